What follows belongs to an exercise in optimizing a design on an open flow for small area; a production flow would make more cautious choices. Where RTL was checked, it was by simulation tests only, not by an equivalence proof against the original. Order is by start time. A run may have started before the one above it ended, and the first run may already hold edits. Not every run is shown, and edits may drop behaviour that the tests do not exercise. For runs 2 to 7, only the layout was checked, not whether the RTL still works. The clock cells of runs 13 and 14 come from the design's own scripts or RTL, not from TritonCTS. The clock input has no modelled driver; a real chip could not lean on it and would need a root buffer or a full tree. Power is estimated from default activity; no workload was simulated.

==> flow/design.v <==
module counters
(
  input wire rst, clk, tick, en, split,
  output wire [3:0] o_hr_0, o_hr_1, o_min_0, o_min_1, o_sec_0, o_sec_1, o_cent_0, o_cent_1
);
reg split_en;
reg [3:0] hr_0, hr_1, min_0, min_1, sec_0, sec_1, cent_0, cent_1;
always @(posedge clk or posedge rst) begin
    if (rst) begin
        hr_0 <= 4'd0;
        hr_1 <= 4'd0;
        min_0 <= 4'd0;
        min_1 <= 4'd0;
        sec_0 <= 4'd0;
        sec_1 <= 4'd0;
        cent_0 <= 4'd0;
        cent_1 <= 4'd0;
    end
    else begin
        if (tick && en) begin
            if (cent_0 == 4'd9) begin
                cent_0 <= 4'd0;
                if (cent_1 == 4'd9) begin
                    cent_1 <= 4'd0;
                    if (sec_0 == 4'd9) begin
                        sec_0 <= 4'd0;
                        if (sec_1 == 4'd5) begin
                            sec_1 <= 4'd0;
                            if (min_0 == 4'd9) begin
                                min_0 <= 4'd0;
                                if (min_1 == 4'd5) begin
                                    min_1 <= 4'd0;
                                    if (hr_0 == 4'd9) begin
                                        hr_0 <= 4'd0;
                                        if (hr_1 == 4'd9) begin
                                            hr_1 <= 4'd0;
                                        end
                                        else begin
                                            hr_1 <= hr_1 + 4'd1;
                                        end
                                    end
                                    else begin
                                        hr_0 <= hr_0 + 4'd1;
                                    end
                                end
                                else begin
                                    min_1 <= min_1 + 4'd1;
                                end
                            end
                            else begin
                                min_0 <= min_0 + 4'd1;
                            end
                        end
                        else begin
                            sec_1 <= sec_1 + 4'd1;
                        end
                    end
                    else begin
                        sec_0 <= sec_0 + 4'd1;
                    end
                end
                else begin
                    cent_1 <= cent_1 + 4'd1;
                end
            end
            else begin
                cent_0 <= cent_0 + 4'd1;
            end
        end
    end
end
assign o_hr_0 = hr_0;
assign o_hr_1 = hr_1;
assign o_min_0 = min_0;
assign o_min_1 = min_1;
assign o_sec_0 = sec_0;
assign o_sec_1 = sec_1;
assign o_cent_0 = cent_0;
assign o_cent_1 = cent_1;
endmodule
module dcm
#(parameter [31:0] CLK_DIV = 32'd1, parameter [31:0] SLOW_DIV = 32'd49)
(
  input wire rst, clk,
  output wire tick_cent, tick_500ms
);
reg [31:0] counter_clk;
reg clock, clock_500ms;
reg [31:0] counter500;
wire wrap    = (counter_clk >= CLK_DIV);
wire wrap500 = wrap && (counter500 >= SLOW_DIV);
always @(posedge clk or posedge rst) begin
  if (rst) begin
    clock <= 0;
    clock_500ms <= 0;
    counter_clk <= 0;
    counter500 <= 32'd0;
  end
  else begin
    if (wrap) begin
      clock <= ~clock;
      counter_clk <= 32'd0;
      counter500 <= counter500 + 32'd1;
      if (counter500 >= SLOW_DIV) begin
        clock_500ms <= ~clock_500ms;
        counter500 <= 32'd0;
      end
    end
    else begin
      counter_clk <= counter_clk + 32'd1;
    end
  end
end
assign tick_cent  = wrap & ~clock;
assign tick_500ms = wrap500 & ~clock_500ms;
endmodule
module dspl_drv_NexysA7 
#(parameter HALF_MS_COUNT = 3)
(
  input clock, reset,
  input [5:0] d1, d2, d3, d4, d5, d6, d7, d8,
  output reg [7:0] an, dec_cat
);
  reg ck_1KHz;
  reg [2:0] dig_selection;
  reg [4:0] selected_dig;
  reg [31:0] count_50K;
  always @(posedge clock or posedge reset)
  begin
    if (reset == 1'b1) begin
      ck_1KHz   <= 1'b0;
      count_50K <= 32'd0;
    end
    else begin
      if (count_50K == HALF_MS_COUNT-1) begin
        ck_1KHz   <= ~ck_1KHz;
        count_50K <= 32'd0;
      end
      else begin
        count_50K <= count_50K + 1;
      end
    end
  end
  wire scan_tick = (count_50K == HALF_MS_COUNT-1) && !ck_1KHz;
  always @(posedge clock or posedge reset)
  begin
    if (reset == 1'b1) begin
      dig_selection <= 3'd0;
      selected_dig  <= 5'd0;
      an            <= 8'b11111111;  
    end
    else if (scan_tick) begin
      if (dig_selection == 3'b111) begin
        dig_selection <= 3'd0;
      end
      else begin
        dig_selection <= dig_selection + 1;
      end
      case (dig_selection)
        3'd0 : begin
          selected_dig <= d1[4:0];
          an <= {7'b1111111, ~d1[5]};
        end
        3'd1 : begin
          selected_dig <= d2[4:0];
          an <= {6'b111111, ~d2[5], 1'b1};
        end
        3'd2 : begin
          selected_dig <= d3[4:0];
          an <= {5'b11111, ~d3[5], 2'b11};
        end
        3'd3 : begin
          selected_dig <= d4[4:0];
          an <= {4'b1111, ~d4[5], 3'b111};
        end
        3'd4 : begin
          selected_dig <= d5[4:0];
          an <= {3'b111, ~d5[5], 4'b1111};
        end
        3'd5 : begin
          selected_dig <= d6[4:0];
          an <= {2'b11, ~d6[5], 5'b11111};
        end
        3'd6 : begin
          selected_dig <= d7[4:0];
          an <= {1'b1, ~d7[5], 6'b111111};
        end
        default : begin
          selected_dig <= d8[4:0];
          an <= {~d8[5], 7'b1111111};
        end
      endcase
    end
  end
  always @*
  begin
    case (selected_dig[4:1])
      4'h0 : dec_cat[7:1] = 7'b0000001;
      4'h1 : dec_cat[7:1] = 7'b1001111;
      4'h2 : dec_cat[7:1] = 7'b0010010;
      4'h3 : dec_cat[7:1] = 7'b0000110;
      4'h4 : dec_cat[7:1] = 7'b1001100;
      4'h5 : dec_cat[7:1] = 7'b0100100;
      4'h6 : dec_cat[7:1] = 7'b0100000;
      4'h7 : dec_cat[7:1] = 7'b0001111;
      4'h8 : dec_cat[7:1] = 7'b0000000;
      4'h9 : dec_cat[7:1] = 7'b0000100;
      default : dec_cat[7:1] = 7'b0111000;
    endcase
    dec_cat[0] = ~selected_dig[0];
  end
endmodule
module dm
(
    input wire rst, clk, tick_500ms, splitcheck,
    input wire [3:0] hr_0, hr_1, min_0, min_1, sec_0, sec_1, cent_0, cent_1,
    output wire [7:0] an, dec_ddp
);
wire [5:0] d1, d2, d3, d4, d5, d6, d7, d8;
reg [3:0] split1, split2, split3, split4, split5, split6, split7, split8;
wire [3:0] digit1, digit2, digit3, digit4, digit5, digit6, digit7, digit8;
reg splitswitch, lightswitch;
always @(posedge clk or posedge rst) begin
  if (rst) begin
    split1 <= 4'b0;
    split2 <= 4'b0;
    split3 <= 4'b0;
    split4 <= 4'b0;
    split5 <= 4'b0;
    split6 <= 4'b0;
    split7 <= 4'b0;
    split8 <= 4'b0;
    splitswitch <= 1'b0;
  end else begin
    if (splitcheck) begin
        split1 <= cent_0;
        split2 <= cent_1;
        split3 <= sec_0;
        split4 <= sec_1;
        split5 <= min_0;
        split6 <= min_1;
        split7 <= hr_0;
        split8 <= hr_1;
        splitswitch <= ~splitswitch;
    end
   end
end
always@(posedge clk or posedge rst) begin
  if (rst) begin
    lightswitch <= 1'b1;
  end else if (tick_500ms) begin
    if (splitswitch) begin
      lightswitch <= ~lightswitch;
    end else begin
      lightswitch <= 1'b1;
    end
  end
end
assign digit1 = splitswitch ? split1 : cent_0;
assign digit2 = splitswitch ? split2 : cent_1;
assign digit3 = splitswitch ? split3 : sec_0;
assign digit4 = splitswitch ? split4 : sec_1;
assign digit5 = splitswitch ? split5 : min_0;
assign digit6 = splitswitch ? split6 : min_1;
assign digit7 = splitswitch ? split7 : hr_0;
assign digit8 = splitswitch ? split8 : hr_1;
assign d1 = ({lightswitch, digit1, 1'b0});
assign d2 = ({lightswitch, digit2, 1'b0});
assign d3 = ({lightswitch, digit3, 1'b0});
assign d4 = ({lightswitch, digit4, 1'b0}); 
assign d5 = ({lightswitch, digit5, 1'b0});
assign d6 = ({lightswitch, digit6, 1'b0}); 
assign d7 = ({lightswitch, digit7, 1'b0});
assign d8 = ({lightswitch, digit8, 1'b0}); 
dspl_drv_NexysA7 driver (
  .reset(rst), 
  .clock(clk), 
  .d1(d1), 
  .d2(d2), 
  .d3(d3), 
  .d4(d4), 
  .d5(d5), 
  .d6(d6), 
  .d7(d7), 
  .d8(d8), 
  .an(an), 
  .dec_cat(dec_ddp)
);
endmodule
module edge_detector_sintese
#(parameter [16:0] DEB = 17'd20)
(
  input clk, rst, din,
  output reg rising
);
  reg [16:0] contador;
  reg [1:0] EA;
  always @(posedge clk or posedge rst)
  begin
    if (rst == 1'b1) begin
	  EA <= 2'd0;
      rising <= 1'b0;
	  contador <= 17'd0;
    end
    else begin
      case (EA)
        2'd0 : begin
          if (din == 1'b1) begin
            contador <= 17'd0;
			EA <= 2'd1;
			rising <= 1'b1;
          end
        end
        2'd1 : begin
	      EA <= 2'd2;
	      rising <= 1'b0;
        end	
        default : begin
          if (contador > DEB) begin  
            if (din == 1'b0) begin
              EA <= 2'd0;
            end
		  end
		  else begin
		    contador <= contador + 1;
          end
        end
      endcase
    end
  end
endmodule
module top
(
    input wire clk, rst, start, stop, split,
    output wire [7:0] an, dec_ddp
);
wire start_ed, stop_ed, split_ed;
wire tick_cent, tick_500ms;
wire [3:0] o_hr_0, o_hr_1, o_min_0, o_min_1, o_sec_0, o_sec_1, o_cent_0, o_cent_1;
reg en;
edge_detector_sintese ed_start (
    .clk(clk),
    .rst(rst),
    .din(start),
    .rising(start_ed)
);
edge_detector_sintese ed_stop (
    .clk(clk),
    .rst(rst),
    .din(stop),
    .rising(stop_ed)
);
edge_detector_sintese ed_split (
    .clk(clk),
    .rst(rst),
    .din(split),
    .rising(split_ed)
);
dcm dcm (
  .rst(rst),
  .clk(clk),
  .tick_cent(tick_cent),
  .tick_500ms(tick_500ms)
);
counters counters (
    .rst(rst),
    .clk(clk),
    .tick(tick_cent),
    .o_hr_0(o_hr_0),
    .o_hr_1(o_hr_1),
    .o_min_0(o_min_0),
    .o_min_1(o_min_1),
    .o_sec_0(o_sec_0),
    .o_sec_1(o_sec_1),
    .o_cent_0(o_cent_0),
    .o_cent_1(o_cent_1),
    .split(split_ed),
    .en(en)
);
dm dm (
    .rst(rst),
    .clk(clk),
    .tick_500ms(tick_500ms),
    .splitcheck(split_ed),
    .hr_0(o_hr_0),
    .hr_1(o_hr_1),
    .min_0(o_min_0),
    .min_1(o_min_1),
    .sec_0(o_sec_0),
    .sec_1(o_sec_1),
    .cent_0(o_cent_0),
    .cent_1(o_cent_1),
    .an(an),
    .dec_ddp(dec_ddp)
);
localparam S_IDLE = 2'b00;
localparam S_RUNNING = 2'b01;
localparam S_SPLIT = 2'b10;
localparam S_STOP = 2'b11;
reg [1:0] EA;
wire splitcontrol;
always @(posedge clk or posedge rst) begin
    if (rst) begin
        EA <= S_IDLE;
    end
    else begin
        case (EA)
            S_IDLE: begin
                if (start_ed == 1) begin
                    EA <= S_RUNNING;
                end
            end
            S_RUNNING: begin
                if (stop_ed == 1) begin
                    EA <= S_STOP;
                end else if (split_ed == 1) begin
                    EA <= S_SPLIT;
                end
            end
            S_SPLIT: begin
                if (splitcontrol == 1) begin
                EA <= S_RUNNING;
                end
            end
            S_STOP: begin
                if (start_ed == 1) begin
                    EA <= S_RUNNING;
                end
            end
            default: begin EA <= S_IDLE; end
        endcase
    end
end
always @(posedge clk or posedge rst) begin
    if (rst) begin
        en <= 1'b0;
    end
    else begin
        case (EA)
            S_IDLE: begin
                en <= 1'b0;
            end
            S_RUNNING: begin
                en <= 1'b1;
            end
            S_SPLIT: begin
                en <= 1'b1;
            end
            S_STOP: begin
                en <= 1'b0;
            end
            default: begin en <= 1'b0; end
        endcase
    end
end
assign splitcontrol = ~split_ed;
endmodule
==> flow/run.sh <==
#!/bin/bash
# synth_recipe.tcl (not shown) runs the flow's synth.tcl, then flattens the netlist and writes it again
# the make line also repeats each setting of config.mk as NAME=value (left out here)
make -C /OpenROAD-flow-scripts/flow DESIGN_CONFIG=/design/flow/config.mk WORK_HOME=/design/flow/orfs CLKGATE_MAP_FILE= SYNTH_SCRIPT=/design/flow/synth_recipe.tcl finish
==> flow/config.mk <==
export PLATFORM = sky130hd
export DESIGN_NAME = top
export DESIGN_NICKNAME = top
export VERILOG_FILES = /design/flow/design.v
export SDC_FILE = /design/flow/constraint.sdc
export NUM_CORES = 4
export LEC_CHECK = 0
export CAP_MARGIN = 20
export CORE_MARGIN = 2
export CORE_UTILIZATION = 40
export SLEW_MARGIN = 20
==> flow/constraint.sdc <==
create_clock -name core_clock -period 10.0 [get_ports {clk}]
set_input_delay 2.0000 -clock core_clock [delete_from_list [all_inputs] [get_ports {clk}]]
set_output_delay 2.0000 -clock core_clock [all_outputs]
set_load 0.01 [all_outputs]
==> key figures, run 1 <==
Power
  – Leak: 5.69 nW
  – Logic pwr share: 16.2%
  – Int Power: 1.88 mW
  – VDD IR max: 165 uV
  – Sw Pwr: 710 uW
  – Part of the power in the clock network: 38.9%
  – Pwr dens: 204 mW/mm^2
  – Sequential Power Share: 45.0%
  – Net Sw Frac: 27.4%

Timing
  – Final setup margin: 5.90 ns
  – Setup Viol. Count Final: 0
  – Fmax: 0.244 GHz
  – Crit share post-route: 41.0%
  – RSZ-0062 raised after global routing: no
  – Slew Viols, Final: 0
  – Worst-Margin Slew: 1.03 ns
  – Final hold viol count: 0
  – Setup Skew: 0.00901 ns
  – Slew headroom: 31.3%
  – Fin crit period: 4.10 ns
  – Setup TNS: 0 ns

Synth
  – Register bit total from synthesis: 243
  – Mux contribution to synthesized area: 7.26%
  – Area leader, netlist: dfrtp_1
  – Syn_area_per_cell: 11.2 sq um
  – Synth Warn #: 6
  – Xor-xnor portion of the synthesized cell area: 4.51%
  – Sequential fraction of the synthesis area: 55.0%
  – Mapped Area: 0.0111 sq mm
  – Post-synthesis adder-cell area fraction: 3.16%
  – Post-synth EDFFs: 0
  – Largest family of logic cells by synthesized area: simple AND/OR/NAND/NOR gates
  – Simple-gate share of the synthesized area: 18.7%
  – Post-synthesis cell type count: 66
  – Post-synth top flop: dfrtp_1
  – Asr flop ratio synth: 100%
  – Compound-Gate Fraction of Synth Area: 8.38%
  – Main area contributors after synthesis: dfrtp_1 (53%), mux2_2 (4.4%), ha_1 (3.2%), xnor2_1 (3.0%), nor2_1 (2.6%)
  – Top-area cell type share of the netlist area: 52.9%
  – Cells after synthesis: 991

Setup path
  – Worst-path fanout max: 6
  – Worst setup startpoint: dm.driver.selected_dig[2]
  – Crit. End Element: output pin
  – WP data arrival: 2.10 ns
  – Critical path class: flip-flop to output pin
  – Worst setup path end: dec_ddp[4]
  – Worst r2r path cells: 6
  – Crit path launch type: flip-flop
  – Worst EP required: 8.00 ns
  – R2R Path End: counters.hr_1[3]
  – Reg2reg start: dcm.counter_clk[0]
  – Worst reg2reg setup slack: 7.19 ns

CTS
  – Worst-case clock buffer depth: 3
  – Post-CTS setup buffer count: 0
  – Cts hold-fix bufs: 0
  – Clock Sinks: 243
  – Clock transition at path regs: 0.06 ns
  – CTS tree: done
  – H-tree depth: 1
  – Post-cts sizing count: 0
  – Worst skew pair latency: 0.54 ns
  – CTS buffer count: 27
  – Clk root buf: clkbuf_16

Flow run
  – Max-Cap Viols: 0

Route
  – Metal2 WL: 9320 microns
  – Met1 WL: 9760 microns
  – TritonRoute pass-1 iters: 4
  – Vias: 7224
  – Highest Signal Layer: met4
  – Initial DRC Count: 411
  – Routed Antenna Nets: 0
  – Drt wl/cell: 14.1 microns
  – WL met3: 778 microns
  – Via density: 5.03
  – DRC: 0
  – Post-Route WL: 20200 microns

Global routing
  – First-pass GRT wire length: 36200 microns
  – GR Overflow Total: 0
  – Overall routing resource usage: 14.9%
  – Largest net degree at the start of global routing: 124
  – Vias in the first global route: 7327
  – Initial antenna violation count: 0

Die
  – FP Rows: 60
  – Die Footprint: 0.0290 sq mm
  – Die span in y: 170 microns
  – Die width: 170 microns
  – Starting Density: 40.9%
  – Area of the core: 0.0271 sq mm
  – IO Pins: 21

Final layout
  – Layout cell share with drive strength beyond 1: 12.1%
  – Area Overhead vs Synth: 14.8%
  – FF/Latch Area: 0.00609 sq mm
  – Commonest non-fill, non-tap cell in the layout: dfrtp_1
  – Area of the multi-input gates: 0.00478 sq mm
  – Filler instances: 2501
  – Commonest cells after routing, fill and taps aside: dfrtp_1 (234), nor2_1 (78), nand2_1 (57)
  – # diodes: 0
  – Final Net Count: 1076

Outcome
  – Status: finished clean

Placed design
  – GPL Wtd Cong: 0.741
  – IO buf count: 19
  – Pre-CTS WS: 5.83 ns
  – Hpwl dp: 13300 microns

Min path
  – Worst min path class: flip-flop to flip-flop
  – HP Start: dcm.clock
Yosys cell counts, types with 7 or more instances:
cell / number
a31oi_1: 10
nand3_1: 32
clkbuf_1: 22
a21o_1: 8
a21oi_1: 29
a22o_1: 7
nor4b_1: 7
nand4_1: 24
dfrtp_1: 234
nand2b_1: 11
nand2_1: 57
mux2_2: 43
o211ai_1: 7
and3_1: 19
nor2b_1: 41
xor2_1: 19
mux2i_1: 23
dfstp_2: 9
o21a_1: 11
nor4_1: 31
and4_1: 12
nor3_1: 17
nor2_1: 78
o21ai_0: 34
inv_1: 48
xnor2_1: 38
ha_1: 28
buf_2: 7
metal layers:
metal | vias up | GRT usage (%)
li1 | 3588 | -
met1 | 3519 | 21.2
met2 | 92 | 24.0
met3 | 25 | 2.44
met4 | 0 | 3.79
met5 | - | 0
cell families (layout without fill, tap and decap cells):
group	count (synthesis)	after routing
buffers and inverters	83	128
adders and majority gates	28	28
and+or+nand+nor	367	367
AOI/OAI and AO/OA	141	141
muxes	70	70
other	2	30
xor gates and xnor gates	57	57
DFF	243	243
worst min path at each step:
stage | endpoint | slack (ns) | cells past startpoint
floorplan | dm.driver.count_50K[31] | 0.45 | 1
detailed placement | dcm.clock_500ms | 0.47 | 1
global route | dm.driver.count_50K[31] | 0.51 | 1
CTS | dcm.clock | 0.48 | 1
finish | dcm.clock | 0.48 | 1
global placement | dcm.clock_500ms | 0.46 | 1
power by group through the flow:
| stage | Clock (mW) | Sequential (mW) | Combinational (mW) |
|---|---|---|---|
| finish | 1.01 | 1.16 | 0.419 |
| global placement | 0 | 1.18 | 0.417 |
| global route | 1.08 | 1.18 | 0.482 |
| detailed placement | 0 | 1.18 | 0.427 |
| floorplan | 0 | 1.14 | 0.360 |
| CTS | 1.04 | 1.17 | 0.428 |
per-stage QoR:
| step | hold slack [ns] | power [mW] | area [sq um] | utilization [%] | cells |
|---|---|---|---|---|---|
| finish | 0.479 | 2.59 | 12700 | 46.9 | 1436 |
| global route | 0.505 | 2.75 | 12700 | 46.9 | 1436 |
| CTS | 0.478 | 2.63 | 12700 | 46.9 | 1436 |
| detailed placement | 0.469 | 1.61 | 11800 | 43.5 | 1386 |
| global placement | 0.462 | 1.60 | 11800 | 43.5 | 1386 |
| floorplan | 0.447 | 1.50 | 11200 | - | 1019 |
final cells by class:
class	count	share of cell area [%]
flip-flops and latches	243	47.9
multi-input cells	693	37.6
clock buffers	39	5.98
well taps	372	3.66
repair buffers	30	2.15
inverters	48	1.48
clock inverters	11	1.24
critical path, cell delays in order, from the launching register on:
cell	delay (ns)
dfrtp_1	0.41
inv_1	0.16
ha_1	0.21
a211oi_1	0.08
a31oi_1	0.15
clkdlybuf4s50_1	0.55
sequential cells by signal (all words and copies together) (netlist names), 8 cells and up:
register             count
dcm.counter_clk         32
ed_split.contador       17
ed_start.contador       17
dm.driver.an             8
dcm.counter500          32
ed_stop.contador        17
dm.driver.count_50K     32
==> run 2, diff against run 1 <==
==> flow/design.v (replaced) <==
module counters
(
  input wire rst, clk, inc, freeze,
  output wire [29:0] disp
);
reg [3:0] c0, c1, c2, c4, c6, c7;
reg [2:0] c3, c5;
reg [29:0] d;
wire w0 = (c0 == 4'd9);
wire w1 = (c1 == 4'd9);
wire w2 = (c2 == 4'd9);
wire w3 = (c3 == 3'd5);
wire w4 = (c4 == 4'd9);
wire w5 = (c5 == 3'd5);
wire w6 = (c6 == 4'd9);
wire w7 = (c7 == 4'd9);
wire i0 = inc;
wire i1 = i0 & w0;
wire i2 = i1 & w1;
wire i3 = i2 & w2;
wire i4 = i3 & w3;
wire i5 = i4 & w4;
wire i6 = i5 & w5;
wire i7 = i6 & w6;
wire [3:0] n0 = i0 ? (w0 ? 4'd0 : c0 + 4'd1) : c0;
wire [3:0] n1 = i1 ? (w1 ? 4'd0 : c1 + 4'd1) : c1;
wire [3:0] n2 = i2 ? (w2 ? 4'd0 : c2 + 4'd1) : c2;
wire [2:0] n3 = i3 ? (w3 ? 3'd0 : c3 + 3'd1) : c3;
wire [3:0] n4 = i4 ? (w4 ? 4'd0 : c4 + 4'd1) : c4;
wire [2:0] n5 = i5 ? (w5 ? 3'd0 : c5 + 3'd1) : c5;
wire [3:0] n6 = i6 ? (w6 ? 4'd0 : c6 + 4'd1) : c6;
wire [3:0] n7 = i7 ? (w7 ? 4'd0 : c7 + 4'd1) : c7;
always @(posedge clk or posedge rst) begin
  if (rst) begin
    c0 <= 4'd0; c1 <= 4'd0; c2 <= 4'd0; c3 <= 3'd0;
    c4 <= 4'd0; c5 <= 3'd0; c6 <= 4'd0; c7 <= 4'd0;
  end else begin
    c0 <= n0; c1 <= n1; c2 <= n2; c3 <= n3;
    c4 <= n4; c5 <= n5; c6 <= n6; c7 <= n7;
  end
end
always @(posedge clk) begin
  if (!freeze)
    d <= {n7, n6, n5, n4, n3, n2, n1, n0};
end
assign disp = d;
endmodule
module dcm
(
  input wire rst, clk,
  output wire tick_cent, tick_500ms, tick_scan
);
reg [1:0] j;     
reg [1:0] m;     
reg [5:0] c50;   
always @(posedge clk or posedge rst) begin
  if (rst) begin
    j <= 2'b00;
    m <= 2'b00;
    c50 <= 6'd0;
  end else begin
    j <= {j[0], ~j[1]};
    m <= {m[0], ~(m[0] | m[1])};
    if (tick_cent)
      c50 <= (c50 == 6'd49) ? 6'd0 : c50 + 6'd1;
  end
end
assign tick_cent  = ~j[1] & j[0];
assign tick_500ms = j[1] & ~j[0] & (c50 == 6'd25);
assign tick_scan  = m[1] & ~(j[1] ^ j[0]);
endmodule
module dspl_drv_NexysA7
(
  input clock, reset, tick, light,
  input [29:0] digits,
  output [7:0] an, dec_cat
);
  reg [2:0] s;
  reg [3:0] sel;
  reg lit;
  reg [3:0] dig;
  always @* begin
    case (s)
      3'd0: dig = digits[3:0];
      3'd1: dig = digits[7:4];
      3'd2: dig = digits[11:8];
      3'd3: dig = {1'b0, digits[14:12]};
      3'd4: dig = digits[18:15];
      3'd5: dig = {1'b0, digits[21:19]};
      3'd6: dig = digits[25:22];
      default: dig = digits[29:26];
    endcase
  end
  always @(posedge clock or posedge reset) begin
    if (reset) begin
      s <= 3'd0;
      sel <= 4'd0;
      lit <= 1'b0;
    end else if (tick) begin
      s <= s + 3'd1;
      sel <= dig;
      lit <= light;
    end
  end
  genvar i;
  generate
    for (i = 0; i < 8; i = i + 1) begin : g_an
      assign an[i] = ~(lit & (s == ((i + 1) % 8)));
    end
  endgenerate
  reg [6:0] seg;
  always @* begin
    case (sel)
      4'h0 : seg = 7'b0000001;
      4'h1 : seg = 7'b1001111;
      4'h2 : seg = 7'b0010010;
      4'h3 : seg = 7'b0000110;
      4'h4 : seg = 7'b1001100;
      4'h5 : seg = 7'b0100100;
      4'h6 : seg = 7'b0100000;
      4'h7 : seg = 7'b0001111;
      4'h8 : seg = 7'b0000000;
      4'h9 : seg = 7'b0000100;
      default : seg = 7'b0111000;
    endcase
  end
  assign dec_cat = {seg, 1'b1};
endmodule
module dm
(
    input wire rst, clk, tick_500ms, splitcheck,
    output wire freeze_next, light
);
reg splitswitch, lightswitch;
always @(posedge clk or posedge rst) begin
  if (rst)
    splitswitch <= 1'b0;
  else
    splitswitch <= splitswitch ^ splitcheck;
end
always @(posedge clk or posedge rst) begin
  if (rst)
    lightswitch <= 1'b1;
  else if (tick_500ms)
    lightswitch <= ~splitswitch | ~lightswitch;
end
assign freeze_next = splitswitch ^ splitcheck;
assign light = lightswitch;
endmodule
module edge_detector_sintese
(
  input clk, rst, din,
  output rising,  
  output held0    
);
  reg [4:0] st;
  always @(posedge clk or posedge rst) begin
    if (rst)
      st <= 5'd0;
    else if (st == 5'd0)
      st <= {4'd0, din};
    else if (st == 5'd23)
      st <= din ? 5'd23 : 5'd0;
    else
      st <= st + 5'd1;
  end
  assign rising = (st == 5'd1);
  assign held0  = (st == 5'd2);
endmodule
module top
(
    input wire clk, rst, start, stop, split,
    output wire [7:0] an, dec_ddp
);
wire start_ed, stop_ed, split_ed, split_h0;
wire start_h0, stop_h0;
wire tick_cent, tick_500ms, tick_scan;
wire freeze_next, light;
wire [29:0] disp;
edge_detector_sintese ed_start (.clk(clk), .rst(rst), .din(start), .rising(start_ed), .held0(start_h0));
edge_detector_sintese ed_stop  (.clk(clk), .rst(rst), .din(stop),  .rising(stop_ed),  .held0(stop_h0));
edge_detector_sintese ed_split (.clk(clk), .rst(rst), .din(split), .rising(split_ed), .held0(split_h0));
dcm dcm (.rst(rst), .clk(clk), .tick_cent(tick_cent), .tick_500ms(tick_500ms), .tick_scan(tick_scan));
reg on, en;
wire in_split = en & split_h0;
always @(posedge clk or posedge rst) begin
    if (rst) begin
        on <= 1'b0;
        en <= 1'b0;
    end else begin
        on <= on ? (in_split | ~stop_ed) : start_ed;
        en <= on;
    end
end
counters counters (.rst(rst), .clk(clk), .inc(tick_cent & en), .freeze(freeze_next), .disp(disp));
dm dm (.rst(rst), .clk(clk), .tick_500ms(tick_500ms), .splitcheck(split_ed),
       .freeze_next(freeze_next), .light(light));
dspl_drv_NexysA7 driver (.clock(clk), .reset(rst), .tick(tick_scan), .light(light),
                         .digits(disp), .an(an), .dec_cat(dec_ddp));
endmodule
==> run 2 against run 1 <==
  * Fmax is 1.5% higher
  * Register-to-register slack worse by 0.15 ns
  * Critical path depth grew 1
  * Routed wire length shrank 58%
  * Flip-flop and latch count decreased by 146
  * Cell area down 58%
  * Clock skew is 0.0015 ns higher
  * Utilization is 0.41 points lower
  * Die area decreased by 56%
  * Sequential share of layout area rose by 0.23 points
  * Non-clock buffer count down 9
  * Critical path type unchanged
  * Largest power group unchanged
==> key figures, run 2 <==
CTS
  – Worst-case clock buffer depth: 2
  – Post-cts sizing count: 0
  – CTS buffer count: 9
  – CTS tree: done
  – Worst skew pair latency: 0.34 ns
  – Clock transition at path regs: 0.07 ns
  – Cts hold-fix bufs: 0
  – Clock Sinks: 97
  – Clk root buf: clkbuf_16
  – Post-CTS setup buffer count: 0
  – H-tree depth: 3

Setup path
  – Buf+Inv Stages, Crit Path: 2
  – Crit path depth: 6
  – Reg2reg start: dcm.j[1]
  – Critical path's most frequent cell: a21oi_1
  – Worst EP required: 8.00 ns
  – Crit path launch type: flip-flop
  – Critical path class: flip-flop to output pin
  – Worst reg2reg setup slack: 7.04 ns
  – Worst-path fanout max: 4
  – Worst r2r path cells: 6
  – Family with the most delay on the worst path: buffers and inverters
  – Worst path slowest cell: clkdlybuf4s50_1
  – Worst-path cell chain: inv_1 > ha_1 > a21oi_1 > nor2_1 > a21oi_1 > clkdlybuf4s50_1
  – Crit. End Element: output pin
  – R2R Path End: counters.d[14]
  – CP peak stage delay: 0.55 ns
  – WP data arrival: 2.04 ns

Min path
  – Worst min path class: flip-flop to flip-flop
  – HP Start: dcm.m[0]
  – WHS Endpoint: dcm.m[1]
  – Depth of the worst hold-timing path: 0

Synth
  – Top cells by count, synth: dfrtp_1 (66), nand2_1 (50), inv_1 (33)
  – Top-area cell type share of the netlist area: 34.7%
  – Post-synth EDFFs: 30
  – Post-synth top flop: dfrtp_1
  – Synth Warn #: 6
  – Syn_area_per_cell: 10.7 sq um
  – Register bit total from synthesis: 97
  – Sequential fraction of the synthesis area: 54.3%
  – Cells after synthesis: 443
  – Main area contributors after synthesis: dfrtp_1 (35%), edfxtp_1 (19%), ha_1 (6.6%), nand2_1 (3.9%), inv_1 (2.6%)
  – Asr flop ratio synth: 69.1%
  – Mapped Area: 0.00475 sq mm
  – Count leader, synth: dfrtp_1
  – Post-synthesis cell type count: 57
  – Area leader, netlist: dfrtp_1

Die
  – IO Pins: 21
  – Area of the core: 0.0115 sq mm
  – Die width: 113 microns
  – Die span in y: 113 microns
  – FP Rows: 39
  – Die Footprint: 0.0128 sq mm
  – Starting Density: 41.3%

Placed design
  – Placed Cells: 590
  – GPL Wtd Cong: 0.794
  – Pre-CTS WS: 6.31 ns
  – Hpwl dp: 5890 microns
  – IO buf count: 19

Final layout
  – Biggest regs: counters.d (30), dcm.c50 (6)
  – Final Net Count: 488
  – # diodes: 0
  – Largest Register: counters.d
  – Filler instances: 1065
  – Area Overhead vs Synth: 12.7%
  – Max reg flops: 30
  – Layout cell share with drive strength beyond 1: 7.34%
  – Commonest cells after routing, fill and taps aside: dfrtp_1 (66), nand2_1 (50), inv_1 (32), nor2_1 (32), edfxtp_1 (30)
  – Fin cells: 606
  – Commonest non-fill, non-tap cell in the layout: dfrtp_1

Timing
  – RSZ-0062 raised after global routing: no
  – Final hold viol count: 0
  – Fin crit period: 4.04 ns
  – Worst-Margin Slew: 0.881 ns
  – Slew Viols, Final: 0
  – Final setup margin: 5.96 ns
  – Slew headroom: 41.3%
  – Crit share post-route: 40.4%
  – Setup TNS: 0 ns
  – Setup Viol. Count Final: 0
  – Setup Skew: 0.0105 ns
  – Fmax: 0.248 GHz

Power
  – Int Power: 894 uW
  – VDD IR max: 108 uV
  – Pwr dens: 248 mW/mm^2
  – Part of the power in the clock network: 24.3%
  – Leak: 2.31 nW
  – Logic pwr share: 26.4%
  – Sequential Power Share: 49.3%
  – Net Sw Frac: 32.6%
  – Sw Pwr: 432 uW

Route
  – Post-Route WL: 8440 microns
  – Via density: 5.15
  – Drt wl/cell: 13.9 microns
  – TritonRoute pass-1 iters: 15
  – Initial DRC Count: 230
  – Vias: 3118
  – DRC: 0
  – Routed Antenna Nets: 0

Global routing
  – Largest net degree at the start of global routing: 68
  – Initial antenna violation count: 0
  – Vias in the first global route: 3050
  – First-pass GRT wire length: 14800 microns
  – GR Overflow Total: 0
  – Overall routing resource usage: 14.6%

Flow run
  – Max-Cap Viols: 0

Outcome
  – Status: finished clean
[run 2: logic make-up after synthesis]
group,share of synthesized area [%]
simple gates,16.8
flops,54.3
compound gates,11.2
buf+inv,4.05
fa+ha+maj,6.58
xor+xnor,3.50
mux,3.55
other cells,0.0789
[run 2: layer usage]
layer	part of all wire [%]	GRT usage (%)	vias up
met5	0	0	-
met1	50	20.6	1466
met4	1.5	7.07	0
met2	45	21.7	49
met3	3.4	2.95	12
li1	-	-	1591
[run 2: cell type report]
type | instances | area (sq um) | share of cell area [%]
multi-input combinational | 296 | 1990 | 37.1
timing repair buffer | 21 | 205 | 3.83
clock buffer | 12 | 256 | 4.79
sequential | 97 | 2580 | 48.1
clock inverter | 4 | 23.8 | 0.444
tap | 143 | 179 | 3.34
inverter | 33 | 124 | 2.31
[run 2: through the flow]
step | util, % | power [mW] | hold WS [ns] | area, sq um
finish | 46.5 | 1.33 | 0.381 | 5360
detailed placement | 44.1 | 1.01 | 0.372 | 5080
CTS | 46.5 | 1.34 | 0.382 | 5360
floorplan | - | 0.878 | 0.355 | 4750
global placement | 44.1 | 1.00 | 0.363 | 5080
global route | 46.5 | 1.42 | 0.400 | 5360
[run 2: power by group through the flow]
| stage | clock network [mW] | registers (mW) | logic, mW |
|---|---|---|---|
| 4_1_cts | 0.332 | 0.655 | 0.356 |
| 3_5_place_dp | 0 | 0.661 | 0.354 |
| 6_report | 0.322 | 0.653 | 0.351 |
| 3_3_place_gp | 0 | 0.661 | 0.343 |
| 2_1_floorplan | 0 | 0.621 | 0.256 |
| 5_1_grt | 0.350 | 0.673 | 0.401 |
[run 2: worst max-delay path by stage]
stage,start,to
final,driver.sel[0],dec_ddp[4]
after CTS,driver.sel[1],dec_ddp[4]
after floorplan,rst,counters.c0[0]
after global placement,driver.s[2],an[2]
after global routing,driver.s[2],an[2]
after detailed placement,driver.s[2],an[2]
==> run 3, diff against run 2 <==
==> flow/design.v (replaced) <==
module counters
(
  input wire rst, clk, inc, hold,
  output wire [29:0] disp
);
reg [29:0] c;    
reg [29:0] d;
wire [29:0] n;
wire [8:0] i;
assign i[0] = inc;
localparam [8*5-1:0] LSB = {5'd26, 5'd22, 5'd19, 5'd15, 5'd12, 5'd8, 5'd4, 5'd0};
genvar k;
generate for (k = 0; k < 8; k = k + 1) begin : g
  localparam integer L = LSB[k*5 +: 5];
  if (k == 3 || k == 5) begin : six
    wire [2:0] b = c[L +: 3];
    wire a = i[k] & b[0];
    assign n[L]   = b[0] ^ i[k];
    assign n[L+1] = b[1] ^ (a & ~b[2]);
    assign n[L+2] = b[2] ^ (a & (b[2] | b[1]));
    assign i[k+1] = a & b[2];
  end else begin : ten
    wire [3:0] b = c[L +: 4];
    wire a = i[k] & b[0];
    assign n[L]   = b[0] ^ i[k];
    assign n[L+1] = b[1] ^ (a & ~b[3]);
    assign n[L+2] = b[2] ^ (a & b[1]);
    assign n[L+3] = b[3] ^ (a & (b[3] | (b[2] & b[1])));
    assign i[k+1] = a & b[3];
  end
end endgenerate
always @(posedge clk or posedge rst)
  if (rst) c <= 30'd0;
  else     c <= n;
always @(posedge clk)
  if (!hold) d <= c;
assign disp = d;
endmodule
module dcm
(
  input wire rst, clk,
  output wire tick_next, tick_500ms, tick_scan
);
reg [1:0] j;    
reg h;          
reg [4:0] q;    
reg [1:0] m;    
always @(posedge clk or posedge rst) begin
  if (rst) begin
    j <= 2'b00;
    h <= 1'b0;
    q <= 5'b11111;
    m <= 2'b00;
  end else begin
    j <= {j[0], ~j[1]};
    h <= h ^ (j[1] & ~j[0]);
    q <= {q[3:0], (q[4] ^ q[2]) | (q[3] & ~q[2] & q[0])};
    m <= {m[0], ~(m[0] | m[1])};
  end
end
assign tick_next  = ~j[1] & ~j[0];
assign tick_500ms = ~h & j[1] & ~j[0] & ~q[4] & q[3] & q[1] & q[0];
assign tick_scan  = m[1] & ~(j[1] ^ j[0]);
endmodule
module dspl_drv_NexysA7
(
  input clock, reset, tick, light,
  input [29:0] digits,
  output [7:0] an, dec_cat
);
  reg [2:0] s;
  reg [3:0] x;
  reg lit;
  reg [3:0] dig;
  always @* begin
    case (s)
      3'd0: dig = digits[3:0];
      3'd1: dig = digits[7:4];
      3'd2: dig = digits[11:8];
      3'd3: dig = {1'b0, digits[14:12]};
      3'd4: dig = digits[18:15];
      3'd5: dig = {1'b0, digits[21:19]};
      3'd6: dig = digits[25:22];
      default: dig = digits[29:26];
    endcase
  end
  always @(posedge clock or posedge reset) begin
    if (reset) begin
      s <= 3'd0;
      x <= 4'd0;
      lit <= 1'b0;
    end else if (tick) begin
      s <= s + 3'd1;
      x <= dig;
      lit <= light;
    end
  end
  genvar i;
  generate for (i = 0; i < 8; i = i + 1) begin : g_an
    assign an[i] = ~(lit & (s == ((i + 1) % 8)));
  end endgenerate
  wire sa = (~x[0] & ~x[1] & x[2]) | (x[0] & ~x[1] & ~x[2] & ~x[3]);
  wire sb = (x[0] & ~x[1] & x[2]) | (~x[0] & x[1] & x[2]);
  wire sc = ~x[0] & x[1] & ~x[2];
  wire sd = (~x[0] & ~x[1] & x[2]) | (x[0] & x[1] & x[2]) | (x[0] & ~x[1] & ~x[2] & ~x[3]);
  wire se = x[0] | (~x[1] & x[2]);
  wire sf = (x[1] & ~x[2]) | (x[0] & x[1]) | (x[0] & ~x[2] & ~x[3]);
  wire sg = (~x[1] & ~x[2] & ~x[3]) | (x[0] & x[1] & x[2]);
  assign dec_cat = {sa, sb, sc, sd, se, sf, sg, 1'b1};
endmodule
module dm
(
    input wire rst, clk, tick_500ms, splitcheck,
    output wire hold_next, light
);
reg splitswitch, lightswitch;
always @(posedge clk or posedge rst) begin
  if (rst)
    splitswitch <= 1'b0;
  else
    splitswitch <= splitswitch ^ splitcheck;
end
always @(posedge clk or posedge rst) begin
  if (rst)
    lightswitch <= 1'b1;
  else if (tick_500ms)
    lightswitch <= ~splitswitch | ~lightswitch;
end
assign hold_next = splitswitch ^ splitcheck;
assign light = lightswitch;
endmodule
module edge_detector_sintese
(
  input clk, rst, din,
  output rising,  
  output held0    
);
  reg [4:0] s;
  wire [4:0] n;
  always @(posedge clk or posedge rst)
    if (rst) s <= 5'd0;
    else     s <= n;
  assign n[0] = (~s[1] & s[4]) | (~s[0] & s[3] & ~s[4]) | (s[1] & s[2] & ~s[4]) |
                (~s[2] & ~s[3] & s[4]) | (s[0] & s[4] & din) | (~s[0] & ~s[1] & ~s[2] & din);
  assign n[1] = s[0] & ~(s[2] & s[3] & s[4] & ~din);
  assign n[2] = s[1] & ~(s[0] & s[2] & s[4] & ~din);
  assign n[3] = s[2] & ~(s[3] & s[4] & ~din);
  assign n[4] = s[3] & ~(s[2] & s[4] & ~din);
  assign rising = s[0] & ~s[1] & ~s[2] & ~s[3] & ~s[4];
  assign held0  = ~s[0] & s[1] & ~s[2] & ~s[3] & ~s[4];
endmodule
module top
(
    input wire clk, rst, start, stop, split,
    output wire [7:0] an, dec_ddp
);
wire start_ed, stop_ed, split_ed, split_h0;
wire tick_next, tick_500ms, tick_scan;
wire hold_next, light;
wire [29:0] disp;
edge_detector_sintese ed_start (.clk(clk), .rst(rst), .din(start), .rising(start_ed), .held0());
edge_detector_sintese ed_stop  (.clk(clk), .rst(rst), .din(stop),  .rising(stop_ed),  .held0());
edge_detector_sintese ed_split (.clk(clk), .rst(rst), .din(split), .rising(split_ed), .held0(split_h0));
dcm dcm (.rst(rst), .clk(clk), .tick_next(tick_next), .tick_500ms(tick_500ms), .tick_scan(tick_scan));
reg on, en;
wire in_split = en & split_h0;
always @(posedge clk or posedge rst) begin
    if (rst) begin
        on <= 1'b0;
        en <= 1'b0;
    end else begin
        on <= on ? (in_split | ~stop_ed) : start_ed;
        en <= on;
    end
end
counters counters (.rst(rst), .clk(clk), .inc(tick_next & on), .hold(hold_next), .disp(disp));
dm dm (.rst(rst), .clk(clk), .tick_500ms(tick_500ms), .splitcheck(split_ed),
       .hold_next(hold_next), .light(light));
dspl_drv_NexysA7 driver (.clock(clk), .reset(rst), .tick(tick_scan), .light(light),
                         .digits(disp), .an(an), .dec_cat(dec_ddp));
endmodule
==> run 3 against run 2 <==
  * Clock power decreased by 29%
  * Die area decreased by 14%
  * Sequential share of layout area increased by 9.2 points
  * Largest power group unchanged
  * Power decreased by 17%
  * Critical endpoint is now an[2]
  * Sequential power decreased by 2%
  * Critical path depth decreased by 2
  * Routed wire length decreased by 25%
  * First-iteration DRC count decreased by 59%
==> key figures, run 3 <==
Global routing
  – First-pass GRT wire length: 11300 microns
  – Largest net degree at the start of global routing: 68
  – Overall routing resource usage: 13.1%
  – GR Overflow Total: 0
  – Vias in the first global route: 2293
  – Initial antenna violation count: 0

Flow run
  – Max-Cap Viols: 0

Placed design
  – GPL Wtd Cong: 0.753
  – Placed Cells: 457
  – Hpwl dp: 4330 microns
  – Pre-CTS WS: 5.89 ns
  – IO buf count: 19

Timing
  – Setup Viol. Count Final: 0
  – Final setup margin: 5.89 ns
  – Fin crit period: 4.11 ns
  – Setup Skew: 0.00860 ns
  – Worst-Margin Slew: 0.825 ns
  – Crit share post-route: 41.1%
  – Slew Viols, Final: 0
  – Hold_ws: 0.372 ns
  – RSZ-0062 raised after global routing: no
  – Slew headroom: 45.0%
  – Fmax: 0.243 GHz
  – Final hold viol count: 0
  – Setup TNS: 0 ns

Die
  – Area of the core: 0.00982 sq mm
  – Die width: 105 microns
  – Starting Density: 41.5%
  – Die span in y: 105 microns
  – IO Pins: 21
  – Die Footprint: 0.0110 sq mm
  – FP Rows: 36

Route
  – Metal2 WL: 2820 microns
  – Post-Route WL: 6350 microns
  – DRC: 0
  – Initial DRC Count: 95
  – Drt wl/cell: 13.4 microns
  – TritonRoute pass-1 iters: 5
  – Routed Antenna Nets: 0
  – Via density: 4.89
  – WL met3: 208 microns
  – Vias: 2314
  – Met1 WL: 3200 microns
  – Highest Signal Layer: met4

Synth
  – Mapped Area: 0.00407 sq mm
  – Simple-gate share of the synthesized area: 10.8%
  – Register bit total from synthesis: 97
  – Top cells by count, synth: dfrtp_1 (61), edfxtp_1 (30), nand2_1 (30)
  – Compound-Gate Fraction of Synth Area: 8.97%
  – Xor-xnor portion of the synthesized cell area: 3.87%
  – Main area contributors after synthesis: dfrtp_1 (37%), edfxtp_1 (22%), ha_1 (4.9%), dfstp_2 (3.9%), xnor2_1 (3.2%)
  – Sequential fraction of the synthesis area: 63.5%
  – Syn_area_per_cell: 12.7 sq um
  – Synth Warn #: 6
  – Post-synth top flop: dfrtp_1
  – Area leader, netlist: dfrtp_1
  – Cells after synthesis: 321
  – Post-synth EDFFs: 30
  – Post-synthesis adder-cell area fraction: 4.91%
  – Largest family of logic cells by synthesized area: simple AND/OR/NAND/NOR gates
  – Count leader, synth: dfrtp_1
  – Post-synthesis cell type count: 44
  – Top-area cell type share of the netlist area: 37.5%
  – Asr flop ratio synth: 69.1%
  – Mux contribution to synthesized area: 3.10%

CTS
  – CTS buffer count: 9
  – Clock transition at path regs: 0.08 ns
  – Clock Sinks: 97
  – CTS tree: done
  – Clk root buf: clkbuf_8
  – Worst-case clock buffer depth: 2
  – Cts hold-fix bufs: 0
  – H-tree depth: 3
  – Post-cts sizing count: 0
  – Worst skew pair latency: 0.36 ns
  – Post-CTS setup buffer count: 0

Setup path
  – Worst r2r path cells: 20
  – CP peak stage delay: 0.78 ns
  – Buf+Inv Stages, Crit Path: 2
  – Crit path launch type: flip-flop
  – WP data arrival: 2.11 ns
  – Crit path depth: 4
  – Crit. End Element: output pin
  – Worst-path cell chain: inv_1 > ha_1 > nand2_1 > clkdlybuf4s50_1
  – Worst EP required: 8.00 ns
  – Worst path slowest cell: dfrtp_1
  – Family with the most delay on the worst path: flip-flops
  – Worst-path fanout max: 21
  – Critical path class: flip-flop to output pin

Final layout
  – Fin cells: 473
  – Biggest regs: counters.c (30), counters.d (30)
  – Commonest cells after routing, fill and taps aside: dfrtp_1 (61), nand2_1 (30), edfxtp_1 (30)
  – Layout cell share with drive strength beyond 1: 10.0%
  – # diodes: 0
  – Area Overhead vs Synth: 10.7%
  – Commonest non-fill, non-tap cell in the layout: dfrtp_1
  – Final Net Count: 356

Power
  – Leak: 1.92 nW
  – Pwr dens: 243 mW/mm^2
  – VDD IR max: 79.0 uV
  – Post-route total power: 1.10 mW

Min path
  – Depth of the worst hold-timing path: 0
  – Worst min path class: flip-flop to flip-flop

Outcome
  – Status: finished clean
[run 3: cell count changes in the layout (fill, tap and decap cells not counted), moves of 6 or more]
| cell | change |
|---|---|
| clkbuf_16 | -9 |
| inv_1 | -14 |
| o21ai_0 | -16 |
| nor2_1 | -26 |
| nand2_1 | -20 |
| ha_1 | -9 |
| clkbuf_8 | +9 |
| and2_1 | +6 |
| a21oi_1 | -7 |
[run 3: metal layers]
layer	track usage, %	up-vias
met4	6.48	0
met5	0	-
met2	18.6	34
met3	3.49	9
li1	-	1141
met1	18.5	1130
[run 3: per-stage QoR]
step / instance area [sq um] / util (%)
floorplan: 4070 / -
global placement: 4330 / 44.1
detailed placement: 4330 / 44.1
finish: 4510 / 45.9
global route: 4510 / 45.9
CTS: 4510 / 45.9
[run 3: cell families (layout without fill, tap and decap cells)]
kind of cell	count (synthesis)	in the layout
buffers and inverters	37	56
xor gates and xnor gates	18	18
other	1	1
and+or+nand+nor	86	86
adders and majority gates	16	16
DFF	97	97
muxes	12	12
AOI/OAI and AO/OA	54	54
[run 3: power breakdown]
group	total, mW	internal [mW]	switching (mW)	leakage [nW]
clock network	0.230	0.103	0.127	0.0927
registers	0.639	0.548	0.0907	1.17
logic	0.228	0.111	0.117	0.655
[run 3: area by class of cell]
cell class	count	area [sq um]
Clock buffer	11	151
Clock inverter	5	30.0
Fill cell	903	5310
Inverter	19	71.3
Multi-Input combinational cell	187	1300
Sequential cell	97	2580
Tap cell	133	166
Timing Repair Buffer	21	205
[run 3: final timing paths]
| check | startpoint | endpoint | slack, ns |
|---|---|---|---|
| min in group asynchronous | rst | ed_stop.s[4] | 2.20 |
| worst min register to register | dcm.q[1] | dcm.q[2] | 0.37 |
| worst max register to register | dcm.j[0] | counters.c[29] | 5.90 |
| worst min-delay path | dcm.q[1] | dcm.q[2] | 0.37 |
| max in group asynchronous | rst | driver.x[1] | 7.26 |
| worst max-delay path | driver.s[2] | an[2] | 5.89 |
==> run 4, diff against run 3 <==
--- a/flow/config.mk
+++ b/flow/config.mk
@@ -8,4 +8,5 @@
 export CAP_MARGIN = 20
 export CORE_MARGIN = 2
 export CORE_UTILIZATION = 40
+export CTS_BUF_LIST = sky130_fd_sc_hd__clkbuf_4 sky130_fd_sc_hd__clkbuf_8
 export SLEW_MARGIN = 20
==> run 4 against run 3 <==
  * Clock skew unchanged
  * Non-clock buffer count is the same
  * Critical endpoint unchanged
  * Clock-buffer cell count stayed put
==> key figures, run 4 <==
Outcome
  – Status: finished clean

CTS
  – Worst-case clock buffer depth: 2
  – Clock Sinks: 97
  – H-tree depth: 3
  – Worst skew pair latency: 0.36 ns
  – Cts hold-fix bufs: 0
  – CTS buffer count: 9
  – CTS tree: done
  – Post-CTS setup buffer count: 0
  – Clock transition at path regs: 0.08 ns
  – Post-cts sizing count: 0
  – Clk root buf: clkbuf_8

Min path
  – Depth of the worst hold-timing path: 0
  – Worst min path class: flip-flop to flip-flop

Synth
  – Mapped Area: 0.00407 sq mm
  – Xor-xnor portion of the synthesized cell area: 3.87%
  – Mux contribution to synthesized area: 3.10%
  – Post-synthesis cell type count: 44
  – Syn_area_per_cell: 12.7 sq um
  – Main area contributors after synthesis: dfrtp_1 (37%), edfxtp_1 (22%), ha_1 (4.9%), dfstp_2 (3.9%), xnor2_1 (3.2%)
  – Sequential fraction of the synthesis area: 63.5%
  – Asr flop ratio synth: 69.1%
  – Post-synth top flop: dfrtp_1
  – Top cells by count, synth: dfrtp_1 (61), edfxtp_1 (30), nand2_1 (30)
  – Area leader, netlist: dfrtp_1
  – Simple-gate share of the synthesized area: 10.8%
  – Post-synth EDFFs: 30
  – Register bit total from synthesis: 97
  – Compound-Gate Fraction of Synth Area: 8.97%
  – Synth Warn #: 6
  – Largest family of logic cells by synthesized area: simple AND/OR/NAND/NOR gates
  – Count leader, synth: dfrtp_1
  – Cells after synthesis: 321
  – Top-area cell type share of the netlist area: 37.5%
  – Post-synthesis adder-cell area fraction: 4.91%

Power
  – Sequential Power Share: 58.3%
  – VDD IR max: 79.0 uV
  – Logic pwr share: 20.8%
  – Leak: 1.92 nW
  – Sw Pwr: 335 uW
  – Part of the power in the clock network: 20.9%
  – Pwr dens: 243 mW/mm^2
  – Net Sw Frac: 30.5%
  – Int Power: 763 uW

Die
  – Die width: 105 microns
  – Area of the core: 0.00982 sq mm
  – Die span in y: 105 microns
  – Die Footprint: 0.0110 sq mm
  – IO Pins: 21
  – FP Rows: 36
  – Starting Density: 41.5%

Setup path
  – WP data arrival: 2.11 ns
  – Crit. End Element: output pin
  – Worst-path fanout max: 21
  – Crit path launch type: flip-flop
  – Critical path class: flip-flop to output pin
  – Worst EP required: 8.00 ns
  – Worst r2r path cells: 20

Global routing
  – Largest net degree at the start of global routing: 68
  – Vias in the first global route: 2293
  – Overall routing resource usage: 13.1%
  – Initial antenna violation count: 0
  – First-pass GRT wire length: 11300 microns
  – GR Overflow Total: 0

Timing
  – Slew Viols, Final: 0
  – Worst-Margin Slew: 0.825 ns
  – Setup Viol. Count Final: 0
  – Slew headroom: 45.0%
  – Fmax: 0.243 GHz
  – Fin crit period: 4.11 ns
  – Setup Skew: 0.00860 ns
  – Final hold viol count: 0
  – Setup TNS: 0 ns
  – RSZ-0062 raised after global routing: no
  – Crit share post-route: 41.1%

Final layout
  – Biggest regs: counters.c (30), counters.d (30)
  – Final Net Count: 356
  – # diodes: 0
  – Layout cell share with drive strength beyond 1: 10.0%
  – Area Overhead vs Synth: 10.7%
  – Commonest non-fill, non-tap cell in the layout: dfrtp_1
  – Final Core Density: 45.9%
  – Commonest cells after routing, fill and taps aside: dfrtp_1 (61), nand2_1 (30), edfxtp_1 (30)

Flow run
  – Max-Cap Viols: 0

Route
  – Drt wl/cell: 13.4 microns
  – Vias: 2314
  – Initial DRC Count: 95
  – DRC: 0
  – TritonRoute pass-1 iters: 5
  – Via density: 4.89
  – Routed Antenna Nets: 0
  – Post-Route WL: 6350 microns

Placed design
  – IO buf count: 19
  – Hpwl dp: 4330 microns
  – GPL Wtd Cong: 0.753
run 4: cell counts after synthesis:
Identical to the previous run, type by type.
run 4: worst max-delay path, cell delays in order (launching register included):
cell and delay, ns:
dfrtp_1 0.78, inv_1 0.10, ha_1 0.26, nand2_1 0.08, clkdlybuf4s50_1 0.54
run 4: cells by family (layout without fill, tap and decap cells):
| logic type | count (synthesis) | after routing |
|---|---|---|
| flip-flops | 97 | 97 |
| AND/OR/NAND/NOR | 86 | 86 |
| AO/OA/AOI/OAI | 54 | 54 |
| buffers and inverters | 37 | 56 |
| XOR/XNOR | 18 | 18 |
| adder cells (fa/ha/maj) | 16 | 16 |
| multiplexers | 12 | 12 |
| other | 1 | 1 |
run 4: cell type report:
class / count / area, sq um
clock buffer: 11 / 151
clock inverter: 5 / 30.0
fill: 903 / 5310
inverter: 19 / 71.3
multi-input combinational: 187 / 1300
sequential: 97 / 2580
tap: 133 / 166
timing repair buffer: 21 / 205
run 4: stage by stage:
stage               total power [mW]  instance area [sq um]  hold WS [ns]  setup WS [ns]  instances
detailed placement             0.880                   4330         0.362           5.89        457
CTS                             1.11                   4510         0.374           5.84        473
global placement               0.867                   4330         0.356           5.95        457
floorplan                      0.804                   4070         0.354           6.16        321
global route                    1.17                   4510         0.381           5.54        473
finish                          1.10                   4510         0.372           5.89        473
run 4: worst paths after layout:
path,start,endpoint,slack (ns)
worst max-delay path,driver.s[2],an[2],5.89
worst min-delay path,dcm.q[1],dcm.q[2],0.37
worst max register to register,dcm.j[0],counters.c[29],5.90
worst min register to register,dcm.q[1],dcm.q[2],0.37
max in group asynchronous,rst,driver.x[1],7.26
min in group asynchronous,rst,ed_stop.s[4],2.20
run 4: routing by layer:
metal | GRT usage, % | share of wire, % | vias up
met4 | 6.48 | 1.8 | 0
li1 | - | - | 1141
met5 | 0 | 0 | -
met2 | 18.6 | 44 | 34
met1 | 18.5 | 50 | 1130
met3 | 3.49 | 3.3 | 9
run 4: power groups by stage:
stage / registers, mW / logic (mW) / clock network (mW)
2_1_floorplan: 0.609 / 0.195 / 0
3_3_place_gp: 0.641 / 0.225 / 0
3_5_place_dp: 0.646 / 0.234 / 0
4_1_cts: 0.639 / 0.234 / 0.239
5_1_grt: 0.657 / 0.260 / 0.257
6_report: 0.639 / 0.228 / 0.230
==> run 5, diff against run 4 <==
==> flow/flow/run.sh (new file) <==
#!/bin/bash
# Standard layout; the full output of the flow goes to flow.log here.
set -e
bash standard.sh > flow.log 2>&1
==> flow/standard.sh (new file) <==
#!/bin/bash
# synth_recipe.tcl (not shown) runs the flow's synth.tcl, then flattens the netlist and writes it again
# the make line also repeats each setting of config.mk as NAME=value (left out here)
make -C /OpenROAD-flow-scripts/flow DESIGN_CONFIG=/design/flow/config.mk WORK_HOME=/design/flow/orfs CLKGATE_MAP_FILE= SYNTH_SCRIPT=/design/flow/synth_recipe.tcl "${@:-finish}"
--- a/flow/config.mk
+++ b/flow/config.mk
@@ -8,5 +8,4 @@
 export CAP_MARGIN = 20
 export CORE_MARGIN = 2
 export CORE_UTILIZATION = 40
-export CTS_BUF_LIST = sky130_fd_sc_hd__clkbuf_4 sky130_fd_sc_hd__clkbuf_8
 export SLEW_MARGIN = 20
removed: flow/run.sh
==> run 5 against run 4 <==
  * Cell count is the same
  * Die area unchanged
  * Clock-buffer cell count did not move
  * Cell area is the same
  * Non-clock buffer count unchanged
  * Critical path depth is the same
  * Critical endpoint unchanged
==> key figures, run 5 <==
Synth
  – Post-synthesis cell type count: 44
  – Asr flop ratio synth: 69.1%
  – Post-synthesis adder-cell area fraction: 4.91%
  – Mux contribution to synthesized area: 3.10%
  – Sequential fraction of the synthesis area: 63.5%
  – Largest family of logic cells by synthesized area: simple AND/OR/NAND/NOR gates
  – Synth Warn #: 6
  – Simple-gate share of the synthesized area: 10.8%
  – Area leader, netlist: dfrtp_1
  – Mapped Area: 0.00407 sq mm
  – Top cells by count, synth: dfrtp_1 (61), edfxtp_1 (30), nand2_1 (30)
  – Compound-Gate Fraction of Synth Area: 8.97%
  – Cells after synthesis: 321
  – Xor-xnor portion of the synthesized cell area: 3.87%
  – Syn_area_per_cell: 12.7 sq um
  – Post-synth EDFFs: 30
  – Register bit total from synthesis: 97
  – Post-synth top flop: dfrtp_1
  – Top-area cell type share of the netlist area: 37.5%
  – Main area contributors after synthesis: dfrtp_1 (37%), edfxtp_1 (22%), ha_1 (4.9%), dfstp_2 (3.9%), xnor2_1 (3.2%)
  – Count leader, synth: dfrtp_1

CTS
  – Post-cts sizing count: 0
  – CTS tree: done
  – Worst-case clock buffer depth: 2
  – Post-CTS setup buffer count: 0
  – Clk root buf: clkbuf_8
  – Worst skew pair latency: 0.36 ns
  – CTS buffer count: 9
  – Clock Sinks: 97
  – H-tree depth: 3
  – Cts hold-fix bufs: 0
  – Clock transition at path regs: 0.08 ns

Placed design
  – IO buf count: 19
  – GPL Wtd Cong: 0.753
  – Hpwl dp: 4330 microns
  – Placed Cells: 457

Global routing
  – First-pass GRT wire length: 11300 microns
  – GR Overflow Total: 0
  – Largest net degree at the start of global routing: 68
  – Overall routing resource usage: 13.1%
  – Vias in the first global route: 2293
  – Initial antenna violation count: 0

Final layout
  – Fin cells: 473
  – Final Net Count: 356
  – Layout cell share with drive strength beyond 1: 10.0%
  – Commonest non-fill, non-tap cell in the layout: dfrtp_1
  – # diodes: 0
  – Commonest cells after routing, fill and taps aside: dfrtp_1 (61), nand2_1 (30), edfxtp_1 (30)
  – Biggest regs: counters.c (30), counters.d (30)
  – Area Overhead vs Synth: 10.7%

Setup path
  – Worst EP required: 8.00 ns
  – CP peak stage delay: 0.78 ns
  – Crit. End Element: output pin
  – Critical path class: flip-flop to output pin
  – Worst-path fanout max: 21
  – Worst path slowest cell: dfrtp_1
  – Family with the most delay on the worst path: flip-flops
  – WP data arrival: 2.11 ns
  – Crit path launch type: flip-flop
  – Buf+Inv Stages, Crit Path: 2
  – Worst-path cell chain: inv_1 > ha_1 > nand2_1 > clkdlybuf4s50_1
  – Worst reg2reg setup slack: 5.90 ns

Timing
  – Setup TNS: 0 ns
  – Fmax: 0.243 GHz
  – Slew headroom: 45.0%
  – Crit share post-route: 41.1%
  – Slew Viols, Final: 0
  – Setup Skew: 0.00860 ns
  – Final hold viol count: 0
  – Worst-Margin Slew: 0.825 ns
  – Setup Viol. Count Final: 0
  – RSZ-0062 raised after global routing: no
  – Fin crit period: 4.11 ns

Die
  – Die width: 105 microns
  – IO Pins: 21
  – Die span in y: 105 microns
  – FP Rows: 36
  – Area of the core: 0.00982 sq mm
  – Starting Density: 41.5%
  – Die Footprint: 0.0110 sq mm

Route
  – Vias: 2314
  – Drt wl/cell: 13.4 microns
  – Via density: 4.89
  – Post-Route WL: 6350 microns
  – TritonRoute pass-1 iters: 5
  – DRC: 0
  – Initial DRC Count: 95
  – Routed Antenna Nets: 0

Power
  – VDD IR max: 79.0 uV
  – Pwr dens: 243 mW/mm^2
  – Leak: 1.92 nW

Min path
  – Worst min path class: flip-flop to flip-flop

Flow run
  – Max-Cap Viols: 0

Outcome
  – Status: finished clean
run 5: cell counts after synthesis:
No cell type changed its count.
run 5: cells by family after synthesis:
logic type	after synthesis
fa+ha+maj	16
xor+xnor	18
buf+inv	37
other cells	1
compound gates	54
mux	12
simple gates	86
flops	97
run 5: area by class of cell:
cell class	instances	area (sq um)
inverters	19	71.3
repair buffers	21	205
clock inverters	5	30.0
fillers	903	5310
multi-input cells	187	1300
well taps	133	166
flip-flops and latches	97	2580
clock buffers	11	151
run 5: report_power, final:
group | total (mW) | internal, mW | switching (mW) | leakage [nW]
Sequential | 0.639 | 0.548 | 0.0907 | 1.17
Clock | 0.230 | 0.103 | 0.127 | 0.0927
Combinational | 0.228 | 0.111 | 0.117 | 0.655
run 5: worst paths after layout:
path                                  start              to  cells after the start
worst max-delay path            driver.s[2]           an[2]                      4
worst min-delay path               dcm.q[1]        dcm.q[2]                      0
worst max register to register     dcm.j[0]  counters.c[29]                     20
worst min register to register     dcm.q[1]        dcm.q[2]                      0
max in group asynchronous               rst     driver.x[1]                      3
min in group asynchronous               rst    ed_stop.s[4]                      3
run 5: routing by layer:
metal  vias to the layer above  global-route usage (%)  part of all wire, %
met3                         9                    3.49                  3.3
met4                         0                    6.48                  1.8
met2                        34                    18.6                   44
met1                      1130                    18.5                   50
li1                       1141                       -                    -
met5                         -                       0                    0
run 5: through the flow:
stage | setup slack [ns] | power [mW] | hold slack [ns] | utilization, % | cell area (sq um)
2_1_floorplan | 6.16 | 0.804 | 0.354 | - | 4070
3_3_place_gp | 5.95 | 0.867 | 0.356 | 44.1 | 4330
3_5_place_dp | 5.89 | 0.880 | 0.362 | 44.1 | 4330
4_1_cts | 5.84 | 1.11 | 0.374 | 45.9 | 4510
5_1_grt | 5.54 | 1.17 | 0.381 | 45.9 | 4510
6_report | 5.89 | 1.10 | 0.372 | 45.9 | 4510
==> run 6, diff against run 5 <==
==> flow/flow/run.sh (replaced) <==
#!/bin/bash
# Standard layout, with the port buffers made of the smallest buffer cell.
# The full output of the flow goes to flow.log here.
set -e
bash standard.sh "BUFFER_PORTS_ARGS=-buffer_cell sky130_fd_sc_hd__buf_1" finish > flow.log 2>&1
==> run 6 against run 5 <==
  * Routed wire length barely moved
  * Critical path type is now flip-flop to flip-flop
  * Clock-buffer cell count fell by 2
  * Utilization fell by 1.1 points
  * Fmax barely moved
  * Global-route usage fell by 0.19 points
  * Hold slack got worse by 0.0031 ns
  * Synthesized cell count did not move
  * Combinational power fell by 12%
  * Via count fell by 1.2%
  * Cell count did not move
  * Critical endpoint is now counters.c[27]
  * First-iteration DRC count rose by 83%
  * Still clean on timing, DRC and antenna
==> key figures, run 6 <==
Outcome
  – Status: finished clean

Synth
  – Mapped Area: 0.00407 sq mm
  – Area leader, netlist: dfrtp_1
  – Syn_area_per_cell: 12.7 sq um
  – Main area contributors after synthesis: dfrtp_1 (37%), edfxtp_1 (22%), ha_1 (4.9%), dfstp_2 (3.9%), xnor2_1 (3.2%)
  – Post-synth top flop: dfrtp_1
  – Top cells by count, synth: dfrtp_1 (61), edfxtp_1 (30), nand2_1 (30)
  – Count leader, synth: dfrtp_1
  – Synth Warn #: 6
  – Asr flop ratio synth: 69.1%
  – Top-area cell type share of the netlist area: 37.5%
  – Sequential fraction of the synthesis area: 63.5%
  – Post-synthesis cell type count: 44
  – Cells after synthesis: 321
  – Post-synth EDFFs: 30
  – Register bit total from synthesis: 97

CTS
  – Cts hold-fix bufs: 0
  – Worst-case clock buffer depth: 2
  – Clk root buf: clkbuf_8
  – Worst skew pair latency: 0.36 ns
  – Clock Sinks: 97
  – Clock transition at path regs: 0.09 ns
  – CTS tree: done
  – Post-CTS setup buffer count: 0
  – CTS buffer count: 9
  – H-tree depth: 3
  – Post-cts sizing count: 0

Timing
  – Slew Viols, Final: 0
  – Setup Viol. Count Final: 0
  – Fin crit period: 4.11 ns
  – Worst-Margin Slew: 0.831 ns
  – Final setup margin: 5.89 ns
  – Setup Skew: 0.00945 ns
  – RSZ-0062 raised after global routing: no
  – Setup TNS: 0 ns
  – Crit share post-route: 41.1%
  – Slew headroom: 44.6%
  – Fmax: 0.243 GHz
  – Final hold viol count: 0

Die
  – Die width: 105 microns
  – IO Pins: 21
  – Die span in y: 105 microns
  – Die Footprint: 0.0110 sq mm
  – Starting Density: 41.5%
  – FP Rows: 36
  – Area of the core: 0.00982 sq mm

Setup path
  – Crit path launch type: flip-flop
  – Crit. End Element: flip-flop
  – Critical path class: flip-flop to flip-flop
  – WP data arrival: 4.39 ns
  – Worst-path fanout max: 5
  – Worst EP required: 10.28 ns

Final layout
  – Commonest non-fill, non-tap cell in the layout: dfrtp_1
  – Commonest cells after routing, fill and taps aside: dfrtp_1 (61), nand2_1 (30), edfxtp_1 (30)
  – Layout cell share with drive strength beyond 1: 9.71%
  – Biggest regs: counters.c (30), counters.d (30)
  – Final Net Count: 356
  – Filler instances: 918
  – # diodes: 0
  – Final Core Density: 44.8%
  – Area Overhead vs Synth: 8.05%

Placed design
  – IO buf count: 19
  – GPL Wtd Cong: 0.756
  – Pre-CTS WS: 5.88 ns
  – Hpwl dp: 4360 microns

Global routing
  – First-pass GRT wire length: 11100 microns
  – Largest net degree at the start of global routing: 68
  – GR Overflow Total: 0
  – Vias in the first global route: 2274
  – Initial antenna violation count: 0
  – Overall routing resource usage: 12.9%

Route
  – Initial DRC Count: 174
  – Routed Antenna Nets: 0
  – TritonRoute pass-1 iters: 5
  – DRC: 0
  – Drt wl/cell: 13.4 microns
  – Via density: 4.84
  – Post-Route WL: 6350 microns
  – Vias: 2287

Min path
  – Worst min path class: flip-flop to flip-flop

Power
  – Pwr dens: 247 mW/mm^2
  – Leak: 1.87 nW
  – VDD IR max: 89.0 uV

Flow run
  – Max-Cap Viols: 0
## run 6: kinds of logic (layout without fill, tap and decap cells)
logic type	count (synthesis)	in the layout	synth area share (%)
adders and majority gates	16	16	4.91
AOI/OAI and AO/OA	54	54	8.97
xor gates and xnor gates	18	18	3.87
muxes	12	12	3.10
buffers and inverters	37	56	4.82
DFF	97	97	63.5
and+or+nand+nor	86	86	10.8
other	1	1	0.0920
## run 6: final timing paths
kind	from	end	slack [ns]	cells past startpoint
min	dcm.q[1]	dcm.q[2]	0.37	0
min in group asynchronous	rst	ed_start.s[1]	1.85	3
max reg2reg	dcm.j[0]	counters.c[27]	5.89	20
min reg2reg	dcm.q[1]	dcm.q[2]	0.37	0
max in group asynchronous	rst	counters.c[26]	7.60	3
max	dcm.j[0]	counters.c[27]	5.89	20
## run 6: per-stage QoR
stage | cell area, sq um | hold slack (ns) | total power, mW | cells
finish | 4400 | 0.369 | 1.09 | 473
global route | 4400 | 0.376 | 1.16 | 473
CTS | 4400 | 0.370 | 1.10 | 473
detailed placement | 4210 | 0.357 | 0.847 | 457
global placement | 4210 | 0.357 | 0.838 | 457
floorplan | 4070 | 0.354 | 0.804 | 321
## run 6: report_power, final
part           internal, mW  total [mW]  switching, mW  leakage (nW)
registers             0.548       0.637         0.0885          1.17
logic                0.0850       0.200          0.115         0.600
clock network         0.116       0.249          0.134        0.0991
## run 6: cell type report
class,count,area [sq um],share of cell area (%)
sequential,97,2580,58.7
clock buffer,9,124,2.81
inverter,19,71.3,1.62
timing repair buffer,21,86.3,1.96
multi-input combinational,187,1300,29.5
clock inverter,7,68.8,1.56
tap,133,166,3.78
## run 6: layer usage
layer  wire length, microns  GRT usage [%]
met1                   3230           17.5
met2                   2760           19.2
met3                    248           4.30
met4                    111           5.14
met5                      0              0
## run 6: critical path, stage by stage (launching register included)
cell	delay, ns
dfrtp_1	0.37
inv_1	0.07
ha_1	0.19
and2_1	0.15
ha_1	0.24
and2_1	0.18
ha_1	0.24
and2_1	0.16
ha_1	0.24
and2_1	0.17
ha_1	0.23
and2_1	0.17
ha_1	0.24
and2_1	0.17
ha_1	0.21
and2_1	0.14
ha_1	0.24
and2_1	0.17
ha_1	0.21
nand2b_1	0.11
xnor2_1	0.12
==> run 7, diff against run 6 <==
==> flow/flow/run.sh (replaced) <==
#!/bin/bash
set -e
bash standard.sh "BUFFER_PORTS_ARGS=-buffer_cell sky130_fd_sc_hd__buf_1" "CTS_ARGS=-sink_clustering_enable -repair_clock_nets -buf_list sky130_fd_sc_hd__clkbuf_8 -dont_use_dummy_load" finish > flow.log 2>&1
==> run 7 against run 6 <==
  * Sequential share of layout area up 0.93 points
  * Sequential power about the same
  * Power down 5.0%
  * Clock power down 22%
  * Critical path depth unchanged
  * Flip-flop and latch count unchanged
  * Register-to-register slack about the same
  * Largest cell class unchanged
  * Largest power group unchanged
==> key figures, run 7 <==
Synth
  – Mapped Area: 0.00407 sq mm
  – Synth Warn #: 6
  – Top-area cell type share of the netlist area: 37.5%
  – Sequential fraction of the synthesis area: 63.5%
  – Register bit total from synthesis: 97
  – Main area contributors after synthesis: dfrtp_1 (37%), edfxtp_1 (22%), ha_1 (4.9%), dfstp_2 (3.9%), xnor2_1 (3.2%)
  – Asr flop ratio synth: 69.1%
  – Post-synth EDFFs: 30
  – Count leader, synth: dfrtp_1
  – Top cells by count, synth: dfrtp_1 (61), edfxtp_1 (30), nand2_1 (30)
  – Syn_area_per_cell: 12.7 sq um
  – Post-synthesis cell type count: 44
  – Area leader, netlist: dfrtp_1
  – Cells after synthesis: 321
  – Post-synth top flop: dfrtp_1

CTS
  – Post-cts sizing count: 0
  – Clk root buf: clkbuf_8
  – Clock transition at path regs: 0.08 ns
  – Clock Sinks: 97
  – Cts hold-fix bufs: 0
  – Worst-case clock buffer depth: 2
  – Worst skew pair latency: 0.36 ns
  – CTS tree: done
  – Post-CTS setup buffer count: 0
  – CTS buffer count: 9
  – H-tree depth: 3

Setup path
  – WP data arrival: 4.37 ns
  – Worst r2r path cells: 20
  – R2R Path End: counters.c[27]
  – Worst setup path end: counters.c[27]
  – Worst reg2reg setup slack: 5.91 ns
  – Reg2reg start: dcm.j[1]
  – Worst-path fanout max: 5
  – Crit. End Element: flip-flop
  – Worst setup startpoint: dcm.j[1]
  – Crit path launch type: flip-flop
  – Critical path class: flip-flop to flip-flop
  – Worst EP required: 10.27 ns

Power
  – Pwr dens: 238 mW/mm^2
  – Post-route total power: 1.03 mW
  – Int Power: 715 uW
  – Sequential Power Share: 61.9%
  – Logic pwr share: 19.3%
  – VDD IR max: 78.1 uV
  – Sw Pwr: 317 uW
  – Leak: 1.84 nW
  – Net Sw Frac: 30.8%
  – Part of the power in the clock network: 18.8%

Final layout
  – Area Overhead vs Synth: 6.36%
  – Final Net Count: 356
  – Biggest regs: counters.c (30), counters.d (30)
  – Layout cell share with drive strength beyond 1: 8.41%
  – Commonest non-fill, non-tap cell in the layout: dfrtp_1
  – # diodes: 0
  – Commonest cells after routing, fill and taps aside: dfrtp_1 (61), nand2_1 (30), edfxtp_1 (30)

Route
  – Vias: 2312
  – TritonRoute pass-1 iters: 6
  – Post-Route WL: 6340 microns
  – Drt wl/cell: 13.6 microns
  – Via density: 4.96
  – DRC: 0
  – Initial DRC Count: 156
  – Routed Antenna Nets: 0

Global routing
  – GR Overflow Total: 0
  – First-pass GRT wire length: 11100 microns
  – Largest net degree at the start of global routing: 68
  – GR Util met3: 4.80%
  – Vias in the first global route: 2276
  – Initial antenna violation count: 0
  – Most Used Layer, Global Route: met2
  – M2 GR Usage: 19.0%
  – Overall routing resource usage: 12.9%
  – Met1 Resource Use GR: 17.2%

Timing
  – Slew headroom: 44.9%
  – RSZ-0062 raised after global routing: no
  – Fmax: 0.244 GHz
  – Final hold viol count: 0
  – Setup Viol. Count Final: 0
  – Fin crit period: 4.09 ns
  – Worst-Margin Slew: 0.827 ns
  – Setup TNS: 0 ns
  – Slew Viols, Final: 0
  – Crit share post-route: 40.9%
  – Setup Skew: 0.0269 ns

Min path
  – HP Start: dcm.q[1]
  – Worst min path class: flip-flop to flip-flop

Die
  – Starting Density: 41.5%
  – Die Footprint: 0.0110 sq mm
  – Die width: 105 microns
  – IO Pins: 21
  – FP Rows: 36
  – Die span in y: 105 microns
  – Area of the core: 0.00982 sq mm

Flow run
  – Max-Cap Viols: 0

Placed design
  – Hpwl dp: 4360 microns
  – GPL Wtd Cong: 0.756
  – IO buf count: 19

Outcome
  – Status: finished clean
run 7: critical path, cell delays in order (launching register included):
cell      delay (ns)
dfrtp_1         0.36
inv_1           0.08
ha_1            0.18
and2_1          0.15
ha_1            0.24
and2_1          0.18
ha_1            0.24
and2_1          0.15
ha_1            0.24
and2_1          0.17
ha_1            0.23
and2_1          0.17
ha_1            0.24
and2_1          0.17
ha_1            0.21
and2_1          0.14
ha_1            0.24
and2_1          0.17
ha_1            0.21
nand2b_1        0.11
xnor2_1         0.12
run 7: layer usage:
layer	vias to the layer above	routed length, microns
li1	1140	-
met1	1118	3210
met2	42	2770
met3	12	244
met4	0	116
met5	-	0
run 7: cells by family (layout without fill, tap and decap cells):
| family | Yosys count | after routing | share of synthesized area [%] |
|---|---|---|---|
| compound gates | 54 | 54 | 8.97 |
| xor+xnor | 18 | 18 | 3.87 |
| fa+ha+maj | 16 | 16 | 4.91 |
| buf+inv | 37 | 49 | 4.82 |
| flops | 97 | 97 | 63.5 |
| mux | 12 | 12 | 3.10 |
| other cells | 1 | 1 | 0.0920 |
| simple gates | 86 | 86 | 10.8 |
run 7: power groups by stage:
stage	sequential [mW]	combinational, mW	clock (mW)
floorplan	0.609	0.195	0
global placement	0.641	0.197	0
detailed placement	0.644	0.203	0
CTS	0.637	0.203	0.202
global route	0.656	0.228	0.216
finish	0.638	0.199	0.195
run 7: layout make-up:
class | instances | area (sq um)
flip-flops and latches | 97 | 2580
multi-input cells | 187 | 1300
clock buffers | 9 | 124
well taps | 133 | 166
inverters | 19 | 71.3
repair buffers | 21 | 86.3
fillers | 915 | 5490
run 7: through the flow:
stage	setup slack (ns)	cells	hold WS (ns)	area [sq um]	util (%)
final	5.91	466	0.368	4330	44.1
after global routing	5.57	466	0.376	4330	44.1
after CTS	5.88	466	0.369	4330	44.1
after detailed placement	5.88	457	0.357	4210	42.9
after global placement	5.96	457	0.357	4210	42.9
after floorplan	6.16	321	0.354	4070	-
run 7: how the worst min path moves through the flow:
stage               end  slack (ns)  cells past startpoint
2_1_floorplan  dcm.q[2]        0.35                      0
3_3_place_gp   dcm.q[2]        0.36                      0
3_5_place_dp   dcm.q[2]        0.36                      0
4_1_cts        dcm.q[2]        0.37                      0
5_1_grt        dcm.q[2]        0.38                      0
6_report       dcm.q[2]        0.37                      0
==> run 8, diff against run 7 <==
--- a/flow/design.v
+++ b/flow/design.v
@@ -71,19 +71,15 @@
   reg [2:0] s;
   reg [3:0] x;
   reg lit;
-  reg [3:0] dig;
-  always @* begin
-    case (s)
-      3'd0: dig = digits[3:0];
-      3'd1: dig = digits[7:4];
-      3'd2: dig = digits[11:8];
-      3'd3: dig = {1'b0, digits[14:12]};
-      3'd4: dig = digits[18:15];
-      3'd5: dig = {1'b0, digits[21:19]};
-      3'd6: dig = digits[25:22];
-      default: dig = digits[29:26];
-    endcase
-  end
+  wire [7:0] oh;
+  genvar i;
+  generate for (i = 0; i < 8; i = i + 1) begin : g_oh
+    assign oh[i] = (s == i);
+  end endgenerate
+  wire [3:0] dig = ({4{oh[0]}} & digits[3:0])  | ({4{oh[1]}} & digits[7:4]) |
+                   ({4{oh[2]}} & digits[11:8]) | ({4{oh[3]}} & {1'b0, digits[14:12]}) |
+                   ({4{oh[4]}} & digits[18:15]) | ({4{oh[5]}} & {1'b0, digits[21:19]}) |
+                   ({4{oh[6]}} & digits[25:22]) | ({4{oh[7]}} & digits[29:26]);
   always @(posedge clock or posedge reset) begin
     if (reset) begin
       s <= 3'd0;
@@ -95,9 +91,8 @@
       lit <= light;
     end
   end
-  genvar i;
   generate for (i = 0; i < 8; i = i + 1) begin : g_an
-    assign an[i] = ~(lit & (s == ((i + 1) % 8)));
+    assign an[i] = ~(lit & oh[(i + 1) % 8]);
   end endgenerate
   wire sa = (~x[0] & ~x[1] & x[2]) | (x[0] & ~x[1] & ~x[2] & ~x[3]);
   wire sb = (x[0] & ~x[1] & x[2]) | (~x[0] & x[1] & x[2]);
@@ -132,45 +127,43 @@
 module edge_detector_sintese
 (
   input clk, rst, din,
-  output rising,  
-  output held0    
+  output rising   
 );
   reg [4:0] s;
   wire [4:0] n;
   always @(posedge clk or posedge rst)
     if (rst) s <= 5'd0;
     else     s <= n;
-  assign n[0] = (~s[1] & s[4]) | (~s[0] & s[3] & ~s[4]) | (s[1] & s[2] & ~s[4]) |
-                (~s[2] & ~s[3] & s[4]) | (s[0] & s[4] & din) | (~s[0] & ~s[1] & ~s[2] & din);
-  assign n[1] = s[0] & ~(s[2] & s[3] & s[4] & ~din);
-  assign n[2] = s[1] & ~(s[0] & s[2] & s[4] & ~din);
-  assign n[3] = s[2] & ~(s[3] & s[4] & ~din);
-  assign n[4] = s[3] & ~(s[2] & s[4] & ~din);
-  assign rising = s[0] & ~s[1] & ~s[2] & ~s[3] & ~s[4];
-  assign held0  = ~s[0] & s[1] & ~s[2] & ~s[3] & ~s[4];
+  wire z    = ~(s[1] | s[2] | s[3] | s[4]);
+  wire wait_ = z & ~s[0];
+  wire last = &s;
+  wire clr  = last & ~din;
+  wire g    = ~((s[1] & ~s[2] & ~s[4]) | (~s[1] & s[3] & s[4]) | (s[2] & ~s[3] & ~s[4]));
+  assign n[0]   = (wait_ | last) ? din : g;
+  assign n[4:1] = s[3:0] & ~{4{clr}};
+  assign rising = z & s[0];
 endmodule
 module top
 (
     input wire clk, rst, start, stop, split,
     output wire [7:0] an, dec_ddp
 );
-wire start_ed, stop_ed, split_ed, split_h0;
+wire start_ed, stop_ed, split_ed;
 wire tick_next, tick_500ms, tick_scan;
 wire hold_next, light;
 wire [29:0] disp;
-edge_detector_sintese ed_start (.clk(clk), .rst(rst), .din(start), .rising(start_ed), .held0());
-edge_detector_sintese ed_stop  (.clk(clk), .rst(rst), .din(stop),  .rising(stop_ed),  .held0());
-edge_detector_sintese ed_split (.clk(clk), .rst(rst), .din(split), .rising(split_ed), .held0(split_h0));
+edge_detector_sintese ed_start (.clk(clk), .rst(rst), .din(start), .rising(start_ed));
+edge_detector_sintese ed_stop  (.clk(clk), .rst(rst), .din(stop),  .rising(stop_ed));
+edge_detector_sintese ed_split (.clk(clk), .rst(rst), .din(split), .rising(split_ed));
 dcm dcm (.rst(rst), .clk(clk), .tick_next(tick_next), .tick_500ms(tick_500ms), .tick_scan(tick_scan));
-reg on, en;
-wire in_split = en & split_h0;
+reg on, in_split;
 always @(posedge clk or posedge rst) begin
     if (rst) begin
         on <= 1'b0;
-        en <= 1'b0;
+        in_split <= 1'b0;
     end else begin
         on <= on ? (in_split | ~stop_ed) : start_ed;
-        en <= on;
+        in_split <= on & split_ed;
     end
 end
 counters counters (.rst(rst), .clk(clk), .inc(tick_next & on), .hold(hold_next), .disp(disp));
==> run 8 against run 7 <==
  * Still clean on timing, DRC and antenna
  * Non-clock buffer count unchanged
  * Clock skew rose by 0.0097 ns
  * Setup slack better by 0.11 ns
  * Combinational power fell by 9%
  * Largest power group unchanged
  * Highest routed layer unchanged
==> key figures, run 8 <==
Outcome
  – Status: finished clean

Power
  – Pwr dens: 224 mW/mm^2
  – Leak: 1.82 nW
  – VDD IR max: 122 uV
  – Post-route total power: 965 uW

Synth
  – Syn_area_per_cell: 12.9 sq um
  – Top-area cell type share of the netlist area: 38.1%
  – Area leader, netlist: dfrtp_1
  – Top cells by count, synth: dfrtp_1 (61), edfxtp_1 (30), nand2_1 (27)
  – Post-synth top flop: dfrtp_1
  – Cells after synthesis: 312
  – Synth Warn #: 6
  – Register bit total from synthesis: 97
  – Sequential fraction of the synthesis area: 64.4%
  – Post-synthesis cell type count: 41
  – Count leader, synth: dfrtp_1
  – Post-synth EDFFs: 30
  – Mapped Area: 0.00401 sq mm
  – Main area contributors after synthesis: dfrtp_1 (38%), edfxtp_1 (22%), ha_1 (5.0%), dfstp_2 (3.9%), xnor2_1 (3.5%)
  – Asr flop ratio synth: 69.1%

Timing
  – Setup Skew: 0.0366 ns
  – Worst-Margin Slew: 0.837 ns
  – Hold_ws: 0.372 ns
  – Final setup margin: 6.01 ns
  – Slew Viols, Final: 0
  – Slew headroom: 44.2%
  – RSZ-0062 raised after global routing: no
  – Final hold viol count: 0
  – Crit share post-route: 39.9%
  – Fmax: 0.251 GHz
  – Setup TNS: 0 ns
  – Setup Viol. Count Final: 0
  – Fin crit period: 3.99 ns

Die
  – Starting Density: 41.0%
  – Area of the core: 0.00977 sq mm
  – Die width: 104 microns
  – Die span in y: 104 microns
  – FP Rows: 36
  – IO Pins: 21
  – Die Footprint: 0.0108 sq mm

Route
  – Vias: 2244
  – Routed Antenna Nets: 0
  – DRC: 0
  – TritonRoute pass-1 iters: 4
  – Via density: 4.88
  – Post-Route WL: 6400 microns
  – Drt wl/cell: 13.9 microns
  – Initial DRC Count: 79

Setup path
  – WP data arrival: 4.26 ns
  – Worst EP required: 10.27 ns
  – Crit. End Element: flip-flop
  – Buf+Inv Stages, Crit Path: 1
  – Crit path launch type: flip-flop
  – Critical path's most frequent cell: ha_1
  – Worst path slowest cell: dfrtp_1
  – CP peak stage delay: 0.36 ns
  – Worst-path fanout max: 5
  – Worst-path cell chain: inv_1 > ha_1 > and2_1 > ha_1 > and2_1 > ha_1 > and2_1 > ha_1 > and2_1 > ha_1 > and2_1 > ha_1 > and2_1 > ha_1 > and2_1 > ha_1 > and2_1 > ha_1 > nand2b_1 > xnor2_1
  – Family with the most delay on the worst path: adder cells
  – Critical path class: flip-flop to flip-flop

Final layout
  – Final Cell Area: 0.00431 sq mm
  – Layout cell share with drive strength beyond 1: 8.87%
  – Area Overhead vs Synth: 7.33%
  – Commonest non-fill, non-tap cell in the layout: dfrtp_1
  – Commonest cells after routing, fill and taps aside: dfrtp_1 (61), edfxtp_1 (30), nand2_1 (27)
  – # diodes: 0
  – Final Net Count: 350
  – Biggest regs: counters.c (30), counters.d (30)
  – Final Core Density: 44.0%
  – Fin cells: 460

Placed design
  – GPL Wtd Cong: 0.710
  – Placed cell areas: 0.00418 sq mm
  – Pre-CTS WS: 5.98 ns
  – IO buf count: 19
  – Placed Cells: 451
  – Hpwl dp: 4430 microns

CTS
  – CTS buffer count: 9
  – Cts hold-fix bufs: 0
  – Worst skew pair latency: 0.36 ns
  – Clock transition at path regs: 0.09 ns
  – Clk root buf: clkbuf_8
  – Worst-case clock buffer depth: 2
  – H-tree depth: 3
  – CTS tree: done
  – Post-CTS setup buffer count: 0
  – Clock Sinks: 97
  – Post-cts sizing count: 0

Flow run
  – Max-Cap Viols: 0

Global routing
  – Vias in the first global route: 2191
  – Overall routing resource usage: 12.8%
  – GR Overflow Total: 0
  – Initial antenna violation count: 0
  – Largest net degree at the start of global routing: 68
  – First-pass GRT wire length: 10900 microns

Min path
  – Worst min path class: flip-flop to flip-flop
==> run 8: cell count changes after synthesis, moves of 4 or more <==
cell / delta
o21ai_0: +4
nand3_1: -4
nor2b_1: +7
nor2_1: +6
a22oi_1: -6
inv_1: -4
==> run 8: cell families after synthesis <==
family                     count (synthesis)  share of synthesized area (%)
other                                      1                         0.0935
and+or+nand+nor                           93                           12.1
muxes                                      9                           2.40
xor gates and xnor gates                  19                           4.15
AOI/OAI and AO/OA                         47                           8.20
buffers and inverters                     30                           3.65
DFF                                       97                           64.4
adders and majority gates                 16                           4.99
==> run 8: report_power, final <==
part | total [mW] | internal [mW] | switching [mW]
Sequential | 0.587 | 0.522 | 0.0648
Clock | 0.197 | 0.0809 | 0.116
Combinational | 0.181 | 0.0819 | 0.0989
Total | 0.965 | 0.685 | 0.280
==> run 8: layout make-up <==
type / count / area (sq um)
Fill cell: 925 / 5470
Multi-Input combinational cell: 185 / 1290
Timing Repair Buffer: 21 / 86.3
Tap cell: 133 / 166
Inverter: 15 / 56.3
Sequential cell: 97 / 2580
Clock buffer: 9 / 124
==> run 8: worst paths after layout <==
path | startpoint | end | slack [ns] | cells past startpoint
worst max-delay path | dcm.j[0] | counters.c[27] | 6.01 | 20
worst min-delay path | dcm.q[1] | dcm.q[2] | 0.37 | 0
worst max register to register | dcm.j[0] | counters.c[27] | 6.01 | 20
worst min register to register | dcm.q[1] | dcm.q[2] | 0.37 | 0
max in group asynchronous | rst | counters.c[23] | 7.57 | 3
min in group asynchronous | rst | counters.c[20] | 1.87 | 3
==> run 8: routing by layer <==
| layer | GRT usage [%] | vias up | part of all wire (%) |
|---|---|---|---|
| li1 | - | 1097 | - |
| met4 | 7.24 | 0 | 2.5 |
| met5 | 0 | - | 0 |
| met2 | 18.9 | 48 | 44 |
| met1 | 17.8 | 1086 | 50 |
| met3 | 2.51 | 13 | 3.2 |
==> run 9, diff against run 8 <==
==> flow/flow/run.sh (replaced) <==
#!/bin/bash
set -e
bash standard.sh "BUFFER_PORTS_ARGS=-buffer_cell sky130_fd_sc_hd__buf_1" "CTS_ARGS=-sink_clustering_enable -repair_clock_nets -buf_list sky130_fd_sc_hd__clkbuf_8 -dont_use_dummy_load -sink_clustering_size 30 -sink_clustering_max_diameter 200 -sink_clustering_levels 1" finish > flow.log 2>&1
==> run 9 against run 8 <==
  * Register-to-register slack about the same
  * Cell count unchanged
  * Non-clock buffer count unchanged
  * Synthesized area unchanged
  * Highest routed layer unchanged
  * Sequential power about the same
  * Power unchanged
==> key figures, run 9 <==
Timing
  – RSZ-0062 raised after global routing: no
  – Final setup margin: 6.01 ns
  – Setup Skew: 0.0366 ns
  – Final hold viol count: 0
  – Crit share post-route: 39.9%
  – Setup Viol. Count Final: 0
  – Hold_ws: 0.372 ns
  – Setup TNS: 0 ns
  – Slew Viols, Final: 0
  – Fin crit period: 3.99 ns
  – Worst-Margin Slew: 0.837 ns
  – Slew headroom: 44.2%
  – Fmax: 0.251 GHz

Synth
  – Post-synth EDFFs: 30
  – Mux contribution to synthesized area: 2.40%
  – Sequential fraction of the synthesis area: 64.4%
  – Cells after synthesis: 312
  – Mapped Area: 0.00401 sq mm
  – Simple-gate share of the synthesized area: 12.1%
  – Area leader, netlist: dfrtp_1
  – Post-synthesis cell type count: 41
  – Compound-Gate Fraction of Synth Area: 8.20%
  – Main area contributors after synthesis: dfrtp_1 (38%), edfxtp_1 (22%), ha_1 (5.0%), dfstp_2 (3.9%), xnor2_1 (3.5%)
  – Top cells by count, synth: dfrtp_1 (61), edfxtp_1 (30), nand2_1 (27)
  – Syn_area_per_cell: 12.9 sq um
  – Asr flop ratio synth: 69.1%
  – Count leader, synth: dfrtp_1
  – Xor-xnor portion of the synthesized cell area: 4.15%
  – Post-synthesis adder-cell area fraction: 4.99%
  – Top-area cell type share of the netlist area: 38.1%
  – Synth Warn #: 6
  – Register bit total from synthesis: 97
  – Largest family of logic cells by synthesized area: simple AND/OR/NAND/NOR gates
  – Post-synth top flop: dfrtp_1

Setup path
  – Buf+Inv Stages, Crit Path: 1
  – Reg2reg start: dcm.j[0]
  – Worst reg2reg setup slack: 6.01 ns
  – Crit. End Element: flip-flop
  – Worst EP required: 10.27 ns
  – Critical path's most frequent cell: ha_1
  – R2R Path End: counters.c[27]
  – Worst path slowest cell: dfrtp_1
  – Critical path class: flip-flop to flip-flop
  – Worst-path cell chain: inv_1 > ha_1 > and2_1 > ha_1 > and2_1 > ha_1 > and2_1 > ha_1 > and2_1 > ha_1 > and2_1 > ha_1 > and2_1 > ha_1 > and2_1 > ha_1 > and2_1 > ha_1 > nand2b_1 > xnor2_1
  – Worst-path fanout max: 5
  – Worst setup path end: counters.c[27]
  – Family with the most delay on the worst path: adder cells
  – WP data arrival: 4.26 ns
  – CP peak stage delay: 0.36 ns
  – Crit path depth: 20
  – Worst r2r path cells: 20
  – Worst setup startpoint: dcm.j[0]
  – Crit path launch type: flip-flop

Route
  – Via density: 4.88
  – TritonRoute pass-1 iters: 4
  – Routed Antenna Nets: 0
  – Initial DRC Count: 79
  – DRC: 0
  – Drt wl/cell: 13.9 microns
  – Post-Route WL: 6400 microns
  – Vias: 2244

Placed design
  – IO buf count: 19
  – GPL Wtd Cong: 0.710
  – Hpwl dp: 4430 microns
  – Pre-CTS WS: 5.98 ns

Power
  – Post-route total power: 965 uW
  – VDD IR max: 122 uV
  – Leak: 1.82 nW
  – Pwr dens: 224 mW/mm^2

Final layout
  – Final Net Count: 350
  – Final Core Density: 44.0%
  – Layout cell share with drive strength beyond 1: 8.87%
  – Filler instances: 925
  – Biggest regs: counters.c (30), counters.d (30)
  – Commonest non-fill, non-tap cell in the layout: dfrtp_1
  – Area Overhead vs Synth: 7.33%
  – Commonest cells after routing, fill and taps aside: dfrtp_1 (61), edfxtp_1 (30), nand2_1 (27)
  – # diodes: 0

Global routing
  – Vias in the first global route: 2191
  – Overall routing resource usage: 12.8%
  – Initial antenna violation count: 0
  – Largest net degree at the start of global routing: 68
  – First-pass GRT wire length: 10900 microns
  – GR Overflow Total: 0

CTS
  – CTS buffer count: 9
  – Cts hold-fix bufs: 0
  – Clock transition at path regs: 0.09 ns
  – Worst-case clock buffer depth: 2
  – H-tree depth: 3
  – Clk root buf: clkbuf_8
  – CTS tree: done
  – Post-CTS setup buffer count: 0
  – Clock Sinks: 97
  – Worst skew pair latency: 0.36 ns
  – Post-cts sizing count: 0

Die
  – Die span in y: 104 microns
  – Starting Density: 41.0%
  – IO Pins: 21
  – Die Footprint: 0.0108 sq mm
  – Die width: 104 microns
  – Area of the core: 0.00977 sq mm
  – FP Rows: 36

Outcome
  – Status: finished clean

Flow run
  – Max-Cap Viols: 0

Min path
  – Worst min path class: flip-flop to flip-flop
==> run 9: area by class of cell <==
cell class                      count  area [sq um]  area share [%]
Clock buffer                        9           124            2.88
Inverter                           15          56.3            1.31
Sequential cell                    97          2580            60.0
Timing Repair Buffer               21          86.3            2.01
Tap cell                          133           166            3.87
Multi-Input combinational cell    185          1290            29.9
==> run 9: cell families (layout without fill, tap and decap cells) <==
logic type,Yosys count,count (layout)
compound gates,47,47
mux,9,9
simple gates,93,93
other cells,1,1
buf+inv,30,45
fa+ha+maj,16,16
xor+xnor,19,19
flops,97,97
==> run 9: worst min path at each step <==
stage,startpoint,slack [ns],to,depth (start not counted)
global placement,dcm.q[1],0.35,dcm.q[2],0
finish,dcm.q[1],0.37,dcm.q[2],0
detailed placement,dcm.q[1],0.36,dcm.q[2],0
global route,dcm.q[1],0.38,dcm.q[2],0
floorplan,dcm.q[1],0.35,dcm.q[2],0
CTS,dcm.q[1],0.37,dcm.q[2],0
==> run 9: where the power goes <==
group,switching (mW),internal (mW),total [mW]
sequential,0.0648,0.522,0.587
combinational,0.0989,0.0819,0.181
clock,0.116,0.0809,0.197
==> run 9: metrics by stage <==
stage,std cells,area [sq um]
2_1_floorplan,312,4010
3_3_place_gp,451,4180
3_5_place_dp,451,4180
4_1_cts,460,4310
5_1_grt,460,4310
6_report,460,4310
==> run 9: routing by layer <==
metal,vias up,part of all wire [%],GRT usage (%)
li1,1097,-,-
met1,1086,50,17.8
met2,48,44,18.9
met3,13,3.2,2.51
met4,0,2.5,7.24
met5,-,0,0
==> run 10, diff against run 9 <==
--- a/flow/design.v
+++ b/flow/design.v
@@ -29,7 +29,7 @@
     assign i[k+1] = a & b[3];
   end
 end endgenerate
-always @(posedge clk or posedge rst)
+always @(posedge clk)
   if (rst) c <= 30'd0;
   else     c <= n;
 always @(posedge clk)
@@ -43,18 +43,23 @@
 );
 reg [1:0] j;    
 reg h;          
-reg [4:0] q;    
+reg [4:0] qn;   
 reg [1:0] m;    
+wire [4:0] q = ~qn;
 always @(posedge clk or posedge rst) begin
+  if (rst)
+    qn <= 5'b00000;
+  else
+    qn <= ~{q[3:0], (q[4] ^ q[2]) | (q[3] & ~q[2] & q[0])};
+end
+always @(posedge clk) begin
   if (rst) begin
     j <= 2'b00;
     h <= 1'b0;
-    q <= 5'b11111;
     m <= 2'b00;
   end else begin
     j <= {j[0], ~j[1]};
     h <= h ^ (j[1] & ~j[0]);
-    q <= {q[3:0], (q[4] ^ q[2]) | (q[3] & ~q[2] & q[0])};
     m <= {m[0], ~(m[0] | m[1])};
   end
 end
@@ -82,14 +87,18 @@
                    ({4{oh[6]}} & digits[25:22]) | ({4{oh[7]}} & digits[29:26]);
   always @(posedge clock or posedge reset) begin
     if (reset) begin
-      s <= 3'd0;
       x <= 4'd0;
       lit <= 1'b0;
     end else if (tick) begin
-      s <= s + 3'd1;
       x <= dig;
       lit <= light;
     end
+  end
+  always @(posedge clock) begin
+    if (reset)
+      s <= 3'd0;
+    else if (tick)
+      s <= s + 3'd1;
   end
   generate for (i = 0; i < 8; i = i + 1) begin : g_an
     assign an[i] = ~(lit & oh[(i + 1) % 8]);
@@ -108,21 +117,21 @@
     input wire rst, clk, tick_500ms, splitcheck,
     output wire hold_next, light
 );
-reg splitswitch, lightswitch;
-always @(posedge clk or posedge rst) begin
+reg splitswitch, dark;    
+always @(posedge clk) begin
   if (rst)
     splitswitch <= 1'b0;
   else
     splitswitch <= splitswitch ^ splitcheck;
 end
-always @(posedge clk or posedge rst) begin
+always @(posedge clk) begin
   if (rst)
-    lightswitch <= 1'b1;
+    dark <= 1'b0;
   else if (tick_500ms)
-    lightswitch <= ~splitswitch | ~lightswitch;
+    dark <= splitswitch & ~dark;
 end
 assign hold_next = splitswitch ^ splitcheck;
-assign light = lightswitch;
+assign light = ~dark;
 endmodule
 module edge_detector_sintese
 (
@@ -131,7 +140,7 @@
 );
   reg [4:0] s;
   wire [4:0] n;
-  always @(posedge clk or posedge rst)
+  always @(posedge clk)
     if (rst) s <= 5'd0;
     else     s <= n;
   wire z    = ~(s[1] | s[2] | s[3] | s[4]);
@@ -157,7 +166,7 @@
 edge_detector_sintese ed_split (.clk(clk), .rst(rst), .din(split), .rising(split_ed));
 dcm dcm (.rst(rst), .clk(clk), .tick_next(tick_next), .tick_500ms(tick_500ms), .tick_scan(tick_scan));
 reg on, in_split;
-always @(posedge clk or posedge rst) begin
+always @(posedge clk) begin
     if (rst) begin
         on <= 1'b0;
         in_split <= 1'b0;
==> flow/flow/run.sh (replaced) <==
#!/bin/bash
set -e
bash standard.sh "BUFFER_PORTS_ARGS=-buffer_cell sky130_fd_sc_hd__buf_1" "CTS_ARGS=-sink_clustering_enable -repair_clock_nets -buf_list sky130_fd_sc_hd__clkbuf_8 -dont_use_dummy_load" finish > flow.log 2>&1
==> run 10 against run 9 <==
  * Fmax is 3.1% lower
  * Register-to-register slack worse by 0.13 ns
  * Highest routed layer unchanged
  * Synthesized cell count is 13% higher
  * Die area is 2.1% lower
  * Critical endpoint is now counters.c[27]
  * Synthesized area is 2.2% lower
  * Global-route usage is 0.80 points higher
  * Clock-buffer cell count stayed put
==> key figures, run 10 <==
Synth
  – Count leader, synth: dfxtp_1
  – Top cells by count, synth: dfxtp_1 (57), nor2_1 (35), edfxtp_1 (30)
  – Area leader, netlist: dfxtp_1
  – Main area contributors after synthesis: dfxtp_1 (29%), edfxtp_1 (23%), dfrtp_1 (6.4%), ha_1 (5.1%), nor2b_1 (3.5%)
  – Sequential fraction of the synthesis area: 58.4%
  – Mapped Area: 0.00392 sq mm
  – Post-synthesis cell type count: 48
  – Asr flop ratio synth: 10.3%
  – Synth Warn #: 6
  – Cells after synthesis: 354
  – Post-synth top flop: dfxtp_1
  – Top-area cell type share of the netlist area: 29.1%
  – Register bit total from synthesis: 97
  – Post-synth EDFFs: 30
  – Syn_area_per_cell: 11.1 sq um

CTS
  – Clock transition at path regs: 0.09 ns
  – Post-CTS setup buffer count: 0
  – Post-cts sizing count: 0
  – CTS buffer count: 9
  – Clk root buf: clkbuf_8
  – Clock Sinks: 97
  – Cts hold-fix bufs: 0
  – CTS tree: done
  – H-tree depth: 3
  – Worst skew pair latency: 0.36 ns
  – Worst-case clock buffer depth: 2

Setup path
  – Worst path slowest cell: dfxtp_1
  – Worst r2r path cells: 21
  – Worst reg2reg setup slack: 5.89 ns
  – Reg2reg start: dcm.j[1]
  – Worst-path fanout max: 5
  – CP peak stage delay: 0.37 ns
  – Critical path's most frequent cell: ha_1
  – Crit path launch type: flip-flop
  – Worst-path cell chain: inv_1 > ha_1 > and2_1 > ha_1 > and2_1 > ha_1 > and2_1 > ha_1 > and2_1 > ha_1 > and2_1 > ha_1 > and2_1 > ha_1 > and2_1 > ha_1 > and2_1 > ha_1 > nor2b_1 > xnor2_1 > nor2_1
  – R2R Path End: counters.c[27]
  – WP data arrival: 4.33 ns
  – Critical path class: flip-flop to flip-flop
  – Crit. End Element: flip-flop
  – Worst EP required: 10.22 ns

Timing
  – Hold_ws: 0.391 ns
  – Slew Viols, Final: 0
  – Setup Skew: 0.0263 ns
  – Crit share post-route: 41.1%
  – Final hold viol count: 0
  – Slew headroom: 33.7%
  – Setup TNS: 0 ns
  – Worst-Margin Slew: 0.994 ns
  – Final setup margin: 5.89 ns
  – Setup Viol. Count Final: 0
  – Fin crit period: 4.11 ns
  – Fmax: 0.243 GHz
  – RSZ-0062 raised after global routing: no

Die
  – Area of the core: 0.00964 sq mm
  – Starting Density: 40.7%
  – FP Rows: 36
  – Die span in y: 103 microns
  – IO Pins: 21
  – Die Footprint: 0.0106 sq mm
  – Die width: 103 microns

Final layout
  – Area Overhead vs Synth: 6.47%
  – Final Net Count: 383
  – Commonest non-fill, non-tap cell in the layout: dfxtp_1
  – Commonest cells after routing, fill and taps aside: dfxtp_1 (57), nor2_1 (35), edfxtp_1 (30)
  – Layout cell share with drive strength beyond 1: 5.56%
  – Filler instances: 978
  – Fin cells: 493
  – # diodes: 0
  – Final Core Density: 43.3%
  – Final Cell Area: 0.00418 sq mm
  – Biggest regs: counters.c (30), counters.d (30)

Min path
  – Depth of the worst hold-timing path: 0
  – Worst min path class: flip-flop to flip-flop
  – HP Start: dcm.qn[1]
  – WHS Endpoint: dcm.qn[2]

Power
  – VDD IR max: 66.6 uV
  – Pwr dens: 180 mW/mm^2
  – Post-route total power: 752 uW
  – Leak: 1.62 nW

Route
  – Initial DRC Count: 114
  – Post-Route WL: 6370 microns
  – DRC: 0
  – Vias: 2398
  – Via density: 4.86
  – Drt wl/cell: 12.9 microns
  – Routed Antenna Nets: 0
  – TritonRoute pass-1 iters: 4

Global routing
  – Largest net degree at the start of global routing: 50
  – Vias in the first global route: 2185
  – First-pass GRT wire length: 10800 microns
  – Overall routing resource usage: 13.6%
  – GR Overflow Total: 0
  – Initial antenna violation count: 0

Placed design
  – GPL Wtd Cong: 0.717
  – Placed Cells: 484
  – Hpwl dp: 4450 microns
  – Pre-CTS WS: 5.89 ns
  – IO buf count: 19
  – Placed cell areas: 0.00405 sq mm

Outcome
  – Status: finished clean

Flow run
  – Max-Cap Viols: 0
-- run 10: worst max path at each step --
stage / from / endpoint / depth (start not counted)
6_report: dcm.j[1] / counters.c[27] / 21
5_1_grt: dcm.j[0] / counters.c[27] / 21
4_1_cts: dcm.j[1] / counters.c[27] / 21
3_5_place_dp: dcm.j[1] / counters.c[27] / 21
3_3_place_gp: dcm.j[0] / counters.c[27] / 21
2_1_floorplan: dcm.j[0] / counters.c[27] / 21
-- run 10: per-layer routing --
layer,global-route usage [%],vias to the layer above,share of wire (%)
li1,-,1230,-
met1,19.5,1132,52
met2,19.3,29,44
met3,3.25,7,2.7
met4,6.68,0,1.4
met5,0,-,0
-- run 10: critical path, delay by kind of cell, from the launching register on --
kind                     cells  cell delay [ns]
AND/OR/NAND/NOR             10             1.46
adder cells (fa/ha/maj)      9             1.97
XOR/XNOR                     1             0.13
flip-flops                   1             0.37
buffers and inverters        1             0.06
-- run 10: report_power, final --
group          internal, mW  total [mW]  switching, mW
Combinational        0.0373      0.0879         0.0506
Sequential            0.444       0.470         0.0270
Clock                0.0809       0.194          0.113
-- run 10: cell families (layout without fill, tap and decap cells) --
kind of cell,after synthesis,after routing,synth area share [%]
AOI/OAI and AO/OA,55,55,9.98
xor gates and xnor gates,17,17,3.79
adders and majority gates,16,16,5.10
buffers and inverters,35,41,4.11
DFF,97,97,58.4
muxes,5,5,1.40
other,1,1,0.0956
and+or+nand+nor,128,128,17.1
-- run 10: area by class of cell --
cell class	count	area [sq um]	share of cell area, %
clock buffers	9	124	2.96
well taps	133	166	3.98
repair buffers	20	80.1	1.92
inverters	12	45.0	1.08
flip-flops and latches	97	2290	54.9
multi-input cells	222	1470	35.2
==> run 11, diff against run 10 <==
--- a/flow/config.mk
+++ b/flow/config.mk
@@ -7,5 +7,5 @@
 export LEC_CHECK = 0
 export CAP_MARGIN = 20
 export CORE_MARGIN = 2
-export CORE_UTILIZATION = 40
+export CORE_UTILIZATION = 65
 export SLEW_MARGIN = 20
==> run 11 against run 10 <==
  * Still clean on timing, DRC and antenna
  * Routed wire length down 4.0%
  * Setup slack worse by 0.014 ns
  * Sequential share of layout area up 0.97 points
  * Synthesized cell count unchanged
  * Global-route usage up 6.2 points
  * Clock skew about the same
  * Critical path depth unchanged
  * Clock-buffer cell count unchanged
  * Largest power group unchanged
==> key figures, run 11 <==
Setup path
  – Reg2reg start: dcm.j[0]
  – R2R Path End: counters.c[27]
  – Family with the most delay on the worst path: adder cells
  – Worst-path fanout max: 5
  – Worst path slowest cell: dfxtp_1
  – Crit. End Element: flip-flop
  – Critical path class: flip-flop to flip-flop
  – Worst reg2reg setup slack: 5.87 ns
  – CP peak stage delay: 0.34 ns
  – Worst r2r path cells: 21
  – WP data arrival: 4.33 ns
  – Worst-path cell chain: inv_1 > ha_1 > and2_1 > ha_1 > and2_1 > ha_1 > and2_1 > ha_1 > and2_1 > ha_1 > and2_1 > ha_1 > and2_1 > ha_1 > and2_1 > ha_1 > and2_1 > ha_1 > nor2b_1 > xnor2_1 > nor2_1
  – Worst EP required: 10.20 ns
  – Critical path's most frequent cell: ha_1
  – Crit path launch type: flip-flop
  – Buf+Inv Stages, Crit Path: 1

Synth
  – Syn_area_per_cell: 11.1 sq um
  – Register bit total from synthesis: 97
  – Synth Warn #: 6
  – Top-area cell type share of the netlist area: 29.1%
  – Post-synth top flop: dfxtp_1
  – Mapped Area: 0.00392 sq mm
  – Cells after synthesis: 354
  – Post-synth EDFFs: 30
  – Top cells by count, synth: dfxtp_1 (57), nor2_1 (35), edfxtp_1 (30)
  – Asr flop ratio synth: 10.3%
  – Sequential fraction of the synthesis area: 58.4%
  – Post-synthesis cell type count: 48
  – Area leader, netlist: dfxtp_1
  – Count leader, synth: dfxtp_1
  – Main area contributors after synthesis: dfxtp_1 (29%), edfxtp_1 (23%), dfrtp_1 (6.4%), ha_1 (5.1%), nor2b_1 (3.5%)

CTS
  – Post-cts sizing count: 0
  – Clock Sinks: 97
  – Clk root buf: clkbuf_8
  – Cts hold-fix bufs: 0
  – Post-CTS setup buffer count: 0
  – CTS tree: done
  – Clock transition at path regs: 0.08 ns
  – Worst-case clock buffer depth: 2
  – CTS buffer count: 9
  – H-tree depth: 3
  – Worst skew pair latency: 0.36 ns

Die
  – Starting Density: 66.7%
  – Die span in y: 81.7 microns
  – Die width: 81.7 microns
  – FP Rows: 28
  – Area of the core: 0.00589 sq mm
  – Die Footprint: 0.00667 sq mm
  – IO Pins: 21

Final layout
  – Area Overhead vs Synth: 4.62%
  – # diodes: 0
  – Commonest cells after routing, fill and taps aside: dfxtp_1 (57), nor2_1 (35), edfxtp_1 (30)
  – Final Net Count: 383
  – Fin cells: 435
  – Final Core Density: 69.7%
  – Filler instances: 437
  – Commonest non-fill, non-tap cell in the layout: dfxtp_1
  – Final Cell Area: 0.00411 sq mm
  – Layout cell share with drive strength beyond 1: 5.56%
  – Biggest regs: counters.c (30), counters.d (30)

Placed design
  – Placed Cells: 426
  – IO buf count: 19
  – Hpwl dp: 4180 microns
  – Placed cell areas: 0.00398 sq mm
  – GPL Wtd Cong: 0.748
  – Pre-CTS WS: 5.91 ns

Route
  – Via density: 5.56
  – Initial DRC Count: 89
  – Post-Route WL: 6110 microns
  – DRC: 0
  – TritonRoute pass-1 iters: 4
  – Drt wl/cell: 14.1 microns
  – Vias: 2417
  – Routed Antenna Nets: 0

Min path
  – HP Start: dcm.qn[1]
  – Depth of the worst hold-timing path: 0
  – WHS Endpoint: dcm.qn[2]
  – Worst min path class: flip-flop to flip-flop

Timing
  – Hold_ws: 0.382 ns
  – Setup Skew: 0.0268 ns
  – Final setup margin: 5.87 ns
  – Slew headroom: 36.6%
  – Final hold viol count: 0
  – Worst-Margin Slew: 0.952 ns
  – Setup Viol. Count Final: 0
  – Fin crit period: 4.13 ns
  – Setup TNS: 0 ns
  – Slew Viols, Final: 0
  – Fmax: 0.242 GHz
  – RSZ-0062 raised after global routing: no
  – Crit share post-route: 41.3%

Power
  – Post-route total power: 751 uW
  – Pwr dens: 183 mW/mm^2
  – VDD IR max: 106 uV
  – Leak: 1.62 nW

Global routing
  – Overall routing resource usage: 19.8%
  – Vias in the first global route: 1990
  – Initial antenna violation count: 0
  – GR Overflow Total: 0
  – First-pass GRT wire length: 9730 microns
  – Largest net degree at the start of global routing: 50

Outcome
  – Status: finished clean

Flow run
  – Max-Cap Viols: 0
run 11: cell counts after synthesis:
Identical to the previous run, type by type.
run 11: power by group:
part	internal (mW)	leakage [nW]	total (mW)	switching (mW)
Combinational	0.0372	0.643	0.0876	0.0505
Clock	0.0807	0.0647	0.191	0.110
Sequential	0.444	0.917	0.472	0.0281
Total	0.562	1.62	0.751	0.189
run 11: layout make-up:
type / count / area (sq um) / area share, %
sequential: 97 / 2290 / 55.8
tap: 75 / 93.8 / 2.29
timing repair buffer: 20 / 80.1 / 1.95
clock buffer: 9 / 124 / 3.02
multi-input combinational: 222 / 1470 / 35.8
inverter: 12 / 45.0 / 1.10
run 11: logic make-up (layout without fill, tap and decap cells):
family          Yosys count  count (layout)  synth area share (%)
buf+inv                  35              41                  4.11
fa+ha+maj                16              16                  5.10
flops                    97              97                  58.4
compound gates           55              55                  9.98
xor+xnor                 17              17                  3.79
mux                       5               5                  1.40
simple gates            128             128                  17.1
other cells               1               1                0.0956
run 11: worst max-delay path by stage:
stage               cells past startpoint      from              to
floorplan                              21  dcm.j[0]  counters.c[27]
global placement                       21  dcm.j[0]  counters.c[27]
detailed placement                     21  dcm.j[0]  counters.c[27]
CTS                                    21  dcm.j[0]  counters.c[27]
global route                           21  dcm.j[0]  counters.c[29]
finish                                 21  dcm.j[0]  counters.c[27]
run 11: per-layer routing:
| layer | up-vias | GRT usage [%] | wire length, microns |
|---|---|---|---|
| met4 | 0 | 7.00 | 84 |
| met5 | - | 0 | 0 |
| met2 | 56 | 28.1 | 2660 |
| met3 | 9 | 6.26 | 311 |
| met1 | 1125 | 28.6 | 3060 |
| li1 | 1227 | - | - |
==> run 12, diff against run 11 <==
==> flow/config.mk (replaced) <==
export PLATFORM = sky130hd
export DESIGN_NAME = top
export DESIGN_NICKNAME = top
export VERILOG_FILES = /design/flow/design.v
export SDC_FILE = /design/flow/constraint.sdc
export NUM_CORES = 4
export LEC_CHECK = 0
export CAP_MARGIN = 0
export CORE_MARGIN = 2
export CORE_UTILIZATION = 40
export SLEW_MARGIN = 0
==> run 12 against run 11 <==
  * Cell count grew 13%
  * Utilization shrank 26 points
  * Flip-flop and latch count is the same
  * First-iteration DRC count grew 28%
  * Die area grew 59%
  * Synthesized area is the same
  * Critical path type unchanged
  * Largest power group unchanged
==> key figures, run 12 <==
Outcome
  – Status: finished clean

Power
  – Leak: 1.62 nW
  – Pwr dens: 180 mW/mm^2
  – Post-route total power: 752 uW
  – VDD IR max: 66.6 uV

Die
  – Area of the core: 0.00964 sq mm
  – FP Rows: 36
  – IO Pins: 21
  – Starting Density: 40.7%
  – Die span in y: 103 microns
  – Die Footprint: 0.0106 sq mm
  – Die width: 103 microns

Setup path
  – Critical path class: flip-flop to flip-flop
  – Crit path launch type: flip-flop
  – WP data arrival: 4.33 ns
  – Crit. End Element: flip-flop
  – Worst-path fanout max: 5
  – Worst EP required: 10.22 ns

Final layout
  – Commonest non-fill, non-tap cell in the layout: dfxtp_1
  – Final Cell Area: 0.00418 sq mm
  – Layout cell share with drive strength beyond 1: 5.56%
  – Biggest regs: counters.c (30), counters.d (30)
  – Area Overhead vs Synth: 6.47%
  – Fin cells: 493
  – Final Core Density: 43.3%
  – Commonest cells after routing, fill and taps aside: dfxtp_1 (57), nor2_1 (35), edfxtp_1 (30)
  – Final Net Count: 383
  – # diodes: 0

Timing
  – Worst-Margin Slew: 0.994 ns
  – Hold_ws: 0.391 ns
  – Setup Skew: 0.0263 ns
  – Setup TNS: 0 ns
  – Slew Viols, Final: 0
  – Crit share post-route: 41.1%
  – Fmax: 0.243 GHz
  – Final setup margin: 5.89 ns
  – Setup Viol. Count Final: 0
  – Fin crit period: 4.11 ns
  – RSZ-0062 raised after global routing: no
  – Slew headroom: 33.7%
  – Final hold viol count: 0

Synth
  – Top cells by count, synth: dfxtp_1 (57), nor2_1 (35), edfxtp_1 (30)
  – Mapped Area: 0.00392 sq mm
  – Main area contributors after synthesis: dfxtp_1 (29%), edfxtp_1 (23%), dfrtp_1 (6.4%), ha_1 (5.1%), nor2b_1 (3.5%)
  – Asr flop ratio synth: 10.3%
  – Post-synth top flop: dfxtp_1
  – Count leader, synth: dfxtp_1
  – Register bit total from synthesis: 97
  – Post-synth EDFFs: 30
  – Sequential fraction of the synthesis area: 58.4%
  – Cells after synthesis: 354
  – Synth Warn #: 6
  – Area leader, netlist: dfxtp_1
  – Top-area cell type share of the netlist area: 29.1%
  – Syn_area_per_cell: 11.1 sq um
  – Post-synthesis cell type count: 48

Global routing
  – Vias in the first global route: 2185
  – First-pass GRT wire length: 10800 microns
  – GR Overflow Total: 0
  – Overall routing resource usage: 13.6%
  – Initial antenna violation count: 0
  – Largest net degree at the start of global routing: 50

Placed design
  – Hpwl dp: 4450 microns
  – Pre-CTS WS: 5.89 ns
  – Placed cell areas: 0.00405 sq mm
  – GPL Wtd Cong: 0.717
  – IO buf count: 19
  – Placed Cells: 484

Route
  – TritonRoute pass-1 iters: 4
  – Routed Antenna Nets: 0
  – WL met3: 172 microns
  – Highest Signal Layer: met4
  – Initial DRC Count: 114
  – Drt wl/cell: 12.9 microns
  – DRC: 0
  – Post-Route WL: 6370 microns
  – Vias: 2398
  – Via density: 4.86
  – Met1 WL: 3310 microns
  – Metal2 WL: 2790 microns

CTS
  – Worst skew pair latency: 0.36 ns
  – Post-cts sizing count: 0
  – CTS buffer count: 9
  – Clk root buf: clkbuf_8
  – H-tree depth: 3
  – Clock transition at path regs: 0.09 ns
  – Post-CTS setup buffer count: 0
  – Worst-case clock buffer depth: 2
  – CTS tree: done
  – Clock Sinks: 97
  – Cts hold-fix bufs: 0

Min path
  – Worst min path class: flip-flop to flip-flop

Flow run
  – Max-Cap Viols: 0
run 12: cell counts after synthesis:
Identical to the previous run, type by type.
run 12: kinds of logic (layout without fill, tap and decap cells):
family | Yosys count | count (layout) | share of synthesized area [%]
muxes | 5 | 5 | 1.40
adders and majority gates | 16 | 16 | 5.10
other | 1 | 1 | 0.0956
DFF | 97 | 97 | 58.4
buffers and inverters | 35 | 41 | 4.11
xor gates and xnor gates | 17 | 17 | 3.79
and+or+nand+nor | 128 | 128 | 17.1
AOI/OAI and AO/OA | 55 | 55 | 9.98
run 12: metal layers:
| layer | up-vias | GRT usage, % |
|---|---|---|
| li1 | 1230 | - |
| met2 | 29 | 19.3 |
| met5 | - | 0 |
| met1 | 1132 | 19.5 |
| met4 | 0 | 6.68 |
| met3 | 7 | 3.25 |
run 12: area by class of cell:
type	instances	area [sq um]
Timing Repair Buffer	20	80.1
Tap cell	133	166
Sequential cell	97	2290
Fill cell	978	5460
Clock buffer	9	124
Multi-Input combinational cell	222	1470
Inverter	12	45.0
run 12: worst max-delay path: stages, from the launching register on:
cell and delay (ns):
dfxtp_1 0.37, inv_1 0.06, ha_1 0.18, and2_1 0.15
ha_1 0.24, and2_1 0.17, ha_1 0.22, and2_1 0.15
ha_1 0.24, and2_1 0.18, ha_1 0.21, and2_1 0.14
ha_1 0.23, and2_1 0.17, ha_1 0.21, and2_1 0.14
ha_1 0.23, and2_1 0.15, ha_1 0.21, nor2b_1 0.16
xnor2_1 0.13, nor2_1 0.05
run 12: final timing paths:
| kind | startpoint | end | slack [ns] | cells past startpoint |
|---|---|---|---|---|
| worst max-delay path | dcm.j[1] | counters.c[27] | 5.89 | 21 |
| worst min-delay path | dcm.qn[1] | dcm.qn[2] | 0.39 | 0 |
| worst max register to register | dcm.j[1] | counters.c[27] | 5.89 | 21 |
| worst min register to register | dcm.qn[1] | dcm.qn[2] | 0.39 | 0 |
| max in group asynchronous | rst | dcm.qn[0] | 7.38 | 2 |
| min in group asynchronous | rst | dcm.qn[2] | 2.32 | 2 |
run 12: report_power, final:
part / internal (mW) / switching (mW)
clock network: 0.0809 / 0.113
registers: 0.444 / 0.0270
logic: 0.0373 / 0.0506
total: 0.562 / 0.191
==> run 13, diff against run 12 <==
==> flow/flow/run.sh (replaced) <==
#!/bin/bash
# Layout flow: the standard flow (standard.sh, standard synthesis
# unchanged) with two changes to how the layout is made:
#  - the port buffers are the smallest buffer cell (buf_1);
#  - the clock tree is built by flow/leaf_clusters.tcl before the CTS step
#    (one root buffer, ten leaf buffers over balanced clusters of flip-flops).
# The full output of the flow goes to flow.log here; ORFS keeps each step's
# log under orfs/logs/.
set -e
here=$(pwd)
bash standard.sh \
  "BUFFER_PORTS_ARGS=-buffer_cell sky130_fd_sc_hd__buf_1" \
  "PRE_CTS_TCL=$here/flow/leaf_clusters.tcl" \
  finish > flow.log 2>&1
==> flow/flow/leaf_clusters.tcl (new file) <==
# Clock tree for this small design, built before CTS (sourced as PRE_CTS_TCL):
# the clock port drives one root buffer, which drives leaf_count leaf
# buffers; the flip-flops are split into that many clusters of nearly equal
# size by location (capacitated k-means) and each cluster is driven by one
# leaf buffer at its centre. TritonCTS is then skipped: its H-tree stops at
# 15 sinks per leaf, which needs more and larger buffers than this design
# needs to keep the clock-pin slew within limits.

set clock_port  clk
set leaf_count  10
set leaf_master sky130_fd_sc_hd__clkbuf_4
set root_master sky130_fd_sc_hd__clkbuf_4

set block [ord::get_db_block]
set clk_bterm [$block findBTerm $clock_port]
set clk_net [$clk_bterm getNet]

# clock sinks and their positions (cell centres)
set pts {}
foreach it [$clk_net getITerms] {
  set inst [$it getInst]
  set bb [$inst getBBox]
  set x [expr { ([$bb xMin] + [$bb xMax]) / 2.0 }]
  set y [expr { ([$bb yMin] + [$bb yMax]) / 2.0 }]
  lappend pts [list $x $y $it]
}
set n [llength $pts]
set cap [expr { int(ceil(double($n) / $leaf_count)) }]
puts "leaf_clusters: $n clock sinks, $leaf_count clusters of at most $cap"

# initial centres: sinks spread along a space-filling order (by x then y)
set sorted [lsort -real -index 0 $pts]
set centres {}
for {set k 0} {$k < $leaf_count} {incr k} {
  set p [lindex $sorted [expr { int(($k + 0.5) * $n / $leaf_count) }]]
  lappend centres [list [lindex $p 0] [lindex $p 1]]
}

proc assign_capacitated { pts centres cap } {
  # every (sink, centre) pair by distance; take the closest pairs first,
  # skipping full centres and assigned sinks
  set pairs {}
  set i 0
  foreach p $pts {
    set k 0
    foreach c $centres {
      set d [expr { abs([lindex $p 0] - [lindex $c 0]) + abs([lindex $p 1] - [lindex $c 1]) }]
      lappend pairs [list $d $i $k]
      incr k
    }
    incr i
  }
  set pairs [lsort -real -index 0 $pairs]
  set assign [lrepeat [llength $pts] -1]
  set count [lrepeat [llength $centres] 0]
  foreach pr $pairs {
    lassign $pr d i k
    if { [lindex $assign $i] >= 0 || [lindex $count $k] >= $cap } { continue }
    lset assign $i $k
    lset count $k [expr { [lindex $count $k] + 1 }]
  }
  return $assign
}

for {set iter 0} {$iter < 20} {incr iter} {
  set assign [assign_capacitated $pts $centres $cap]
  set sx [lrepeat $leaf_count 0.0]
  set sy [lrepeat $leaf_count 0.0]
  set cnt [lrepeat $leaf_count 0]
  foreach p $pts k $assign {
    lset sx $k [expr { [lindex $sx $k] + [lindex $p 0] }]
    lset sy $k [expr { [lindex $sy $k] + [lindex $p 1] }]
    lset cnt $k [expr { [lindex $cnt $k] + 1 }]
  }
  for {set k 0} {$k < $leaf_count} {incr k} {
    if { [lindex $cnt $k] > 0 } {
      lset centres $k [list [expr { [lindex $sx $k] / [lindex $cnt $k] }] \
                            [expr { [lindex $sy $k] / [lindex $cnt $k] }]]
    }
  }
}
puts "leaf_clusters: cluster sizes $cnt"

set db [ord::get_db]
set leaf_m [$db findMaster $leaf_master]
set root_m [$db findMaster $root_master]

# root buffer at the centre of the leaf buffers, fed by the clock port
set rx 0.0
set ry 0.0
foreach c $centres {
  set rx [expr { $rx + [lindex $c 0] / $leaf_count }]
  set ry [expr { $ry + [lindex $c 1] / $leaf_count }]
}
set root [odb::dbInst_create $block $root_m "clkbuf_root"]
$root setLocation [expr { int($rx) }] [expr { int($ry) }]
$root setPlacementStatus PLACED
set root_net [odb::dbNet_create $block "clknet_root"]
$root_net setSigType CLOCK
$clk_net setSigType CLOCK
foreach p $pts { [lindex $p 2] disconnect }
[$root findITerm A] connect $clk_net
[$root findITerm X] connect $root_net

for {set k 0} {$k < $leaf_count} {incr k} {
  set c [lindex $centres $k]
  set leaf [odb::dbInst_create $block $leaf_m "clkbuf_leaf_$k"]
  $leaf setLocation [expr { int([lindex $c 0]) }] [expr { int([lindex $c 1]) }]
  $leaf setPlacementStatus PLACED
  set net [odb::dbNet_create $block "clknet_leaf_$k"]
  $net setSigType CLOCK
  [$leaf findITerm A] connect $root_net
  [$leaf findITerm X] connect $net
  foreach p $pts a $assign {
    if { $a == $k } { [lindex $p 2] connect $net }
  }
}

set_propagated_clock [all_clocks]

# the tree is complete: make the CTS step's clock_tree_synthesis call a no-op
rename clock_tree_synthesis tritoncts_clock_tree_synthesis
proc clock_tree_synthesis { args } {
  puts "leaf_clusters: clock tree already built, clock_tree_synthesis skipped"
}
--- a/flow/config.mk
+++ b/flow/config.mk
@@ -5,7 +5,7 @@
 export SDC_FILE = /design/flow/constraint.sdc
 export NUM_CORES = 4
 export LEC_CHECK = 0
-export CAP_MARGIN = 0
+export CAP_MARGIN = 20
 export CORE_MARGIN = 2
 export CORE_UTILIZATION = 40
-export SLEW_MARGIN = 0
+export SLEW_MARGIN = 20
==> run 13 against run 12 <==
  * Still clean
  * Hold slack gained 0.015 ns
  * Die area is the same
  * Clock skew shrank 0.0095 ns
  * Via count about the same
  * Cell area is 0.99% lower
  * Largest power group unchanged
==> key figures, run 13 <==
Placed design
  – Placed Cells: 484
  – Pre-CTS WS: 5.89 ns
  – Hpwl dp: 4450 microns
  – GPL Wtd Cong: 0.717
  – IO buf count: 19

Synth
  – Count leader, synth: dfxtp_1
  – Cells after synthesis: 354
  – Syn_area_per_cell: 11.1 sq um
  – Top-area cell type share of the netlist area: 29.1%
  – Area leader, netlist: dfxtp_1
  – Sequential fraction of the synthesis area: 58.4%
  – Register bit total from synthesis: 97
  – Post-synth top flop: dfxtp_1
  – Synth Warn #: 6
  – Top cells by count, synth: dfxtp_1 (57), nor2_1 (35), edfxtp_1 (30)
  – Asr flop ratio synth: 10.3%
  – Post-synthesis cell type count: 48
  – Post-synth EDFFs: 30
  – Main area contributors after synthesis: dfxtp_1 (29%), edfxtp_1 (23%), dfrtp_1 (6.4%), ha_1 (5.1%), nor2b_1 (3.5%)
  – Mapped Area: 0.00392 sq mm

CTS
  – Post-cts sizing count: 0
  – Post-CTS setup buffer count: 0
  – Cts hold-fix bufs: 0
  – Clock transition at path regs: 0.10 ns
  – Worst skew pair latency: 0.44 ns

Timing
  – RSZ-0062 raised after global routing: no
  – Fmax: 0.243 GHz
  – Slew headroom: 33.5%
  – Setup Viol. Count Final: 0
  – Final setup margin: 5.89 ns
  – Worst-Margin Slew: 0.998 ns
  – Final hold viol count: 0
  – Fin crit period: 4.11 ns
  – Crit share post-route: 41.1%
  – Setup Skew: 0.0169 ns
  – Slew Viols, Final: 0
  – Setup TNS: 0 ns

Setup path
  – Crit. End Element: flip-flop
  – Worst EP required: 10.30 ns
  – Worst-path fanout max: 5
  – Worst reg2reg setup slack: 5.89 ns
  – Crit path launch type: flip-flop
  – WP data arrival: 4.41 ns
  – Critical path class: flip-flop to flip-flop

Global routing
  – M2 GR Usage: 19.6%
  – Most Used Layer, Global Route: met2
  – Overall routing resource usage: 12.7%
  – Vias in the first global route: 2218
  – GR Overflow Total: 0
  – Largest net degree at the start of global routing: 50
  – First-pass GRT wire length: 10900 microns
  – Met1 Resource Use GR: 19.2%
  – GR Util met3: 1.49%
  – Initial antenna violation count: 0

Power
  – Leak: 1.61 nW
  – VDD IR max: 69.3 uV
  – Pwr dens: 175 mW/mm^2

Route
  – DRC: 0
  – Post-Route WL: 6430 microns
  – Via density: 4.85
  – Routed Antenna Nets: 0
  – Drt wl/cell: 13.0 microns
  – Vias: 2400
  – TritonRoute pass-1 iters: 4
  – Initial DRC Count: 136

Die
  – FP Rows: 36
  – Die Footprint: 0.0106 sq mm
  – Starting Density: 40.7%
  – Die span in y: 103 microns
  – IO Pins: 21
  – Die width: 103 microns
  – Area of the core: 0.00964 sq mm

Outcome
  – Status: finished clean

Final layout
  – Commonest cells after routing, fill and taps aside: dfxtp_1 (57), nor2_1 (35), edfxtp_1 (30)
  – Biggest regs: counters.c (30), counters.d (30)
  – Area Overhead vs Synth: 5.42%
  – # diodes: 0
  – Layout cell share with drive strength beyond 1: 6.08%
  – Commonest non-fill, non-tap cell in the layout: dfxtp_1
  – Fin cells: 495
  – Final Net Count: 385

Flow run
  – Max-Cap Viols: 0

Min path
  – Worst min path class: flip-flop to flip-flop
==> run 13: changes by cell type in the layout (fill, tap and decap cells not counted) <==
cell,previous run,this run
clkbuf_4,0,11
clkbuf_8,9,0
==> run 13: per-layer routing <==
metal	share of wire [%]	up-vias
met1	51	1120
met2	43	38
met5	0	-
met3	3.7	9
li1	-	1233
met4	1.9	0
==> run 13: final timing paths <==
check                                  to       from  depth (start not counted)
hold / removal                  dcm.qn[2]  dcm.qn[1]                          0
hold reg to reg                 dcm.qn[2]  dcm.qn[1]                          0
max in group asynchronous     driver.x[3]        rst                          2
setup reg to reg           counters.c[27]   dcm.j[0]                         21
min in group asynchronous       dcm.qn[2]        rst                          2
setup / recovery           counters.c[27]   dcm.j[0]                         21
==> run 13: where the power goes <==
part,switching [mW],internal (mW),total [mW]
Sequential,0.0273,0.443,0.471
Clock,0.113,0.0510,0.164
Combinational,0.0509,0.0373,0.0882
Total,0.191,0.532,0.723
==> run 13: kinds of logic after synthesis <==
family / after synthesis / synth area share, %
buf+inv: 35 / 4.11
mux: 5 / 1.40
fa+ha+maj: 16 / 5.10
flops: 97 / 58.4
compound gates: 55 / 9.98
xor+xnor: 17 / 3.79
other cells: 1 / 0.0956
simple gates: 128 / 17.1
==> run 13: critical path, cell delays in order (launching register included) <==
cell	delay, ns
dfxtp_1	0.35
inv_1	0.07
ha_1	0.20
and2_1	0.15
ha_1	0.23
and2_1	0.17
ha_1	0.22
and2_1	0.15
ha_1	0.24
and2_1	0.18
ha_1	0.21
and2_1	0.14
ha_1	0.23
and2_1	0.17
ha_1	0.21
and2_1	0.15
ha_1	0.22
and2_1	0.15
ha_1	0.21
nor2b_1	0.16
xnor2_1	0.13
nor2_1	0.05
==> run 13: metrics by stage <==
step                utilization (%)  power [mW]  hold slack [ns]  cell area [sq um]
floorplan                         -       0.559            0.355               3920
global placement               42.1       0.567            0.361               4050
detailed placement             42.1       0.569            0.366               4050
CTS                            42.9       0.733            0.403               4140
global route                   42.9       0.766            0.428               4140
finish                         42.9       0.723            0.407               4140
==> run 13: area by class of cell <==
| class | instances | area (sq um) |
|---|---|---|
| sequential | 97 | 2290 |
| tap | 133 | 166 |
| fill | 985 | 5500 |
| multi-input combinational | 222 | 1470 |
| buffer | 11 | 82.6 |
| timing repair buffer | 20 | 80.1 |
| inverter | 12 | 45.0 |
==> run 14, diff against run 13 <==
--- a/flow/flow/run.sh
+++ b/flow/flow/run.sh
@@ -3,7 +3,7 @@
 # unchanged) with two changes to how the layout is made:
 #  - the port buffers are the smallest buffer cell (buf_1);
 #  - the clock tree is built by flow/leaf_clusters.tcl before the CTS step
-#    (one root buffer, ten leaf buffers over balanced clusters of flip-flops).
+#    (one root buffer, nine leaf buffers over balanced clusters of flip-flops).
 # The full output of the flow goes to flow.log here; ORFS keeps each step's
 # log under orfs/logs/.
 set -e
--- a/flow/flow/leaf_clusters.tcl
+++ b/flow/flow/leaf_clusters.tcl
@@ -7,7 +7,7 @@
 # needs to keep the clock-pin slew within limits.
 
 set clock_port  clk
-set leaf_count  10
+set leaf_count  9
 set leaf_master sky130_fd_sc_hd__clkbuf_4
 set root_master sky130_fd_sc_hd__clkbuf_4
 
--- a/flow/config.mk
+++ b/flow/config.mk
@@ -7,5 +7,5 @@
 export LEC_CHECK = 0
 export CAP_MARGIN = 20
 export CORE_MARGIN = 2
-export CORE_UTILIZATION = 40
+export CORE_UTILIZATION = 65
 export SLEW_MARGIN = 20
==> run 14 against run 13 <==
  * Still clean on timing, DRC and antenna
  * Cell area fell by 1.9%
  * Clock skew shrank 0.0090 ns
  * Setup slack better by 0.0023 ns
  * Largest power group unchanged
==> key figures, run 14 <==
Die
  – Die Footprint: 0.00667 sq mm
  – FP Rows: 28
  – Area of the core: 0.00589 sq mm
  – Die span in y: 81.7 microns
  – Starting Density: 66.7%
  – Die width: 81.7 microns
  – IO Pins: 21

Final layout
  – Biggest regs: counters.c (30), counters.d (30)
  – # diodes: 0
  – Commonest cells after routing, fill and taps aside: dfxtp_1 (57), nor2_1 (35), edfxtp_1 (30)
  – Layout cell share with drive strength beyond 1: 5.82%
  – FF/Latch Area: 0.00229 sq mm
  – Area of the multi-input gates: 0.00147 sq mm
  – Fin cells: 436
  – Commonest non-fill, non-tap cell in the layout: dfxtp_1
  – Final Net Count: 384
  – Area Overhead vs Synth: 3.38%
  – Filler instances: 444

Setup path
  – Worst path slowest cell: dfxtp_1
  – Worst reg2reg setup slack: 5.89 ns
  – Worst setup path end: counters.c[27]
  – Family with the most delay on the worst path: adder cells
  – Critical path's most frequent cell: ha_1
  – Crit path depth: 21
  – Worst EP required: 10.30 ns
  – Critical path class: flip-flop to flip-flop
  – R2R Path End: counters.c[27]
  – Reg2reg start: dcm.j[0]
  – Worst-path cell chain: inv_1 > ha_1 > and2_1 > ha_1 > and2_1 > ha_1 > and2_1 > ha_1 > and2_1 > ha_1 > and2_1 > ha_1 > and2_1 > ha_1 > and2_1 > ha_1 > and2_1 > ha_1 > nor2b_1 > xnor2_1 > nor2_1
  – Worst setup startpoint: dcm.j[0]
  – Worst-path fanout max: 5
  – WP data arrival: 4.40 ns
  – CP peak stage delay: 0.35 ns
  – Crit. End Element: flip-flop
  – Buf+Inv Stages, Crit Path: 1
  – Crit path launch type: flip-flop
  – Worst r2r path cells: 21

Synth
  – Mapped Area: 0.00392 sq mm
  – Top cells by count, synth: dfxtp_1 (57), nor2_1 (35), edfxtp_1 (30)
  – Cells after synthesis: 354
  – Post-synth top flop: dfxtp_1
  – Syn_area_per_cell: 11.1 sq um
  – Main area contributors after synthesis: dfxtp_1 (29%), edfxtp_1 (23%), dfrtp_1 (6.4%), ha_1 (5.1%), nor2b_1 (3.5%)
  – Post-synth EDFFs: 30
  – Count leader, synth: dfxtp_1
  – Synth Warn #: 6
  – Register bit total from synthesis: 97
  – Area leader, netlist: dfxtp_1
  – Asr flop ratio synth: 10.3%
  – Post-synthesis cell type count: 48
  – Sequential fraction of the synthesis area: 58.4%
  – Top-area cell type share of the netlist area: 29.1%

Power
  – VDD IR max: 111 uV
  – Leak: 1.61 nW
  – Pwr dens: 176 mW/mm^2

Placed design
  – GPL Wtd Cong: 0.748
  – Hpwl dp: 4180 microns
  – Placed Cells: 426
  – IO buf count: 19

Global routing
  – First-pass GRT wire length: 9720 microns
  – Initial antenna violation count: 0
  – GR Overflow Total: 0
  – Largest net degree at the start of global routing: 50
  – Overall routing resource usage: 18.3%
  – Vias in the first global route: 2012

Route
  – TritonRoute pass-1 iters: 4
  – WL met3: 272 microns
  – Routed Antenna Nets: 0
  – Initial DRC Count: 77
  – Vias: 2378
  – Post-Route WL: 6110 microns
  – Drt wl/cell: 14.0 microns
  – Via density: 5.45
  – DRC: 0
  – Highest Signal Layer: met4
  – Metal2 WL: 2650 microns
  – Met1 WL: 3100 microns

Timing
  – Setup Skew: 0.00786 ns
  – Worst-Margin Slew: 0.956 ns
  – Fmax: 0.243 GHz
  – Crit share post-route: 41.1%
  – Setup Viol. Count Final: 0
  – Fin crit period: 4.11 ns
  – Slew headroom: 36.3%
  – RSZ-0062 raised after global routing: no
  – Slew Viols, Final: 0
  – Setup TNS: 0 ns
  – Final hold viol count: 0

CTS
  – Post-cts sizing count: 0
  – Worst skew pair latency: 0.43 ns
  – Clock transition at path regs: 0.11 ns
  – Post-CTS setup buffer count: 0
  – Cts hold-fix bufs: 0

Outcome
  – Status: finished clean

Min path
  – Worst min path class: flip-flop to flip-flop

Flow run
  – Max-Cap Viols: 0
run 14: changes by cell type in the layout (fill, tap and decap cells not counted):
cell,previous run,this run
clkbuf_4,11,10
run 14: worst min path at each step:
stage,start,end,slack (ns),cells past startpoint
after global placement,dcm.qn[1],dcm.qn[2],0.37,0
after detailed placement,dcm.qn[1],dcm.qn[2],0.37,0
after floorplan,dcm.qn[1],dcm.qn[2],0.35,0
final,dcm.qn[1],dcm.qn[2],0.39,0
after CTS,dcm.qn[1],dcm.qn[2],0.39,0
after global routing,dcm.qn[1],dcm.qn[2],0.41,0
run 14: area by class of cell:
type	count	share of cell area (%)
multi-input cells	222	36.2
plain buffers	10	1.85
repair buffers	20	1.97
flip-flops and latches	97	56.5
inverters	12	1.11
well taps	75	2.31
run 14: per-stage QoR:
stage          total power, mW  worst slack, ns  area [sq um]  hold WS [ns]  utilization (%)
2_1_floorplan            0.559             6.17          3920         0.355                -
3_3_place_gp             0.566             5.96          3980         0.369             67.6
3_5_place_dp             0.569             5.91          3980         0.370             67.6
4_1_cts                  0.722             5.87          4060         0.389             68.9
5_1_grt                  0.751             5.55          4060         0.408             68.9
6_report                 0.713             5.89          4060         0.388             68.9
run 14: cell families (layout without fill, tap and decap cells):
logic type | Yosys count | after routing | share of synthesized area [%]
multiplexers | 5 | 5 | 1.40
other | 1 | 1 | 0.0956
AND/OR/NAND/NOR | 128 | 128 | 17.1
flip-flops | 97 | 97 | 58.4
adder cells (fa/ha/maj) | 16 | 16 | 5.10
buffers and inverters | 35 | 42 | 4.11
XOR/XNOR | 17 | 17 | 3.79
AO/OA/AOI/OAI | 55 | 55 | 9.98
run 14: power breakdown:
part           internal (mW)  leakage, nW  switching, mW  total (mW)
logic                 0.0372        0.643         0.0505      0.0876
clock network         0.0465       0.0460          0.107       0.154
registers              0.444        0.917         0.0278       0.471
total                  0.527         1.61          0.185       0.713
run 14: routing by layer:
layer	track usage (%)	up-vias
met2	27.4	44
met1	28.8	1098
met4	4.00	0
met3	1.98	7
li1	-	1229
met5	0	-

## afterwards: timing with drivers on the ports
The results above use ideal ports. As a check the final layouts listed here were re-extracted and re-timed, cells and wires unchanged.
Step 1, drivers: a clkbuf_16 drives clk and a buf_2 each remaining input, both assumed.
Step 2 adds t to the input delays and takes it off the output delays; t is the mean of the earliest and latest rising clock arrival at the registers after step 1. Input paths then give back, and output paths get back, about the clock's delay inside the block.
a / b / c = ideal ports / drivers / drivers and shift; a / b = the first two.
run | t (ns) | setup slack, ns | worst slew at a driven data input, ns
run 1 | 0.587 | 5.897 / 5.847 / 5.959 | 0.04
run 2 | 0.375 | 5.960 / 5.921 / 6.296 | 0.03
run 3 | 0.386 | 5.891 / 5.859 / 5.899 | 0.03
run 4 | 0.386 | 5.891 / 5.859 / 5.899 | 0.03
run 5 | 0.386 | 5.891 / 5.859 / 5.899 | 0.03
run 6 | 0.388 | 5.891 / 5.891 / 5.891 | 0.03
run 7 | 0.384 | 5.905 / 5.905 / 5.905 | 0.03
run 8 | 0.376 | 6.012 / 6.012 / 6.012 | 0.03
run 9 | 0.376 | 6.012 / 6.012 / 6.012 | 0.03
run 10 | 0.376 | 5.886 / 5.886 / 5.886 | 0.03
run 11 | 0.374 | 5.872 / 5.872 / 5.872 | 0.03
run 12 | 0.376 | 5.886 / 5.886 / 5.886 | 0.03
run 13 | 0.463 | 5.890 / 5.890 / 5.890 | 0.03
run 14 | 0.453 | 5.893 / 5.893 / 5.893 | 0.03
After both steps every run listed still meets setup and hold. Setup slack includes reset recovery checks.
